This design comes from an exercise in tuning for small area on the open sky130 flow, not from production work.
Only simulation tests tie the RTL to the original design; equivalence was not proved.
Runs are listed by start time; runs that overlapped did not see each other's results, and the first one shown may already differ from the original design.
The series may have gaps, and a smaller design here may also do less where the tests do not look.
No driver is modelled on the clock port, so clocking that relies on it looks cheaper here than on a real chip.
Power and IR drop assume default switching activity.

File: design.v
module epl_FFRAM02_top_fi (
           input  wire [4-1 :0] pA_i,
           input  wire [1-1:0]       pFS_i,
           input  wire [4-1:0]  pD_i,
           input  wire                    pCLOCK_i,
           input  wire                    nRESET_i,
           input  wire                    nCEN_i,
           input  wire                    nWEN_i,
           output reg  [4-1:0]  pQ_o,
           output reg                     pERR_o,
           output wire [6:0]              pCcodeword1_o
       );
wire pWrite_w = ~nCEN_i & ~nWEN_i;
wire pRead_w  = ~nCEN_i &  nWEN_i;
wire pWrFail_w = pFS_i[0] & (pA_i[3:1] == 3'b010);
wire pRdHit_w  = pFS_i[0] & (pA_i[3:1] == 3'b001);
reg [3:0]  pMem_r [0:15];
reg [15:0] pOk_r;
genvar gi;
generate
    for (gi = 0; gi < 16; gi = gi + 1)
    begin : g_word
        wire pWe_w = pWrite_w & (pA_i == gi);
        always @(posedge pCLOCK_i)
        begin
            if (pWe_w)
                pMem_r[gi] <= pD_i;
        end
        always @(posedge pCLOCK_i or negedge nRESET_i)
        begin
            if (!nRESET_i)
                pOk_r[gi] <= 1'b0;
            else if (pWe_w)
                pOk_r[gi] <= ((gi == 4) || (gi == 5)) ? ~pFS_i[0] : 1'b1;
        end
    end
endgenerate
reg        pV1_r, pV2_r, pV3_r;
reg [4:0]  pS1_r, pS2_r, pS3_r;      
reg        pDist_r;
always @(posedge pCLOCK_i or negedge nRESET_i)
begin
    if (!nRESET_i)
    begin
        pV1_r <= 1'b0;
        pV2_r <= 1'b0;
        pV3_r <= 1'b0;
    end
    else
    begin
        pV1_r <= pRead_w;
        pV2_r <= pV1_r;
        pV3_r <= pV2_r;
    end
end
always @(posedge pCLOCK_i)
begin
    pS1_r <= {pOk_r[pA_i], pMem_r[pA_i]};
    pS2_r <= pS1_r;
    pS3_r <= pS2_r;
end
always @(posedge pCLOCK_i or negedge nRESET_i)
begin
    if (!nRESET_i)
        pDist_r <= 1'b0;
    else if (pRead_w)
        pDist_r <= pRdHit_w;
    else if (pV3_r)
        pDist_r <= 1'b0;
end
always @(posedge pCLOCK_i or negedge nRESET_i)
begin
    if (!nRESET_i)
    begin
        pQ_o   <= 4'b0;
        pERR_o <= 1'b0;
    end
    else if (!pV3_r)
    begin
        pQ_o   <= 4'b0;
        pERR_o <= 1'b0;
    end
    else if (pS3_r[4])
    begin
        pQ_o   <= pS3_r[3:0];
        pERR_o <= pDist_r;
    end
    else
    begin
        pQ_o   <= pDist_r ? 4'b0100 : 4'b1000;
        pERR_o <= 1'b1;
    end
end
reg       pW1_r;
reg [3:0] pWd_r;
always @(posedge pCLOCK_i or negedge nRESET_i)
begin
    if (!nRESET_i)
        pW1_r <= 1'b0;
    else
        pW1_r <= pWrite_w;
end
always @(posedge pCLOCK_i)
    pWd_r <= pD_i;
assign pCcodeword1_o = {7{pW1_r}} & {pWd_r[3], pWd_r[2], pWd_r[1],
                                      ~(pWd_r[1] ^ pWd_r[2] ^ pWd_r[3]),
                                      pWd_r[0],
                                      ~(pWd_r[0] ^ pWd_r[2] ^ pWd_r[3]),
                                      ~(pWd_r[0] ^ pWd_r[1] ^ pWd_r[3])};
endmodule
File: run.sh
#!/bin/bash
# synth_recipe.tcl (not shown) runs the flow's synth.tcl, then flattens the netlist and writes it again
# the make line also repeats each setting of config.mk as NAME=value (left out here)
make -C /OpenROAD-flow-scripts/flow DESIGN_CONFIG=/design/flow/config.mk WORK_HOME=/design/flow/orfs CLKGATE_MAP_FILE= SYNTH_SCRIPT=/design/flow/synth_recipe.tcl finish
File: config.mk
export PLATFORM = sky130hd
export DESIGN_NAME = epl_FFRAM02_top_fi
export DESIGN_NICKNAME = epl_FFRAM02_top_fi
export VERILOG_FILES = /design/flow/design.v
export SDC_FILE = /design/flow/constraint.sdc
export NUM_CORES = 4
export LEC_CHECK = 0
export CAP_MARGIN = 20
export CORE_MARGIN = 2
export CORE_UTILIZATION = 40
export SLEW_MARGIN = 20
File: constraint.sdc
create_clock -name core_clock -period 4.0 [get_ports {pCLOCK_i}]
set_input_delay 0.8000 -clock core_clock [delete_from_list [all_inputs] [get_ports {pCLOCK_i}]]
set_output_delay 0.8000 -clock core_clock [all_outputs]
set_load 0.01 [all_outputs]
==> impl_results.md, run 1 <==
- Rows: 37
- RSZ-0062 raised after global routing: no
- Post-synthesis cell area: 0.00412 mm²
- Required @ worst endpoint: 4.01 ns
- Worst Skew: 0.00842 ns
- Max Clk Rate: 365 MHz
- Die W: 105 µm
- Synth warn: 2
- Worst endpoint data arrival time: 2.75 ns
- Clock Pin Slew Worst Setup and Hold Paths: 0.11 ns
- Via/cell ratio: 5.20
- Crit-path cells: clkdlybuf4s50_1 > nand2_1 > nor2_1
- Core ar.: 0.0101 mm²
- DRC viols: 0
- Setup violators final: 0
- Worst skew pair latency: 0.37 ns
- Worst Path Max Fanout: 21
- Hold Crit Start: pS1_r[1]
- Height of the die: 105 µm
- Slowest-stage cell, CP: clkdlybuf4s50_1
- Area added between synthesis and finish: 13.8%
- Quantity of I/O buffers inserted on ports: 24
- Slowest Stage Delay on Critical Path: 1.03 ns
- Leakage: 1.68 nW
- Final HPWL DP: 5.76 mm
- Via count: 2335
- Initial Util: 40.6%
- Ys flop type: edfxtp_1
- First-pass GRT wire length: 13.6 mm
- Pre-antenna DRT Iters: 4
- RePlAce Congestion: 0.864
- Flops & latches, synth: 109
- Flop2flop setup slack: 2.48 ns
- Crit Path Category: input pin to register
- CTS tree: built
- Hold crit path type: register to register
- Critical Path Sink Type: register
- # hold bufs at CTS: 0
- Final Hold Vio Count: 0
- Slew @ Worst Pin: 0.859 ns
- Worst Hold Slack: 0.325 ns
- Avg WL per Cell: 19.0 µm
- Placed cell area: 0.00450 mm²
- Nets: 321
- Hold path cells: 0
- Worst rel slew slack: 42.5%
- Largest net degree at the start of global routing: 33
- Initial antenna violation count: 0
- Vias in the first global route: 2448
- Async S/R FF share, synth: 23.9%
- EDFF count, synth: 64
- Syn Inst Count: 280
- Final Cycle Share: 68.4%
- H-tree Lvls: 3
- CP startpoint kind: input pin
- Post-synth net total: 293
- MaxCap Viol Count: 0
- DR iter-0 viols: 217
- Total CTS buffers: 9
- Power Dens Cells: 452 mW/mm²
- Slew Viols, Final: 0
- Synth unique cells: 40
- Tot GR Track Use: 16.6%
- Tmin final: 2.74 ns
- Hold EP: pS2_r[1]
- Buf/Inv on CP: 1
- Final Cell Area: 0.00468 mm²
- Clock Sinks: 109
- Syn avg cell area: 14.7 µm²
- Layout cells sized above 1: 14.4%
- Crit-path leading delay family: buffers and inverters
- Die Area: 0.0111 mm²
- Diode count: 0
- Grt ovf: 0
- Setup TNS: 0 ns
- Critical R2R Capture: pS1_r[0]
- Top Ports: 25
- Antenna-violating nets left: 0
- Post-CTS setup repair buffer count: 0
- Number of gates resized after cts: 0
- Critical R2R Launch: pMem_r[4][0]
- R2R depth: 5
- Outcome: no timing/DRC/antenna violations
- Total routed wirelength: 8.52 mm
- Clk root buf: clkbuf_8
- Peak VDD IR: 0.266 mV
- Worst-case clock buffer depth: 2
- Seq/Total Area, Yosys: 71.7%
## how the worst max path moves through the flow
stage	cells after the start	end	startpoint	slack [ns]
floorplan	5	pMem_r[0][0]	pA_i[1]	1.89
global placement	6	pS1_r[1]	pA_i[1]	0.87
detailed placement	6	pS1_r[1]	pA_i[1]	0.90
CTS	6	pS1_r[1]	pA_i[1]	1.29
global route	3	pMem_r[4][1]	pA_i[1]	1.18
finish	3	pMem_r[15][3]	pA_i[1]	1.26
## kinds of logic after synthesis
kind of cell | count (synthesis) | synth area share (%)
xor gates and xnor gates | 5 | 1.06
muxes | 20 | 7.29
AOI/OAI and AO/OA | 39 | 6.44
and+or+nand+nor | 89 | 11.4
buffers and inverters | 18 | 2.13
DFF | 109 | 71.7
## cell type report
cell class                 instances  area (µm²)
timing repair buffer              30         285
clock buffer                       9         124
fill                             898        5450
sequential                       109        2950
inverter                           5        18.8
multi-input combinational        153        1080
clock inverter                     7        56.3
tap                              136         170
## report_power, final
part	internal (mW)	switching [mW]	leakage (nW)
sequential	1.27	0.0341	1.05
clock	0.236	0.378	0.0969
combinational	0.105	0.0981	0.529
total	1.61	0.510	1.68
## cell usage after synthesis (all sizes together) (3+ instances only)
| cell type | number | area [µm²] |
|---|---|---|
| edfxtp | 64 | 1920 |
| dfrtp | 26 | 651 |
| nor2 | 26 | 97.6 |
| dfxtp | 19 | 380 |
| or2 | 15 | 93.8 |
| mux2i | 12 | 120 |
| buf | 11 | 61.3 |
| nand2 | 10 | 37.5 |
| nor2b | 10 | 62.6 |
| and2 | 8 | 50.1 |
| mux4 | 8 | 180 |
| a31oi | 7 | 43.8 |
| o21ai | 7 | 35.0 |
| a21oi | 6 | 30.0 |
| inv | 5 | 18.8 |
| nor3 | 4 | 20.0 |
| a22o | 3 | 26.3 |
| nand2b | 3 | 18.8 |
| nand3 | 3 | 15.0 |
| nand3b | 3 | 22.5 |
| nor3b | 3 | 22.5 |
| xnor2 | 3 | 26.3 |
## flip-flops by register name, summed over array words and instances (netlist names)
register,count
pOk_r,16
pMem_r,64
pS1_r,5
pERR_o,1
pV2_r,1
pDist_r,1
pV1_r,1
pW1_r,1
pQ_o,4
pV3_r,1
pS2_r,5
pS3_r,5
pWd_r,4
## placed cells by master, fill, tap and decap left out, types with 3 or more instances in the layout
cell type,netlist,layout
o21ai_0,7,7
edfxtp_1,64,64
xnor2_1,3,3
nand2_1,10,10
a21oi_1,6,6
inv_4,0,3
nand3b_1,3,3
and2_1,8,8
dfxtp_1,19,19
or2_2,15,15
buf_4,1,6
clkdlybuf4s50_1,0,24
clkbuf_8,0,9
mux2i_1,12,12
a31oi_1,7,7
nand2b_1,3,3
dfrtp_1,26,26
nand3_1,3,3
nor3_1,4,4
a22o_1,3,3
nor2b_1,10,10
nor2_1,26,26
mux4_2,8,8
inv_1,5,5
nor3b_1,3,3
## routing by layer
| layer | vias to the layer above | global-route usage, % | share of wire (%) |
|---|---|---|---|
| met3 | 11 | 3.77 | 5.6 |
| met5 | - | 0 | 0 |
| met1 | 1172 | 21.7 | 42 |
| met4 | 0 | 5.14 | 1.2 |
| met2 | 70 | 27.5 | 51 |
| li1 | 1082 | - | - |
## metrics by stage
step	instances	setup slack (ns)	util (%)	total power, mW
floorplan	280	1.89	-	1.44
global placement	433	0.870	44.4	1.53
detailed placement	433	0.899	44.4	1.53
CTS	449	1.29	46.2	2.14
global route	449	1.18	46.2	2.21
finish	449	1.26	46.2	2.12
==> run 2, diff against run 1 <==
==> flow/run.sh (new file) <==
#!/bin/bash
# Standard ORFS layout with two changes:
#  - port buffers use the smallest buffer cell (every port still gets one);
#  - clock tree synthesis inserts no dummy loads.
set -euo pipefail
export BUFFER_PORTS_ARGS="-buffer_cell sky130_fd_sc_hd__buf_1"
export CTS_ARGS="-sink_clustering_enable -repair_clock_nets -dont_use_dummy_load"
bash standard.sh > standard_flow.log 2>&1
==> standard.sh (new file) <==
#!/bin/bash
# synth_recipe.tcl (not shown) runs the flow's synth.tcl, then flattens the netlist and writes it again
# the make line also repeats each setting of config.mk as NAME=value (left out here)
make -C /OpenROAD-flow-scripts/flow DESIGN_CONFIG=/design/flow/config.mk WORK_HOME=/design/flow/orfs CLKGATE_MAP_FILE= SYNTH_SCRIPT=/design/flow/synth_recipe.tcl "${@:-finish}"
removed: run.sh
==> impl_results.md, run 2 <==
- Outcome: no timing/DRC/antenna violations
- DRC viols: 0 (unchanged)
- Hold Crit Start: pS1_r[3]
- Die W: 105 µm (unchanged)
- Layout cells sized above 1: 12.2% (-2.2 points)
- MaxCap Viol Count: 0 (unchanged)
- Combinational Power Share: 9.0% (-0.6 points)
- Crit Path Category: input pin to register
- Antenna-violating nets left: 0 (unchanged)
- CTS tree: built
- Largest reg by FF count: pMem_r
- Vias in the first global route: 2234 (-8.7%)
- Total CTS buffers: 9 (unchanged)
- Ys flop type: edfxtp_1
- Top Ports: 25 (unchanged)
- Power Dens Cells: 447 mW/mm² (-1.2%)
- # hold bufs at CTS: 0 (unchanged)
- Post-synth top area share: 46.7% (unchanged)
- Synth unique cells: 40 (unchanged)
- Psw: 0.439 mW (-14%)
- Number of gates resized after cts: 0 (unchanged)
- Crit-path cells: buf_1 > nor2_1 > nand2_1 > nor3_1
- Most numerous cell in the Yosys netlist: edfxtp_1
- Grt ovf: 0 (unchanged)
- Final Hold Vio Count: 0 (unchanged)
- Diode count: 0 (unchanged)
- Worst skew pair latency: 0.37 ns (about the same)
- Tmin final: 2.40 ns (-0.339 ns)
- Worst Skew: 0.0253 ns (+0.0169 ns)
- Area added between synthesis and finish: 8.42%
- First-pass GRT wire length: 12.9 mm (-5.4%)
- Initial antenna violation count: 0 (unchanged)
- Nets: 319 (-0.62%)
- Clk root buf: clkbuf_8
- Slew @ Worst Pin: 0.883 ns (+0.0242 ns)
- Flops & latches, synth: 109 (unchanged)
- Setup TNS: 0 ns (unchanged)
- Via/cell ratio: 5.22 (+0.43%)
- Tot GR Track Use: 15.8% (-0.80 points)
- Syn avg cell area: 14.7 µm² (unchanged)
- Worst Path Max Fanout: 16 (-24%)
- Critical R2R Launch: pMem_r[11][3]
- Final Cycle Share: 60.0% (-8.5 points)
- End-of-flow core utilization: 44.0% (-2.2 points)
- Largest net degree at the start of global routing: 33 (unchanged)
- RSZ-0062 raised after global routing: no
- Async S/R FF share, synth: 23.9% (unchanged)
- DR iter-0 viols: 171 (-21%)
- Pre-antenna DRT Iters: 5 (+1)
- Clock network fraction of total power: 25.8% (-3.2 points)
- Syn Inst Count: 280 (unchanged)
- Avg WL per Cell: 18.7 µm (-1.4%)
- Slowest Stage Delay on Critical Path: 0.58 ns (-0.45 ns)
- Clock Pin Slew Worst Setup and Hold Paths: 0.08 ns (-0.03 ns)
- Post-synth net total: 293 (unchanged)
- Net Sw Frac: 22.0% (-2.1 points)
- Yosys top cell by area: edfxtp_1
- Required @ worst endpoint: 3.98 ns (-0.03 ns)
- Peak VDD IR: 0.240 mV (-9.6%)
- Max Clk Rate: 417 MHz (+14%)
- Crit path from: pA_i[3]
- Seq/Total Area, Yosys: 71.7% (unchanged)
- Slew Viols, Final: 0 (unchanged)
- Core ar.: 0.0101 mm² (unchanged)
- Int Power: 1.56 mW (-3.3%)
- Setup violators final: 0 (unchanged)
- Commonest non-fill, non-tap cell in the layout: edfxtp_1
- Most frequent cells in the layout: 64 x edfxtp_1, 26 x nor2_1, 26 x dfrtp_1, 23 x buf_1, 19 x dfxtp_1
- Flop2flop setup slack: 2.51 ns (+0.03 ns)
- Leakage: 1.58 nW (-5.9%)
- Post-CTS setup repair buffer count: 0 (unchanged)
- Worst-case clock buffer depth: 2 (unchanged)
- Synth warn: 2 (unchanged)
- Rows: 37 (unchanged)
- Clock Sinks: 109 (unchanged)
- Quantity of I/O buffers inserted on ports: 24 (unchanged)
- Total routed wirelength: 8.24 mm (-3.4%)
- Post-synthesis cell area: 0.00412 mm² (unchanged)
- Critical Path Sink Type: register
- Die Area: 0.0111 mm² (unchanged)
- Via count: 2298 (-1.6%)
- RePlAce Congestion: 0.827 (-4.3%)
- EDFF count, synth: 64 (unchanged)
- Top cell types by occurrence after synthesis: 64 x edfxtp_1, 26 x dfrtp_1, 26 x nor2_1, 19 x dfxtp_1, 15 x or2_2
- Slowest-stage cell, CP: nor3_1
- Max FFs per register: 64 (unchanged)
- Final HPWL DP: 5.45 mm (-5.5%)
- Worst endpoint data arrival time: 2.38 ns (-0.37 ns)
- Initial Util: 40.6% (unchanged)
- Reg power frac: 65.2% (+3.8 points)
- H-tree Lvls: 3 (unchanged)
- CP startpoint kind: input pin
- Largest regs: pMem_r (64), pOk_r (16)
- Synth top area cells: edfxtp_1 47%, dfrtp_1 16%, dfxtp_1 9.2%
- Worst rel slew slack: 41.1% (-1.4 points)
- Hold crit path type: register to register
- Height of the die: 105 µm (unchanged)
-- run 2: cell counts after synthesis --
No cell type changed its count.
-- run 2: final timing paths --
path,endpoint,cells after the start
min reg2reg,pS2_r[3],0
min in group asynchronous,pOk_r[9],2
max in group asynchronous,pOk_r[4],2
max reg2reg,pS1_r[3],3
max,pMem_r[0][1],4
min,pS2_r[3],0
-- run 2: cell type report --
type | count | area, µm²
Fill cell | 928 | 5670
Inverter | 5 | 18.8
Multi-Input combinational cell | 153 | 1080
Timing Repair Buffer | 28 | 121
Clock buffer | 9 | 124
Tap cell | 136 | 170
Sequential cell | 109 | 2950
-- run 2: cells by family after synthesis --
group / count (synthesis) / synth area share [%]
compound gates: 39 / 6.44
xor+xnor: 5 / 1.06
buf+inv: 18 / 2.13
flops: 109 / 71.7
mux: 20 / 7.29
simple gates: 89 / 11.4
-- run 2: metal layers --
layer	GRT usage [%]	part of all wire (%)	wire, µm	up-vias
met5	0	0	0	-
met2	24.4	49	4040	70
met1	21.5	44	3610	1147
met4	6.19	1.8	148	0
met3	3.83	5.2	432	15
li1	-	-	-	1066
-- run 2: power by group through the flow --
stage               clock, mW  combinational (mW)  sequential, mW
CTS                     0.534               0.181            1.30
global route            0.579               0.198            1.31
finish                  0.515               0.180            1.30
floorplan                   0               0.126            1.32
detailed placement          0               0.181            1.33
global placement            0               0.177            1.33
-- run 2: per-stage QoR --
stage                     worst slack (ns)  area, µm²  total power, mW  std cells  hold slack (ns)
after floorplan                       1.89       4120             1.44        280            0.310
after global placement                1.26       4340             1.50        431            0.311
after detailed placement              1.21       4340             1.51        431            0.312
after CTS                             1.62       4460             2.02        440            0.319
after global routing                  1.41       4460             2.09        440            0.332
final                                 1.60       4460             2.00        440            0.324
-- run 2: worst max-delay path, delay by kind of cell --
kind	cells	cell delay, ns
AND/OR/NAND/NOR	3	1.24
buffers and inverters	1	0.32
==> run 3, diff against run 2 <==
--- a/design.v
+++ b/design.v
@@ -1,2 +1,47 @@
+module epl_Row_Decode_sub (
+           input  wire [3:0]  pA_i,
+           input  wire        pWrite_i,
+           output wire [15:0] pSel_o,
+           output wire [15:0] pWe_o
+       );
+wire [3:0] pLo_w = 4'b0001 << pA_i[1:0];
+wire [3:0] pHi_w = 4'b0001 << pA_i[3:2];
+wire [3:0] pHiW_w = pHi_w & {4{pWrite_i}};
+genvar gi;
+generate
+    for (gi = 0; gi < 16; gi = gi + 1)
+    begin : g_dec
+        assign pSel_o[gi] = pHi_w[gi / 4]  & pLo_w[gi % 4];
+        assign pWe_o[gi]  = pHiW_w[gi / 4] & pLo_w[gi % 4];
+    end
+endgenerate
+endmodule
+module epl_Column_Access_sub (
+           input  wire [2:0] pS_i,
+           input  wire [2:0] pD_i,
+           output wire       pYn_o
+       );
+assign pYn_o = ~|(pS_i & pD_i);
+endmodule
+module epl_Read_Mux_sub (
+           input  wire [15:0] pSel_i,
+           input  wire [15:0] pD_i,
+           output wire        pQ_o
+       );
+wire [5:0] pGrpN_w;
+genvar gi;
+generate
+    for (gi = 0; gi < 5; gi = gi + 1)
+    begin : g_grp
+        epl_Column_Access_sub AOI_s (
+                                  .pS_i(pSel_i[3*gi +: 3]),
+                                  .pD_i(pD_i[3*gi +: 3]),
+                                  .pYn_o(pGrpN_w[gi])
+                              );
+    end
+endgenerate
+assign pGrpN_w[5] = ~(pSel_i[15] & pD_i[15]);
+assign pQ_o = ~&pGrpN_w;
+endmodule
 module epl_FFRAM02_top_fi (
            input  wire [4-1 :0] pA_i,
@@ -17,12 +62,18 @@
 reg [3:0]  pMem_r [0:15];
 reg [15:0] pOk_r;
+wire [15:0] pSel_w, pWe_w;
+epl_Row_Decode_sub RD_s (
+                       .pA_i    (pA_i),
+                       .pWrite_i(pWrite_w),
+                       .pSel_o  (pSel_w),
+                       .pWe_o   (pWe_w)
+                   );
 genvar gi;
 generate
     for (gi = 0; gi < 16; gi = gi + 1)
     begin : g_word
-        wire pWe_w = pWrite_w & (pA_i == gi);
         always @(posedge pCLOCK_i)
         begin
-            if (pWe_w)
+            if (pWe_w[gi])
                 pMem_r[gi] <= pD_i;
         end
@@ -31,5 +82,5 @@
             if (!nRESET_i)
                 pOk_r[gi] <= 1'b0;
-            else if (pWe_w)
+            else if (pWe_w[gi])
                 pOk_r[gi] <= ((gi == 4) || (gi == 5)) ? ~pFS_i[0] : 1'b1;
         end
@@ -54,7 +105,27 @@
     end
 end
+wire [4:0] pRd_w;
+generate
+    for (gi = 0; gi < 5; gi = gi + 1)
+    begin : g_rd
+        wire [15:0] pCol_w;
+        genvar gw;
+        for (gw = 0; gw < 16; gw = gw + 1)
+        begin : g_col
+            if (gi == 4)
+                assign pCol_w[gw] = pOk_r[gw];
+            else
+                assign pCol_w[gw] = pMem_r[gw][gi];
+        end
+        epl_Read_Mux_sub RM_s (
+                             .pSel_i(pSel_w),
+                             .pD_i  (pCol_w),
+                             .pQ_o  (pRd_w[gi])
+                         );
+    end
+endgenerate
 always @(posedge pCLOCK_i)
 begin
-    pS1_r <= {pOk_r[pA_i], pMem_r[pA_i]};
+    pS1_r <= pRd_w;
     pS2_r <= pS1_r;
     pS3_r <= pS2_r;
--- a/config.mk
+++ b/config.mk
@@ -10,2 +10,4 @@
 export CORE_UTILIZATION = 40
 export SLEW_MARGIN = 20
+export SYNTH_HIERARCHICAL = 1
+export SYNTH_MINIMUM_KEEP_SIZE = 0
==> impl_results.md, run 3 <==
- Yosys top cell by area: edfxtp_1
- Tot GR Track Use: 15.7% (-0.051 points)
- Syn avg cell area: 15.8 µm² (+7.6%)
- H-tree Lvls: 3 (unchanged)
- Largest reg by FF count: pMem_r
- Grt ovf: 0 (unchanged)
- Final Hold Vio Count: 0 (unchanged)
- Total routed wirelength: 7.45 mm (-9.6%)
- Vias in the first global route: 2123 (-5.0%)
- Syn Inst Count: 241 (-14%)
- Flops & latches, synth: 109 (unchanged)
- R2R depth: 3 (unchanged)
- Final HPWL DP: 5.19 mm (-4.6%)
- Antenna-violating nets left: 0 (unchanged)
- Seq/Total Area, Yosys: 77.4% (+5.7 points)
- Final Cycle Share: 56.2% (-3.8 points)
- Commonest non-fill, non-tap cell in the layout: edfxtp_1
- Most frequent cells in the layout: 64 x edfxtp_1, 29 x nor2_1, 26 x dfrtp_1, 25 x a222oi_1, 24 x buf_1
- MaxCap Viol Count: 0 (unchanged)
- Placed Cells incl. Taps: 390 (-9.5%)
- Crit Path Category: register to output port
- Largest net degree at the start of global routing: 27 (-18%)
- Worst endpoint data arrival time: 1.45 ns (-0.93 ns)
- CTS tree: built
- Worst Hold Slack: 0.314 ns (-0.00931 ns)
- Tmin final: 2.25 ns (-0.151 ns)
- Quantity of I/O buffers inserted on ports: 24 (unchanged)
- Worst Skew: 0.0322 ns (+0.00692 ns)
- Leakage: 1.43 nW (-9.8%)
- # hold bufs at CTS: 0 (unchanged)
- Final Cell Area: 0.00417 mm² (-6.7%)
- Post-CTS setup repair buffer count: 0 (unchanged)
- Async S/R FF share, synth: 23.9% (unchanged)
- Max FFs per register: 64 (unchanged)
- Critical R2R Launch: pMem_r[12][2]
- Total CTS buffers: 9 (unchanged)
- DRC viols: 0 (unchanged)
- Clk root buf: clkbuf_8
- Post-synthesis cell area: 0.00381 mm² (-7.4%)
- Diode count: 0 (unchanged)
- Area added between synthesis and finish: 9.18%
- Core ar.: 0.00924 mm² (-8.9%)
- Synth warn: 8 (+6)
- Outcome: no timing/DRC/antenna violations
- Critical Path Sink Type: output port
- Worst-case clock buffer depth: 2 (unchanged)
- Die Area: 0.0103 mm² (-7.1%)
- Hold crit path type: register to register
- DR iter-0 viols: 258 (+51%)
- Number of gates resized after cts: 0 (unchanged)
- Synth top area cells: edfxtp_1 50%, dfrtp_1 17%, dfxtp_1 10%
- Via/cell ratio: 5.34 (+2.2%)
- Hold EP: pS2_r[2]
- Via count: 2130 (-7.3%)
- Peak VDD IR: 0.204 mV (-15%)
- Hold Crit Start: pS1_r[2]
- Post-synth net total: 254 (-13%)
- Avg WL per Cell: 18.7 µm (-0.30%)
- Layout cells sized above 1: 4.81% (-7.4 points)
- CP startpoint kind: register
- Worst Path Max Fanout: 3 (-13)
- Worst rel slew slack: 45.3% (+4.2 points)
- Clock Pin Slew Worst Setup and Hold Paths: 0.10 ns (+0.02 ns)
- Worst skew pair latency: 0.36 ns (about the same)
- Crit path from: pWd_r[3]
- Initial antenna violation count: 0 (unchanged)
- Clock Sinks: 109 (unchanged)
- Pre-antenna DRT Iters: 7 (+2)
- Flop2flop setup slack: 2.72 ns (+0.21 ns)
- Die W: 102 µm (-3.6%)
- RSZ-0062 raised after global routing: no
- Slew @ Worst Pin: 0.821 ns (-0.0624 ns)
- Initial Util: 41.3% (+0.67 points)
- Hold path cells: 0 (unchanged)
- Top cell types by occurrence after synthesis: 64 x edfxtp_1, 29 x nor2_1, 26 x dfrtp_1, 25 x a222oi_1, 19 x dfxtp_1
- Final Non-Filler Cells: 399 (-9.3%)
- # fillers: 832 (-10%)
- Most numerous cell in the Yosys netlist: edfxtp_1
- Synth unique cells: 25 (-38%)
- Nets: 285 (-11%)
- Setup TNS: 0 ns (unchanged)
- RePlAce Congestion: 0.800 (-3.2%)
- First-pass GRT wire length: 11.7 mm (-8.9%)
- Largest regs: pMem_r (64), pOk_r (16)
- Rows: 35 (-5.4%)
- EDFF count, synth: 64 (unchanged)
- Placed cell area: 0.00404 mm² (-6.9%)
- Height of the die: 102 µm (-3.6%)
- Power Dens Cells: 462 mW/mm² (+3.4%)
- Critical R2R Capture: pS1_r[2]
- Required @ worst endpoint: 3.20 ns (-0.78 ns)
- Max Clk Rate: 445 MHz (+6.7%)
- Slew Viols, Final: 0 (unchanged)
- Top Ports: 25 (unchanged)
- Ys flop type: edfxtp_1
- Setup violators final: 0 (unchanged)
- Post-synth top area share: 50.4% (+3.7 points)
## run 3: per-module statistics from Yosys, one instance, submodules excluded
| module | cells inside | copies in the design |
|---|---|---|
| epl_Read_Mux_sub | 3 | 5 |
| epl_Column_Access_sub | 1 | 25 |
| epl_FFRAM02_top_fi | 153 | 1 |
| epl_Row_Decode_sub | 48 | 1 |
## run 3: logic make-up (layout without fill, tap and decap cells)
group | count (synthesis) | after routing | synth area share, %
compound gates | 27 | 27 | 6.95
xor+xnor | 2 | 2 | 0.459
buf+inv | 9 | 38 | 1.25
flops | 109 | 109 | 77.4
mux | 6 | 6 | 1.71
simple gates | 88 | 88 | 12.2
## run 3: metal layers
metal / global-route usage (%) / share of wire (%) / vias up
met5: 0 / 0 / -
met4: 4.47 / 0.94 / 0
met3: 5.04 / 5.3 / 7
met2: 25.3 / 50 / 81
met1: 20.6 / 43 / 1066
li1: - / - / 976
## run 3: worst max-delay path by stage
stage                                  end  slack, ns  cells after the start
after floorplan               pMem_r[4][0]       1.97                      3
after global placement        pMem_r[4][1]       1.43                      4
after detailed placement      pMem_r[4][1]       1.44                      4
after CTS                 pCcodeword1_o[0]       1.72                      3
after global routing      pCcodeword1_o[0]       1.68                      3
final                     pCcodeword1_o[0]       1.75                      3
## run 3: final cells by class
cell class	instances	area, µm²	share of cell area [%]
Sequential cell	109	2950	70.9
Multi-Input combinational cell	123	815	19.6
Tap cell	129	161	3.88
Clock buffer	9	124	2.97
Timing Repair Buffer	25	97.6	2.34
Inverter	4	15.0	0.360
## run 3: per-stage QoR
| step | worst slack [ns] | power, mW | util [%] |
|---|---|---|---|
| floorplan | 1.97 | 1.39 | - |
| global placement | 1.43 | 1.44 | 43.7 |
| detailed placement | 1.44 | 1.45 | 43.7 |
| CTS | 1.72 | 1.95 | 45.1 |
| global route | 1.68 | 2.01 | 45.1 |
| finish | 1.75 | 1.92 | 45.1 |
## run 3: critical path, stage by stage, from the launching register on
cell and delay, ns:
dfxtp_1 0.34, xnor2_1 0.29, mux2_4 0.33, buf_1 0.13
## run 3: power by group
group	switching (mW)	internal (mW)
logic	0.0696	0.0492
registers	0.0345	1.26
clock network	0.305	0.203
==> run 4, diff against run 3 <==
--- a/flow/run.sh
+++ b/flow/run.sh
@@ -5,4 +5,4 @@
 set -euo pipefail
 export BUFFER_PORTS_ARGS="-buffer_cell sky130_fd_sc_hd__buf_1"
-export CTS_ARGS="-sink_clustering_enable -repair_clock_nets -dont_use_dummy_load"
+export CTS_ARGS="-sink_clustering_enable -repair_clock_nets -dont_use_dummy_load -buf_list sky130_fd_sc_hd__clkbuf_16 -sink_clustering_size 30 -sink_clustering_max_diameter 200"
 bash standard.sh > standard_flow.log 2>&1
==> impl_results.md, run 4 <==
- Outcome: no timing/DRC/antenna violations
- Tmin final: 2.22 ns (-0.0296 ns)
- Int Power: 1.71 mW (+13%)
- Final HPWL DP: 5.19 mm (unchanged)
- Psw: 0.434 mW (+6.2%)
- Syn Inst Count: 241 (unchanged)
- Pre-antenna DRT Iters: 6 (-1)
- Initial Util: 41.3% (unchanged)
- MaxCap Viol Count: 0 (unchanged)
- Largest reg by FF count: pMem_r
- Post-CTS setup repair buffer count: 0 (unchanged)
- # hold bufs at CTS: 0 (unchanged)
- Via/cell ratio: 5.35 (+0.28%)
- Placed cell area: 0.00404 mm² (unchanged)
- Height of the die: 102 µm (unchanged)
- Total routed wirelength: 7.53 mm (+1.2%)
- Synth top area cells: edfxtp_1 50%, dfrtp_1 17%, dfxtp_1 10%
- Initial antenna violation count: 0 (unchanged)
- Final Cell Area: 0.00427 mm² (+2.4%)
- Async S/R FF share, synth: 23.9% (unchanged)
- Synth Area in Compound Gates: 6.95% (unchanged)
- Post-synthesis xor/xnor area fraction: 0.459% (unchanged)
- DRC viols: 0 (unchanged)
- Simple-gate share of the synthesized area: 12.2% (unchanged)
- End-of-flow core utilization: 46.2% (+1.1 points)
- Worst-case clock buffer depth: 2 (unchanged)
- Worst skew pair latency: 0.34 ns (-0.02 ns)
- Crit Path Category: register to output port
- Syn avg cell area: 15.8 µm² (unchanged)
- Combinational family with the most area after synthesis: simple AND/OR/NAND/NOR gates
- R2R depth: 3 (unchanged)
- # fillers: 819 (-1.6%)
- Critical R2R Capture: pS1_r[0]
- Slew Viols, Final: 0 (unchanged)
- Mux cell area share after synthesis: 1.71% (unchanged)
- Reg power frac: 60.6% (-6.9 points)
- Commonest non-fill, non-tap cell in the layout: edfxtp_1
- Tot GR Track Use: 15.8% (+0.076 points)
- Final Hold Vio Count: 0 (unchanged)
- Ys flop type: edfxtp_1
- Worst Path Max Fanout: 3 (unchanged)
- Multi-input gate area: 815 µm² (unchanged)
- Yosys top cell by area: edfxtp_1
- Nets: 285 (unchanged)
- Synth Area in Adders: 0% (unchanged)
- Antenna-violating nets left: 0 (unchanged)
- Vias in the first global route: 2134 (+0.52%)
- Peak VDD IR: 0.220 mV (+7.9%)
- Clock Sinks: 109 (unchanged)
- Top cell types by occurrence after synthesis: 64 x edfxtp_1, 29 x nor2_1, 26 x dfrtp_1, 25 x a222oi_1, 19 x dfxtp_1
- Most numerous cell in the Yosys netlist: edfxtp_1
- Synth unique cells: 25 (unchanged)
- Via count: 2136 (+0.28%)
- Place WS: 1.44 ns (unchanged)
- H-tree Lvls: 3 (unchanged)
- Largest net degree at the start of global routing: 27 (unchanged)
- End of the critical path: pCcodeword1_o[0]
- Setup violators final: 0 (unchanged)
- Die Area: 0.0103 mm² (unchanged)
- Total CTS buffers: 9 (unchanged)
- Final Cycle Share: 55.5% (-0.74 points)
- Post-synth top area share: 50.4% (unchanged)
- Post-synthesis cell area: 0.00381 mm² (unchanged)
- Diode count: 0 (unchanged)
- Largest regs: pMem_r (64), pOk_r (16)
- Leakage: 1.47 nW (+3.2%)
- RePlAce Congestion: 0.800 (unchanged)
- Worst rel slew slack: 43.9% (-1.3 points)
- Net Sw Frac: 20.2% (-1.0 points)
- Post-synth net total: 254 (unchanged)
- Synth warn: 8 (unchanged)
- Clock Pin Slew Worst Setup and Hold Paths: 0.07 ns (-0.03 ns)
- Clock network fraction of total power: 33.8% (+7.4 points)
- CTS tree: built
- Hold crit path type: register to register
- Required @ worst endpoint: 3.20 ns (about the same)
- Slew @ Worst Pin: 0.841 ns (+0.0199 ns)
- DR iter-0 viols: 249 (-3.5%)
- RSZ-0062 raised after global routing: no
- Rows: 35 (unchanged)
- Fin worst setup slack: 1.78 ns (+0.0296 ns)
- Most frequent cells in the layout: 64 x edfxtp_1, 29 x nor2_1, 26 x dfrtp_1, 25 x a222oi_1, 24 x buf_1
- Critical R2R Launch: pMem_r[9][0]
- Flops & latches, synth: 109 (unchanged)
- Layout cells sized above 1: 4.81% (unchanged)
- Quantity of I/O buffers inserted on ports: 24 (unchanged)
- Worst Skew: 0.0208 ns (-0.0114 ns)
- Combinational Power Share: 5.6% (-0.6 points)
- Power Dens Cells: 503 mW/mm² (+8.8%)
- Critical Path Sink Type: output port
- Clk root buf: clkbuf_16
- CP startpoint kind: register
- Grt ovf: 0 (unchanged)
- Max FFs per register: 64 (unchanged)
- Max Clk Rate: 451 MHz (+1.3%)
- Avg WL per Cell: 18.9 µm (+1.2%)
- Worst endpoint data arrival time: 1.42 ns (-0.03 ns)
- Area added between synthesis and finish: 11.8%
- Flop2flop setup slack: 2.76 ns (+0.04 ns)
- Setup TNS: 0 ns (unchanged)
- Crit path from: pWd_r[3]
- Sequential cell area: 0.00295 mm² (unchanged)
- Seq/Total Area, Yosys: 77.4% (unchanged)
- Number of gates resized after cts: 0 (unchanged)
- Die W: 102 µm (unchanged)
- EDFF count, synth: 64 (unchanged)
- Top Ports: 25 (unchanged)
- Core ar.: 0.00924 mm² (unchanged)
- First-pass GRT wire length: 11.8 mm (+0.30%)
run 4: worst max-delay path, stage by stage (launching register included):
cell and delay, ns:
dfxtp_1 0.33, xnor2_1 0.29, mux2_4 0.33, buf_1 0.13
run 4: worst min-delay path by stage:
stage / startpoint / to / slack (ns) / cells past startpoint
floorplan: pS1_r[0] / pS2_r[0] / 0.31 / 0
global placement: pS2_r[3] / pS3_r[3] / 0.31 / 0
detailed placement: pS2_r[2] / pS3_r[2] / 0.31 / 0
CTS: pS1_r[2] / pS2_r[2] / 0.32 / 0
global route: pS1_r[2] / pS2_r[2] / 0.33 / 0
finish: pS1_r[2] / pS2_r[2] / 0.32 / 0
run 4: cell type report:
type / instances / share of cell area (%)
Sequential cell: 109 / 69.2
Multi-Input combinational cell: 123 / 19.1
Inverter: 4 / 0.352
Timing Repair Buffer: 25 / 2.29
Clock buffer: 9 / 5.28
Tap cell: 129 / 3.78
run 4: per-stage QoR:
step | instances | hold WS, ns | power (mW)
floorplan | 241 | 0.310 | 1.39
global placement | 390 | 0.311 | 1.44
detailed placement | 390 | 0.312 | 1.45
CTS | 399 | 0.316 | 2.17
global route | 399 | 0.333 | 2.23
finish | 399 | 0.317 | 2.15
run 4: logic make-up after synthesis:
family | Yosys count
AO/OA/AOI/OAI | 27
multiplexers | 6
flip-flops | 109
AND/OR/NAND/NOR | 88
XOR/XNOR | 2
buffers and inverters | 9
run 4: layer usage:
layer	share of wire (%)	vias to the layer above	track usage, %	wire length, µm
met2	50	73	25.6	3740
met3	5.1	11	4.97	382
met4	1.5	0	4.89	111
li1	-	981	-	-
met1	44	1071	20.4	3300
met5	0	-	0	0
run 4: power groups by stage:
stage	Clock [mW]	Combinational (mW)	Sequential (mW)
CTS	0.751	0.122	1.30
global route	0.791	0.134	1.31
global placement	0	0.119	1.32
detailed placement	0	0.121	1.32
floorplan	0	0.0763	1.31
finish	0.725	0.120	1.30
run 4: Yosys stat by module (local to each module, per instance):
module                 flops+latches  area [µm²]  cells
epl_Column_Access_sub              0        10.0      1
epl_FFRAM02_top_fi               109        3250    153
epl_Read_Mux_sub                   0        16.3      3
epl_Row_Decode_sub                 0         233     48
==> run 5, diff against run 4 <==
==> flow/run.sh (replaced) <==
#!/bin/bash
# Standard ORFS layout with two changes:
#  - port buffers use the smallest buffer cell (every port still gets one);
#  - clock tree synthesis inserts no dummy loads.
set -euo pipefail
export BUFFER_PORTS_ARGS="-buffer_cell sky130_fd_sc_hd__buf_1"
export CTS_ARGS="-sink_clustering_enable -repair_clock_nets -dont_use_dummy_load -buf_list sky130_fd_sc_hd__clkbuf_8 -sink_clustering_size 20 -sink_clustering_max_diameter 200"
bash standard.sh > standard_flow.log 2>&1
==> impl_results.md, run 5 <==
- Outcome: no timing/DRC/antenna violations
- Slew @ Worst Pin: 0.821 ns (-0.0199 ns)
- Power, Total: 1.92 mW (-10%)
- DRC viols: 0 (unchanged)
- Avg WL per Cell: 18.7 µm (-1.2%)
- Worst rel slew slack: 45.3% (+1.3 points)
- Commonest non-fill, non-tap cell in the layout: edfxtp_1
- Initial Util: 41.3% (unchanged)
- Final Hold Vio Count: 0 (unchanged)
- Antenna-violating nets left: 0 (unchanged)
- Required @ worst endpoint: 3.20 ns (about the same)
- Vias in the first global route: 2123 (-0.52%)
- Sequential cell area: 0.00295 mm² (unchanged)
- Slew Viols, Final: 0 (unchanged)
- Clk root buf: clkbuf_8
- Area added between synthesis and finish: 9.18%
- Place WS: 1.44 ns (unchanged)
- Worst-case clock buffer depth: 2 (unchanged)
- Critical Path Sink Type: output port
- Yosys top cell by area: edfxtp_1
- DR iter-0 viols: 258 (+3.6%)
- Worst Skew: 0.0322 ns (+0.0114 ns)
- Top Ports: 25 (unchanged)
- Buf/Inv on CP: 1 (unchanged)
- Power Dens Cells: 462 mW/mm² (-8.1%)
- # hold bufs at CTS: 0 (unchanged)
- End-of-flow core utilization: 45.1% (-1.1 points)
- Max FFs per register: 64 (unchanged)
- CP startpoint kind: register
- RSZ-0062 raised after global routing: no
- Pre-antenna DRT Iters: 7 (+1)
- Syn Inst Count: 241 (unchanged)
- Post-synth top area share: 50.4% (unchanged)
- Worst skew pair latency: 0.36 ns (+0.02 ns)
- Number of gates resized after cts: 0 (unchanged)
- Layout cells sized above 1: 4.81% (unchanged)
- Async S/R FF share, synth: 23.9% (unchanged)
- First-pass GRT wire length: 11.7 mm (-0.30%)
- Ys flop type: edfxtp_1
- H-tree Lvls: 3 (unchanged)
- Largest regs: pMem_r (64), pOk_r (16)
- Syn avg cell area: 15.8 µm² (unchanged)
- Crit-path cells: xnor2_1 > mux2_4 > buf_1
- Multi-input gate area: 815 µm² (unchanged)
- Initial antenna violation count: 0 (unchanged)
- Leakage: 1.43 nW (-3.1%)
- Fin worst setup slack: 1.75 ns (-0.0296 ns)
- Setup violators final: 0 (unchanged)
- Largest reg by FF count: pMem_r
- EDFF count, synth: 64 (unchanged)
- Nets: 285 (unchanged)
- Post-CTS setup repair buffer count: 0 (unchanged)
- Hold crit path type: register to register
- Rows: 35 (unchanged)
- Post-synthesis cell area: 0.00381 mm² (unchanged)
- Final Cycle Share: 56.2% (+0.74 points)
- Setup TNS: 0 ns (unchanged)
- Slowest Stage Delay on Critical Path: 0.34 ns (about the same)
- Max Clk Rate: 445 MHz (-1.3%)
- Worst Hold Slack: 0.314 ns (-0.00229 ns)
- Total routed wirelength: 7.45 mm (-1.2%)
- Largest net degree at the start of global routing: 27 (unchanged)
- RePlAce Congestion: 0.800 (unchanged)
- Total CTS buffers: 9 (unchanged)
- Core ar.: 0.00924 mm² (unchanged)
- Clock Pin Slew Worst Setup and Hold Paths: 0.10 ns (+0.03 ns)
- Worst endpoint data arrival time: 1.45 ns (+0.03 ns)
- Via count: 2130 (-0.28%)
- Final HPWL DP: 5.19 mm (unchanged)
- Height of the die: 102 µm (unchanged)
- Tmin final: 2.25 ns (+0.0296 ns)
- Most numerous cell in the Yosys netlist: edfxtp_1
- Crit-path leading delay family: flip-flops
- Peak VDD IR: 0.204 mV (-7.4%)
- Grt ovf: 0 (unchanged)
- Diode count: 0 (unchanged)
- Via/cell ratio: 5.34 (-0.28%)
- Synth unique cells: 25 (unchanged)
- Clock Sinks: 109 (unchanged)
- CTS tree: built
- # fillers: 832 (+1.6%)
- MaxCap Viol Count: 0 (unchanged)
- Die Area: 0.0103 mm² (unchanged)
- Slowest-stage cell, CP: dfxtp_1
- Synth warn: 8 (unchanged)
- Tot GR Track Use: 15.7% (-0.076 points)
- Die W: 102 µm (unchanged)
- Seq/Total Area, Yosys: 77.4% (unchanged)
- Most frequent cells in the layout: 64 x edfxtp_1, 29 x nor2_1, 26 x dfrtp_1, 25 x a222oi_1, 24 x buf_1
- Top cell types by occurrence after synthesis: 64 x edfxtp_1, 29 x nor2_1, 26 x dfrtp_1, 25 x a222oi_1, 19 x dfxtp_1
- Quantity of I/O buffers inserted on ports: 24 (unchanged)
- Worst Path Max Fanout: 3 (unchanged)
- Post-synth net total: 254 (unchanged)
- Synth top area cells: edfxtp_1 50%, dfrtp_1 17%, dfxtp_1 10%
- Crit Path Category: register to output port
- Flops & latches, synth: 109 (unchanged)
==> run 5: cell counts after synthesis <==
No cell type changed its count.
==> run 5: layer usage <==
| metal | GRT usage, % | share of wire, % | vias up |
|---|---|---|---|
| li1 | - | - | 976 |
| met1 | 20.6 | 43 | 1066 |
| met2 | 25.3 | 50 | 81 |
| met3 | 5.04 | 5.3 | 7 |
| met4 | 4.47 | 0.94 | 0 |
| met5 | 0 | 0 | - |
==> run 5: path summary, 6_finish.rpt <==
check | start | to | slack, ns | cells past startpoint
max in group asynchronous | nRESET_i | pOk_r[2] | 3.27 | 2
min in group asynchronous | nRESET_i | pERR_o | 0.43 | 2
setup / recovery | pWd_r[3] | pCcodeword1_o[0] | 1.75 | 3
hold / removal | pS1_r[2] | pS2_r[2] | 0.31 | 0
setup reg to reg | pMem_r[12][2] | pS1_r[2] | 2.72 | 3
hold reg to reg | pS1_r[2] | pS2_r[2] | 0.31 | 0
==> run 5: worst reg2reg max path, stage by stage (launching register included) <==
cell      delay [ns]
edfxtp_1        0.40
a222oi_1        0.42
and3_1          0.25
nand4_1         0.09
==> run 5: kinds of logic (layout without fill, tap and decap cells) <==
family,count (synthesis),after routing,share of synthesized area [%]
multiplexers,6,6,1.71
XOR/XNOR,2,2,0.459
flip-flops,109,109,77.4
buffers and inverters,9,38,1.25
AND/OR/NAND/NOR,88,88,12.2
AO/OA/AOI/OAI,27,27,6.95
==> run 5: final cells by class <==
cell class / instances / share of cell area [%]
flip-flops and latches: 109 / 70.9
inverters: 4 / 0.360
clock buffers: 9 / 2.97
well taps: 129 / 3.88
multi-input cells: 123 / 19.6
repair buffers: 25 / 2.34
==> run 5: power by group <==
part | switching, mW | internal [mW] | total, mW | leakage, nW
clock network | 0.305 | 0.203 | 0.507 | 0.0647
logic | 0.0696 | 0.0492 | 0.119 | 0.312
registers | 0.0345 | 1.26 | 1.30 | 1.05
==> run 5: modules after synthesis, one instance, submodules excluded <==
| module | area, µm² | flip-flops and latches | times used | cells |
|---|---|---|---|---|
| epl_Column_Access_sub | 10.0 | 0 | 25 | 1 |
| epl_FFRAM02_top_fi | 3250 | 109 | 1 | 153 |
| epl_Read_Mux_sub | 16.3 | 0 | 5 | 3 |
| epl_Row_Decode_sub | 233 | 0 | 1 | 48 |
==> run 5: through the flow <==
stage,area [µm²],cells
2_1_floorplan,3810,241
3_3_place_gp,4040,390
3_5_place_dp,4040,390
4_1_cts,4170,399
5_1_grt,4170,399
6_report,4170,399
==> run 6, diff against run 5 <==
==> design.v (replaced) <==
module epl_Row_Decode_sub (
           input  wire [3:0]  pA_i,
           input  wire        pRead_i,
           input  wire        pWrite_i,
           output wire [15:0] pSel_o,
           output wire [15:0] pWe_o
       );
wire [3:0] pLo_w  = 4'b0001 << pA_i[1:0];
wire [3:0] pHi_w  = 4'b0001 << pA_i[3:2];
wire [3:0] pHiR_w = pHi_w & {4{pRead_i}};
wire [3:0] pHiW_w = pHi_w & {4{pWrite_i}};
genvar gi;
generate
    for (gi = 0; gi < 16; gi = gi + 1)
    begin : g_dec
        assign pSel_o[gi] = pHiR_w[gi / 4] & pLo_w[gi % 4];
        assign pWe_o[gi]  = pHiW_w[gi / 4] & pLo_w[gi % 4];
    end
endgenerate
endmodule
module epl_Column_Decode_sub (
           input  wire [15:0] pSel_i,
           input  wire [15:0] pD_i,
           output wire        pQ_o
       );
wire [5:0] pGrpN_w;
genvar gi;
generate
    for (gi = 0; gi < 5; gi = gi + 1)
    begin : g_grp
        epl_Column_Access_sub AOI_s (
                                  .pS_i(pSel_i[3*gi +: 3]),
                                  .pD_i(pD_i[3*gi +: 3]),
                                  .pYn_o(pGrpN_w[gi])
                              );
    end
endgenerate
assign pGrpN_w[5] = ~(pSel_i[15] & pD_i[15]);
assign pQ_o = ~&pGrpN_w;
endmodule
module epl_Column_Access_sub (
           input  wire [2:0] pS_i,
           input  wire [2:0] pD_i,
           output wire       pYn_o
       );
assign pYn_o = ~|(pS_i & pD_i);
endmodule
module epl_Read_Mux_sub (
           input  wire [15:0] pSel_i,
           input  wire [15:0] pD_i,
           input  wire        pWrite_i,
           input  wire        pWd_i,
           output wire        pQ_o
       );
wire [5:0] pGrpN_w;
genvar gi;
generate
    for (gi = 0; gi < 5; gi = gi + 1)
    begin : g_grp
        epl_Column_Access_sub AOI_s (
                                  .pS_i(pSel_i[3*gi +: 3]),
                                  .pD_i(pD_i[3*gi +: 3]),
                                  .pYn_o(pGrpN_w[gi])
                              );
    end
endgenerate
assign pGrpN_w[5] = ~((pSel_i[15] & pD_i[15]) | (pWrite_i & pWd_i));
assign pQ_o = ~&pGrpN_w;
endmodule
module epl_FFRAM02_top_fi (
           input  wire [4-1 :0] pA_i,
           input  wire [1-1:0]       pFS_i,
           input  wire [4-1:0]  pD_i,
           input  wire                    pCLOCK_i,
           input  wire                    nRESET_i,
           input  wire                    nCEN_i,
           input  wire                    nWEN_i,
           output reg  [4-1:0]  pQ_o,
           output reg                     pERR_o,
           output wire [6:0]              pCcodeword1_o
       );
wire pWrite_w = ~nCEN_i & ~nWEN_i;
wire pRead_w  = ~nCEN_i &  nWEN_i;
wire pRdHit_w = pFS_i[0] & (pA_i[3:1] == 3'b001);
reg [3:0]  pMem_r [0:15];
reg [15:0] pOk_r;
wire [15:0] pSel_w, pWe_w;
epl_Row_Decode_sub RD_s (
                       .pA_i    (pA_i),
                       .pRead_i (pRead_w),
                       .pWrite_i(pWrite_w),
                       .pSel_o  (pSel_w),
                       .pWe_o   (pWe_w)
                   );
genvar gi;
generate
    for (gi = 0; gi < 16; gi = gi + 1)
    begin : g_word
        always @(posedge pCLOCK_i)
        begin
            if (pWe_w[gi])
                pMem_r[gi] <= pD_i;
        end
        always @(posedge pCLOCK_i or negedge nRESET_i)
        begin
            if (!nRESET_i)
                pOk_r[gi] <= 1'b0;
            else if (pWe_w[gi])
                pOk_r[gi] <= ((gi == 4) || (gi == 5)) ? ~pFS_i[0] : 1'b1;
        end
    end
endgenerate
wire [4:0] pX_w;                     
generate
    for (gi = 0; gi < 4; gi = gi + 1)
    begin : g_rd
        wire [15:0] pCol_w;
        genvar gw;
        for (gw = 0; gw < 16; gw = gw + 1)
        begin : g_col
            assign pCol_w[gw] = pMem_r[gw][gi];
        end
        epl_Read_Mux_sub RM_s (
                             .pSel_i  (pSel_w),
                             .pD_i    (pCol_w),
                             .pWrite_i(pWrite_w),
                             .pWd_i   (pD_i[gi]),
                             .pQ_o    (pX_w[gi])
                         );
    end
endgenerate
epl_Column_Decode_sub OK_s (
                          .pSel_i(pSel_w),
                          .pD_i  (pOk_r),
                          .pQ_o  (pX_w[4])
                      );
reg        pW1_r, pV1_r, pV2_r, pV3_r;
reg [4:0]  pS1_r, pS2_r, pS3_r;      
reg        pDist_r;
always @(posedge pCLOCK_i or negedge nRESET_i)
begin
    if (!nRESET_i)
    begin
        pW1_r <= 1'b0;
        pV1_r <= 1'b0;
        pV2_r <= 1'b0;
        pV3_r <= 1'b0;
    end
    else
    begin
        pW1_r <= pWrite_w;
        pV1_r <= pRead_w;
        pV2_r <= pV1_r;
        pV3_r <= pV2_r;
    end
end
always @(posedge pCLOCK_i)
begin
    pS1_r <= pX_w;
    pS2_r <= pS1_r;
    pS3_r <= pS2_r;
end
always @(posedge pCLOCK_i or negedge nRESET_i)
begin
    if (!nRESET_i)
        pDist_r <= 1'b0;
    else if (pRead_w)
        pDist_r <= pRdHit_w;
    else if (pV3_r)
        pDist_r <= 1'b0;
end
always @(posedge pCLOCK_i or negedge nRESET_i)
begin
    if (!nRESET_i)
    begin
        pQ_o   <= 4'b0;
        pERR_o <= 1'b0;
    end
    else if (!pV3_r)
    begin
        pQ_o   <= 4'b0;
        pERR_o <= 1'b0;
    end
    else if (pS3_r[4])
    begin
        pQ_o   <= pS3_r[3:0];
        pERR_o <= pDist_r;
    end
    else
    begin
        pQ_o   <= pDist_r ? 4'b0100 : 4'b1000;
        pERR_o <= 1'b1;
    end
end
wire [3:0] pWd_w = pS1_r[3:0];
assign pCcodeword1_o = {7{pW1_r}} & {pWd_w[3], pWd_w[2], pWd_w[1],
                                      ~(pWd_w[1] ^ pWd_w[2] ^ pWd_w[3]),
                                      pWd_w[0],
                                      ~(pWd_w[0] ^ pWd_w[2] ^ pWd_w[3]),
                                      ~(pWd_w[0] ^ pWd_w[1] ^ pWd_w[3])};
endmodule
==> flow/run.sh (replaced) <==
#!/bin/bash
# Standard ORFS layout with two changes:
#  - port buffers use the smallest buffer cell (every port still gets one);
#  - clock tree synthesis inserts no dummy loads.
set -euo pipefail
export BUFFER_PORTS_ARGS="-buffer_cell sky130_fd_sc_hd__buf_1"
export CTS_ARGS="-sink_clustering_enable -repair_clock_nets -dont_use_dummy_load"
bash standard.sh > standard_flow.log 2>&1
==> impl_results.md, run 6 <==
- Diode count: 0 (unchanged)
- Setup violators final: 0 (unchanged)
- Power Dens Cells: 449 mW/mm² (-2.8%)
- Post-synth top area share: 51.3% (+0.87 points)
- Tmin final: 2.28 ns (+0.0276 ns)
- Worst rel slew slack: 42.0% (-3.2 points)
- Worst-case clock buffer depth: 2 (unchanged)
- Max FFs per register: 64 (unchanged)
- H-tree Lvls: 3 (unchanged)
- Die W: 101 µm (-0.83%)
- RSZ-0062 raised after global routing: no
- Final Cycle Share: 56.9% (+0.69 points)
- Height of the die: 101 µm (-0.83%)
- Syn Inst Count: 240 (-0.41%)
- EDFF count, synth: 64 (unchanged)
- Peak VDD IR: 0.211 mV (+3.4%)
- DR iter-0 viols: 276 (+7.0%)
- Int Power: 1.46 mW (-3.7%)
- Synth unique cells: 26 (+4.0%)
- Worst Path Max Fanout: 4 (+1)
- CP startpoint kind: register
- Top cell types by occurrence after synthesis: 64 x edfxtp_1, 33 x nor2_1, 26 x dfrtp_1, 25 x a222oi_1, 15 x dfxtp_1
- Top Ports: 25 (unchanged)
- Largest net degree at the start of global routing: 27 (unchanged)
- Largest reg by FF count: pMem_r
- Antenna-violating nets left: 0 (unchanged)
- Largest regs: pMem_r (64), pOk_r (16)
- Commonest non-fill, non-tap cell in the layout: edfxtp_1
- First-pass GRT wire length: 11.8 mm (about the same)
- Power, Total: 1.84 mW (-4.2%)
- Crit Path Category: register to output port
- Worst Hold Slack: 0.309 ns (-0.00505 ns)
- Post-synth net total: 253 (-0.39%)
- Core ar.: 0.00915 mm² (-0.95%)
- Worst skew pair latency: 0.37 ns (about the same)
- RePlAce Congestion: 0.852 (+6.6%)
- Clock Pin Slew Worst Setup and Hold Paths: 0.10 ns (about the same)
- Placed cell area: 0.00398 mm² (-1.5%)
- Number of gates resized after cts: 0 (unchanged)
- Most frequent cells in the layout: 64 x edfxtp_1, 33 x nor2_1, 26 x dfrtp_1, 25 x a222oi_1, 24 x buf_1
- Final HPWL DP: 5.21 mm (+0.29%)
- Mux cell area share after synthesis: 1.74% (+0.030 points)
- Reg power frac: 67.4% (about the same)
- Seq/Total Area, Yosys: 76.6% (-0.79 points)
- Post-synthesis xor/xnor area fraction: 0.467% (+0.0080 points)
- Initial Util: 41.0% (-0.32 points)
- Simple-gate share of the synthesized area: 12.4% (+0.21 points)
- Grt ovf: 0 (unchanged)
- Post-synthesis cell area: 0.00375 mm² (-1.7%)
- Layout cells sized above 1: 5.51% (+0.70 points)
- Area added between synthesis and finish: 9.48%
- Worst endpoint data arrival time: 1.48 ns (+0.03 ns)
- Final Hold Vio Count: 0 (unchanged)
- Psw: 0.385 mW (-5.7%)
- Via/cell ratio: 5.60 (+4.8%)
- DRC viols: 0 (unchanged)
- Avg WL per Cell: 19.6 µm (+5.2%)
- Setup TNS: 0 ns (unchanged)
- Required @ worst endpoint: 3.20 ns (about the same)
- MaxCap Viol Count: 0 (unchanged)
- Combinational Power Share: 5.8% (-0.4 points)
- End-of-flow core utilization: 44.9% (-0.22 points)
- Syn avg cell area: 15.6 µm² (-1.3%)
- Clock Sinks: 105 (-3.7%)
- Crit path from: pS1_r[3]
- Hold Crit Start: pS2_r[4]
- Outcome: no timing/DRC/antenna violations
- Total routed wirelength: 7.52 mm (+1.0%)
- Critical Path Sink Type: output port
- Max Clk Rate: 439 MHz (-1.2%)
- CTS tree: built
- Async S/R FF share, synth: 24.8% (+0.91 points)
- Leakage: 1.45 nW (+1.7%)
- Net Sw Frac: 20.9% (-0.35 points)
- Rows: 35 (unchanged)
- Initial antenna violation count: 0 (unchanged)
- Most numerous cell in the Yosys netlist: edfxtp_1
- Synth Area in Adders: 0% (unchanged)
- Worst Skew: 0.0335 ns (+0.00131 ns)
- Vias in the first global route: 2131 (+0.38%)
- Quantity of I/O buffers inserted on ports: 24 (unchanged)
- # hold bufs at CTS: 0 (unchanged)
- Nets: 287 (+0.70%)
- Tot GR Track Use: 16.0% (+0.25 points)
- Synth Area in Compound Gates: 8.01% (+1.1 points)
- Clock network fraction of total power: 26.8% (+0.4 points)
- Flops & latches, synth: 105 (-3.7%)
- Ys flop type: edfxtp_1
- Final Cell Area: 0.00411 mm² (-1.4%)
- Via count: 2143 (+0.61%)
- Die Area: 0.0102 mm² (-1.6%)
- Pre-antenna DRT Iters: 6 (-1)
- Total CTS buffers: 9 (unchanged)
- Hold crit path type: register to register
- Slew @ Worst Pin: 0.870 ns (+0.0484 ns)
- Synth warn: 8 (unchanged)
- Combinational family with the most area after synthesis: simple AND/OR/NAND/NOR gates
- Slew Viols, Final: 0 (unchanged)
- Synth top area cells: edfxtp_1 51%, dfrtp_1 17%, dfxtp_1 8.0%
- Yosys top cell by area: edfxtp_1
- Critical R2R Launch: pMem_r[6][0]
- Clk root buf: clkbuf_8
- Post-CTS setup repair buffer count: 0 (unchanged)
## run 6: changes by cell type in the layout (fill, tap and decap cells not counted), moves of 2 or more
cell / change
nand3_1: +5
nor3_1: -3
nor2_1: +4
a22o_1: +4
nand2b_1: -2
or3_1: +4
dfxtp_1: -4
nand3b_1: +2
nand4_1: -4
and3_1: -4
## run 6: cell type report
cell class | count | area [µm²]
repair buffers | 26 | 105
well taps | 111 | 139
inverters | 4 | 15.0
multi-input cells | 128 | 850
fillers | 828 | 5050
flip-flops and latches | 105 | 2870
clock buffers | 9 | 124
## run 6: path summary, 6_finish.rpt
check / endpoint / slack (ns) / cells past startpoint
max in group asynchronous: pOk_r[10] / 3.28 / 2
min in group asynchronous: pQ_o[0] / 0.42 / 2
worst min-delay path: pS3_r[4] / 0.31 / 0
worst min register to register: pS3_r[4] / 0.31 / 0
worst max-delay path: pCcodeword1_o[0] / 1.72 / 3
worst max register to register: pS1_r[0] / 2.56 / 3
## run 6: kinds of logic after synthesis
logic type / after synthesis
AO/OA/AOI/OAI: 31
flip-flops: 105
buffers and inverters: 7
AND/OR/NAND/NOR: 89
XOR/XNOR: 2
multiplexers: 6
## run 6: modules after synthesis (local to each module, per instance)
module / flip-flops and latches / area (µm²)
epl_Read_Mux_sub: 0 / 23.8
epl_Column_Decode_sub: 0 / 16.3
epl_Row_Decode_sub: 0 / 218
epl_Column_Access_sub: 0 / 10.0
epl_FFRAM02_top_fi: 105 / 3170
## run 6: metal layers
layer | global-route usage, % | wire, µm
met1 | 22.1 | 3520
met4 | 4.74 | 64
met2 | 24.6 | 3490
met3 | 4.65 | 446
met5 | 0 | 0
## run 6: stage by stage
| stage | instances | setup WS [ns] |
|---|---|---|
| floorplan | 240 | 1.83 |
| global placement | 374 | 1.42 |
| detailed placement | 374 | 1.40 |
| CTS | 383 | 1.68 |
| global route | 383 | 1.63 |
| finish | 383 | 1.72 |
## run 6: power groups by stage
stage                     combinational (mW)  clock [mW]  sequential (mW)
after floorplan                       0.0652           0             1.26
after global placement                 0.105           0             1.27
after detailed placement               0.108           0             1.27
after CTS                              0.108       0.513             1.24
after global routing                   0.119       0.557             1.25
final                                  0.106       0.494             1.24
## run 6: critical path, stage by stage (launching register included)
cell     delay, ns
dfxtp_1       0.37
xnor2_1       0.30
mux2_4        0.33
buf_1         0.12
==> run 7, diff against run 6 <==
==> flow/run.sh (replaced) <==
#!/bin/bash
# The standard layout (standard.sh), with two changes:
#  - port buffers use the smallest buffer cell (every port still gets one);
#  - the clock tree is built by flow/clock_tree.tcl instead of TritonCTS:
#    the clock port drives one inverter, which drives a few large inverters,
#    each driving one position-based cluster of flip-flops.
# Each tool's output goes to a log file of its own in this folder.
set -euo pipefail
export BUFFER_PORTS_ARGS="-buffer_cell sky130_fd_sc_hd__buf_1"
bash standard.sh place > log_standard_place.log 2>&1
openroad -no_init -exit flow/clock_tree.tcl > log_clock_tree.log 2>&1
bash standard.sh > log_standard_finish.log 2>&1
==> flow/clock_tree.tcl (new file) <==
# Clock tree for the placed design, in place of ORFS's CTS step.
# Reads ORFS's 3_place result and writes the 4_1_cts result that the rest of
# the standard flow continues from.
set res orfs/results/sky130hd/epl_FFRAM02_top_fi/base
set nleaf 3
set leafcell sky130_fd_sc_hd__inv_16
set rootcell sky130_fd_sc_hd__inv_4

read_liberty $::env(FLOW_HOME)/platforms/sky130hd/lib/sky130_fd_sc_hd__tt_025C_1v80.lib
read_db $res/3_place.odb
read_sdc $res/3_place.sdc
source $::env(FLOW_HOME)/platforms/sky130hd/setRC.tcl
source flow/mcts.tcl

mcts_build $nleaf $leafcell $rootcell

detailed_placement
check_placement -verbose
set_propagated_clock [all_clocks]
estimate_parasitics -placement
report_clock_skew
report_worst_slack -min
report_worst_slack -max
set m 0
foreach p [get_pins */CLK] {
  set s [get_property $p slew_max]
  if {$s > $m} { set m $s }
}
puts "largest flip-flop clock pin slew (placement estimate): $m"

write_db $res/4_1_cts.odb
write_sdc -no_timestamp $res/4_cts.sdc
==> flow/mcts.tcl (new file) <==
# Clock tree builder: flip-flops are split into K clusters by position
# (balanced k-means); each cluster gets one leaf driver at its centre.
proc mcts_build { K bufcell {rootcell ""} } {
  set block [ord::get_db_block]
  set clknet [$block findNet pCLOCK_i]
  set sinks {}
  foreach it [$clknet getITerms] {
    set inst [$it getInst]
    set b [$inst getBBox]
    lappend sinks [list $it [expr {([$b xMin]+[$b xMax])/2.0}] [expr {([$b yMin]+[$b yMax])/2.0}]]
  }
  set n [llength $sinks]
  # init centers: spread along sorted x then y
  set sorted [lsort -real -index 1 $sinks]
  set cx {}; set cy {}
  for {set k 0} {$k < $K} {incr k} {
    set s [lindex $sorted [expr {int(($k + 0.5) * $n / $K)}]]
    lappend cx [lindex $s 1]; lappend cy [lindex $s 2]
  }
  set cap [expr {int(ceil(double($n) / $K)) + 2}]
  for {set iter 0} {$iter < 30} {incr iter} {
    # balanced assignment: greedy by distance with capacity
    set pairs {}
    set i 0
    foreach s $sinks {
      for {set k 0} {$k < $K} {incr k} {
        set d [expr {abs([lindex $s 1]-[lindex $cx $k]) + abs([lindex $s 2]-[lindex $cy $k])}]
        lappend pairs [list $d $i $k]
      }
      incr i
    }
    set pairs [lsort -real -index 0 $pairs]
    array unset asg; array unset cnt
    for {set k 0} {$k < $K} {incr k} { set cnt($k) 0 }
    foreach p $pairs {
      lassign $p d i k
      if {[info exists asg($i)]} continue
      if {$cnt($k) >= $cap} continue
      set asg($i) $k; incr cnt($k)
    }
    set sx {}; set sy {}
    for {set k 0} {$k < $K} {incr k} { set sumx($k) 0.0; set sumy($k) 0.0 }
    set i 0
    foreach s $sinks {
      set k $asg($i)
      set sumx($k) [expr {$sumx($k) + [lindex $s 1]}]
      set sumy($k) [expr {$sumy($k) + [lindex $s 2]}]
      incr i
    }
    set cx {}; set cy {}
    for {set k 0} {$k < $K} {incr k} {
      lappend cx [expr {$sumx($k) / max(1,$cnt($k))}]
      lappend cy [expr {$sumy($k) / max(1,$cnt($k))}]
    }
  }
  set master [[ord::get_db] findMaster $bufcell]
  set srcnet $clknet
  if {$rootcell ne ""} {
    set rm [[ord::get_db] findMaster $rootcell]
    set rinst [odb::dbInst_create $block $rm "clkroot_0"]
    set sx 0.0; set sy 0.0
    for {set k 0} {$k < $K} {incr k} { set sx [expr {$sx + [lindex $cx $k]}]; set sy [expr {$sy + [lindex $cy $k]}] }
    $rinst setLocation [expr {int($sx / $K)}] [expr {int($sy / $K)}]
    $rinst setPlacementStatus PLACED
    $rinst setSourceType TIMING
    set srcnet [odb::dbNet_create $block "clknet_root"]
    $srcnet setSigType CLOCK
    [$rinst findITerm A] connect $clknet
    [$rinst findITerm Y] connect $srcnet
  }
  for {set k 0} {$k < $K} {incr k} {
    set inst [odb::dbInst_create $block $master "clkbuf_leaf_$k"]
    $inst setLocation [expr {int([lindex $cx $k])}] [expr {int([lindex $cy $k])}]
    $inst setPlacementStatus PLACED
    $inst setSourceType TIMING
    set net [odb::dbNet_create $block "clknet_leaf_$k"]
    $net setSigType CLOCK
    [$inst findITerm A] connect $srcnet
    set oterm [$inst findITerm X]
    if {$oterm eq "NULL" || $oterm eq ""} { set oterm [$inst findITerm Y] }
    $oterm connect $net
    set lists($k) $net
  }
  set i 0
  foreach s $sinks {
    set it [lindex $s 0]
    $it disconnect
    $it connect $lists($asg($i))
    incr i
  }
  for {set k 0} {$k < $K} {incr k} { puts "cluster $k: $cnt($k) sinks" }
}
==> impl_results.md, run 7 <==
- Outcome: no timing/DRC/antenna violations
- Worst Hold Slack: 0.336 ns (+0.0266 ns)
- Die Area: 0.0102 mm² (unchanged)
- Yosys top cell by area: edfxtp_1
- Die W: 101 µm (unchanged)
- Leakage: 1.42 nW (-2.1%)
- Most frequent cells in the layout: 64 x edfxtp_1, 33 x nor2_1, 26 x dfrtp_1, 25 x a222oi_1, 24 x buf_1
- Setup violators final: 0 (unchanged)
- Final Cell Area: 0.00405 mm² (-1.4%)
- Diode count: 0 (unchanged)
- # fillers: 829 (+0.12%)
- Synth Area in Compound Gates: 8.01% (unchanged)
- Tmin final: 2.35 ns (+0.0728 ns)
- Top Ports: 25 (unchanged)
- Synth top area cells: edfxtp_1 51%, dfrtp_1 17%, dfxtp_1 8.0%
- Post-synth net total: 253 (unchanged)
- Max Clk Rate: 426 MHz (-3.1%)
- RSZ-0062 raised after global routing: no
- Worst endpoint data arrival time: 2.55 ns (+1.07 ns)
- Place WS: 1.40 ns (unchanged)
- Final HPWL DP: 5.21 mm (unchanged)
- Setup TNS: 0 ns (unchanged)
- Area added between synthesis and finish: 7.94%
- EDFF count, synth: 64 (unchanged)
- Crit-path cells: buf_1 > nor2b_1 > or3b_4 > nor2_1 > a222oi_1 > nand3_1 > or3_1
- Seq/Total Area, Yosys: 76.6% (unchanged)
- CP startpoint kind: input pin
- Worst Skew: 0.00705 ns (-0.0265 ns)
- MaxCap Viol Count: 0 (unchanged)
- Total routed wirelength: 7.43 mm (-1.3%)
- Post-synthesis cell area: 0.00375 mm² (unchanged)
- RePlAce Congestion: 0.852 (unchanged)
- Async S/R FF share, synth: 24.8% (unchanged)
- Synth warn: 8 (unchanged)
- Mux cell area share after synthesis: 1.74% (unchanged)
- Top cell types by occurrence after synthesis: 64 x edfxtp_1, 33 x nor2_1, 26 x dfrtp_1, 25 x a222oi_1, 15 x dfxtp_1
- Quantity of I/O buffers inserted on ports: 24 (unchanged)
- Via count: 2109 (-1.6%)
- Max FFs per register: 64 (unchanged)
- Slowest-stage cell, CP: or3b_4
- Hold crit path type: register to register
- Slew Viols, Final: 0 (unchanged)
- Simple-gate share of the synthesized area: 12.4% (unchanged)
- Power, Total: 1.74 mW (-5.4%)
- Core ar.: 0.00915 mm² (unchanged)
- Nets: 282 (-1.7%)
- Post-synthesis xor/xnor area fraction: 0.467% (unchanged)
- Final Non-Filler Cells: 378 (-1.3%)
- Pre-antenna DRT Iters: 5 (-1)
- Rows: 35 (unchanged)
- Layout cells sized above 1: 3.75% (-1.8 points)
- First-pass GRT wire length: 11.7 mm (-0.47%)
- Worst skew pair latency: 0.25 ns (-0.12 ns)
- Largest regs: pMem_r (64), pOk_r (16)
- Clock Pin Slew Worst Setup and Hold Paths: 0.10 ns (about the same)
- Via/cell ratio: 5.58 (-0.28%)
- Critical Path Sink Type: register
- Fin worst setup slack: 1.65 ns (-0.0728 ns)
- Ys flop type: edfxtp_1
- Power Dens Cells: 431 mW/mm² (-4.1%)
- Placed Cells incl. Taps: 374 (unchanged)
- Initial Util: 41.0% (unchanged)
- Flops & latches, synth: 105 (unchanged)
- Tot GR Track Use: 14.8% (-1.2 points)
- Placed cell area: 0.00398 mm² (unchanged)
- DR iter-0 viols: 195 (-29%)
- Antenna-violating nets left: 0 (unchanged)
- Grt ovf: 0 (unchanged)
- Final Hold Vio Count: 0 (unchanged)
- Synth unique cells: 26 (unchanged)
- Vias in the first global route: 2087 (-2.1%)
- Height of the die: 101 µm (unchanged)
- Syn avg cell area: 15.6 µm² (unchanged)
- Commonest non-fill, non-tap cell in the layout: edfxtp_1
- Peak VDD IR: 0.195 mV (-7.4%)
- Worst rel slew slack: 41.9% (-0.12 points)
- Post-synth top area share: 51.3% (unchanged)
- Final Cycle Share: 58.7% (+1.8 points)
- Syn Inst Count: 240 (unchanged)
- Avg WL per Cell: 19.6 µm (about the same)
- Combinational family with the most area after synthesis: simple AND/OR/NAND/NOR gates
- Synth Area in Adders: 0% (unchanged)
- Required @ worst endpoint: 4.20 ns (+1.00 ns)
- Worst Path Max Fanout: 6 (+2)
- Most numerous cell in the Yosys netlist: edfxtp_1
- DRC viols: 0 (unchanged)
- Slew @ Worst Pin: 0.871 ns (+0.00178 ns)
- Largest reg by FF count: pMem_r
- Initial antenna violation count: 0 (unchanged)
- Slowest Stage Delay on Critical Path: 0.47 ns (+0.10 ns)
- Largest net degree at the start of global routing: 38 (+41%)
- End-of-flow core utilization: 44.2% (-0.63 points)
- Crit Path Category: input pin to register
run 7: cell type report:
type,instances,area (µm²),area share (%)
inverters,4,15.0,0.371
multi-input cells,128,850,21.0
flip-flops and latches,105,2870,71.0
repair buffers,26,105,2.60
well taps,111,139,3.43
clock inverters,4,66.3,1.64
run 7: per-module statistics from Yosys, one instance, submodules excluded:
module	times used	cells	flops+latches	cell area, µm²
epl_Column_Access_sub	25	1	0	10.0
epl_Column_Decode_sub	1	3	0	16.3
epl_FFRAM02_top_fi	1	149	105	3170
epl_Read_Mux_sub	4	4	0	23.8
epl_Row_Decode_sub	1	47	0	218
run 7: power breakdown:
group | switching [mW] | internal, mW | total [mW]
registers | 0.0319 | 1.21 | 1.24
clock network | 0.341 | 0.0534 | 0.394
logic | 0.0612 | 0.0452 | 0.106
total | 0.434 | 1.31 | 1.74
run 7: metal layers:
layer	global-route usage (%)	wire (µm)	vias up
met5	0	0	-
met2	24.3	3390	79
met3	1.11	396	7
li1	-	-	981
met4	1.26	74	0
met1	22.5	3570	1042
run 7: worst max-delay path: cells and delay by family:
kind / cells / cell delay [ns]
buf+inv: 1 / 0.08
compound gates: 1 / 0.19
simple gates: 5 / 1.48
run 7: kinds of logic (layout without fill, tap and decap cells):
logic type / after synthesis / count (layout)
DFF: 105 / 105
and+or+nand+nor: 89 / 89
AOI/OAI and AO/OA: 31 / 31
buffers and inverters: 7 / 34
muxes: 6 / 6
xor gates and xnor gates: 2 / 2
run 7: worst paths after layout:
| kind | slack [ns] | depth (start not counted) | from | to |
|---|---|---|---|---|
| worst max-delay path | 1.65 | 7 | nWEN_i | pS1_r[2] |
| worst min-delay path | 0.34 | 0 | pS2_r[1] | pS3_r[1] |
| worst max register to register | 2.57 | 3 | pMem_r[6][0] | pS1_r[0] |
| worst min register to register | 0.34 | 0 | pS2_r[1] | pS3_r[1] |
| max in group asynchronous | 3.19 | 2 | nRESET_i | pQ_o[1] |
| min in group asynchronous | 0.53 | 2 | nRESET_i | pOk_r[10] |
==> run 8, diff against run 7 <==
--- a/design.v
+++ b/design.v
@@ -38,4 +38,29 @@
 assign pGrpN_w[5] = ~(pSel_i[15] & pD_i[15]);
 assign pQ_o = ~&pGrpN_w;
+endmodule
+module epl_ecc_encoder (
+           input  wire       pWRITE_i,
+           input  wire [3:0] pDATA_i,
+           output wire [6:0] pCODEWORD_o
+       );
+wire [3:0] pG_w = pDATA_i & {4{pWRITE_i}};
+wire       pS_w, pR_w, pT_w;
+epl_ecc_xor2 X0 (.pA_i(pWRITE_i), .pB_i(pG_w[3]), .pY_o(pS_w));
+epl_ecc_xor2 X1 (.pA_i(pS_w),     .pB_i(pG_w[2]), .pY_o(pR_w));
+epl_ecc_xor2 X2 (.pA_i(pR_w),     .pB_i(pG_w[1]), .pY_o(pCODEWORD_o[3]));
+epl_ecc_xor2 X3 (.pA_i(pR_w),     .pB_i(pG_w[0]), .pY_o(pCODEWORD_o[1]));
+epl_ecc_xor2 X4 (.pA_i(pS_w),     .pB_i(pG_w[1]), .pY_o(pT_w));
+epl_ecc_xor2 X5 (.pA_i(pT_w),     .pB_i(pG_w[0]), .pY_o(pCODEWORD_o[0]));
+assign pCODEWORD_o[6] = pG_w[3];
+assign pCODEWORD_o[5] = pG_w[2];
+assign pCODEWORD_o[4] = pG_w[1];
+assign pCODEWORD_o[2] = pG_w[0];
+endmodule
+module epl_ecc_xor2 (
+           input  wire pA_i,
+           input  wire pB_i,
+           output wire pY_o
+       );
+assign pY_o = pA_i ^ pB_i;
 endmodule
 module epl_Column_Access_sub (
@@ -193,9 +218,8 @@
     end
 end
-wire [3:0] pWd_w = pS1_r[3:0];
-assign pCcodeword1_o = {7{pW1_r}} & {pWd_w[3], pWd_w[2], pWd_w[1],
-                                      ~(pWd_w[1] ^ pWd_w[2] ^ pWd_w[3]),
-                                      pWd_w[0],
-                                      ~(pWd_w[0] ^ pWd_w[2] ^ pWd_w[3]),
-                                      ~(pWd_w[0] ^ pWd_w[1] ^ pWd_w[3])};
-endmodule
+epl_ecc_encoder EE_s (
+                    .pWRITE_i   (pW1_r),
+                    .pDATA_i    (pS1_r[3:0]),
+                    .pCODEWORD_o(pCcodeword1_o)
+                );
+endmodule
--- a/config.mk
+++ b/config.mk
@@ -8,5 +8,5 @@
 export CAP_MARGIN = 20
 export CORE_MARGIN = 2
-export CORE_UTILIZATION = 40
+export CORE_UTILIZATION = 60
 export SLEW_MARGIN = 20
 export SYNTH_HIERARCHICAL = 1
==> impl_results.md, run 8 <==
- Max FFs per register: 64 (unchanged)
- Worst rel slew slack: 47.1% (+5.2 points)
- Yosys top cell by area: edfxtp_1
- Area added between synthesis and finish: 6.55%
- Post-synth top area share: 51.3% (+0.051 points)
- Avg WL per Cell: 21.0 µm (+6.7%)
- Final Hold Vio Count: 0 (unchanged)
- Final Non-Filler Cells: 339 (-10%)
- Synth unique cells: 27 (+3.8%)
- Most frequent cells in the layout: 64 x edfxtp_1, 33 x nor2_1, 26 x dfrtp_1, 25 x a222oi_1, 24 x buf_1
- Via count: 2106 (-0.14%)
- Setup violators final: 0 (unchanged)
- Slew @ Worst Pin: 0.793 ns (-0.0785 ns)
- Post-synthesis cell area: 0.00375 mm² (-0.10%)
- Power Dens Cells: 438 mW/mm² (+1.6%)
- Peak VDD IR: 0.350 mV (+80%)
- Slowest Stage Delay on Critical Path: 0.42 ns (-0.05 ns)
- Tot GR Track Use: 20.5% (+5.7 points)
- Crit-path cells: and2_1 > xor2_1 > xor2_1 > xor2_1 > buf_1
- Tmin final: 2.53 ns (+0.178 ns)
- Leakage: 1.43 nW (+0.93%)
- Antenna-violating nets left: 0 (unchanged)
- Grt ovf: 0 (unchanged)
- Placed Cells incl. Taps: 335 (-10%)
- Final HPWL DP: 5.07 mm (-2.7%)
- Outcome: no timing/DRC/antenna violations
- EDFF count, synth: 64 (unchanged)
- Crit-path leading delay family: XOR/XNOR gates
- Diode count: 0 (unchanged)
- Seq/Total Area, Yosys: 76.7% (+0.077 points)
- Largest net degree at the start of global routing: 38 (unchanged)
- Total routed wirelength: 7.11 mm (-4.3%)
- Commonest non-fill, non-tap cell in the layout: edfxtp_1
- Worst skew pair latency: 0.25 ns (about the same)
- Nets: 279 (-1.1%)
- Pre-antenna DRT Iters: 6 (+1)
- Core ar.: 0.00599 mm² (-35%)
- Worst Path Max Fanout: 5 (-1)
- Flops & latches, synth: 105 (unchanged)
- Hold crit path type: register to register
- DRC viols: 0 (unchanged)
- Ys flop type: edfxtp_1
- Buf/Inv on CP: 1 (unchanged)
- Die W: 83.0 µm (-18%)
- Most numerous cell in the Yosys netlist: edfxtp_1
- Slowest-stage cell, CP: dfrtp_1
- Synth warn: 8 (unchanged)
- Die Area: 0.00689 mm² (-32%)
- MaxCap Viol Count: 0 (unchanged)
- Largest regs: pMem_r (64), pOk_r (16)
- Synth top area cells: edfxtp_1 51%, dfrtp_1 17%, dfxtp_1 8.0%
- Worst endpoint data arrival time: 1.73 ns (-0.82 ns)
- Required @ worst endpoint: 3.20 ns (-1.00 ns)
- Slew Viols, Final: 0 (unchanged)
- Max Clk Rate: 396 MHz (-7.0%)
- Final Cycle Share: 63.1% (+4.4 points)
- Initial antenna violation count: 0 (unchanged)
- Via/cell ratio: 6.21 (+11%)
- Worst Skew: 0.00785 ns (+0.000798 ns)
- Critical Path Sink Type: output port
- First-pass GRT wire length: 11.1 mm (-5.1%)
- RSZ-0062 raised after global routing: no
- Top cell types by occurrence after synthesis: 64 x edfxtp_1, 33 x nor2_1, 26 x dfrtp_1, 25 x a222oi_1, 15 x dfxtp_1
- Crit Path Category: register to output port
- Height of the die: 83.0 µm (-18%)
- Syn Inst Count: 238 (-0.83%)
- Top Ports: 25 (unchanged)
- CP startpoint kind: register
- Layout cells sized above 1: 8.71% (+5.0 points)
- # fillers: 422 (-49%)
- Crit-path most repeated cell: xor2_1
- Post-synth net total: 251 (-0.79%)
- Setup TNS: 0 ns (unchanged)
- Rows: 28 (-20%)
- Quantity of I/O buffers inserted on ports: 24 (unchanged)
- RePlAce Congestion: 0.910 (+6.8%)
- Vias in the first global route: 2038 (-2.3%)
- Initial Util: 62.5% (+22 points)
- DR iter-0 viols: 272 (+39%)
- Largest reg by FF count: pMem_r
- Clock Pin Slew Worst Setup and Hold Paths: 0.10 ns (about the same)
- Syn avg cell area: 15.7 µm² (+0.74%)
- Async S/R FF share, synth: 24.8% (unchanged)
run 8: per-module statistics from Yosys, one instance, submodules excluded:
module                 flip-flops and latches  area, µm²  times used  cells inside
epl_Column_Access_sub                       0       10.0          25             1
epl_Column_Decode_sub                       0       16.3           1             3
epl_FFRAM02_top_fi                        105       3090           1           137
epl_Read_Mux_sub                            0       23.8           4             4
epl_Row_Decode_sub                          0        218           1            47
epl_ecc_encoder                             0       25.0           1             4
epl_ecc_xor2                                0       8.76           6             1
run 8: logic make-up (layout without fill, tap and decap cells):
family          Yosys count  after routing  synth area share (%)
flops                   105            105                  76.7
simple gates             87             87                  12.5
compound gates           31             31                  8.02
xor+xnor                  6              6                  1.40
buf+inv                   6             32                 0.635
mux                       3              3                 0.802
run 8: per-stage QoR:
stage | utilization, % | hold slack [ns] | power (mW) | instance area (µm²) | setup slack (ns)
finish | 66.6 | 0.337 | 1.75 | 3990 | 1.47
global route | 66.6 | 0.347 | 1.81 | 3990 | 1.32
detailed placement | 65.5 | 0.315 | 1.38 | 3930 | 1.36
global placement | 65.5 | 0.310 | 1.37 | 3930 | 1.40
floorplan | - | 0.310 | 1.32 | 3750 | 1.83
run 8: metal layers:
| layer | global-route usage [%] | share of wire [%] | vias up |
|---|---|---|---|
| li1 | - | - | 964 |
| met1 | 33.2 | 45 | 1048 |
| met2 | 30.6 | 46 | 82 |
| met3 | 1.69 | 6.3 | 12 |
| met4 | 5.07 | 2.5 | 0 |
| met5 | 0 | 0 | - |
run 8: path summary, 6_finish.rpt:
path | from | end | slack [ns] | depth (start not counted)
min in group asynchronous | nRESET_i | pOk_r[3] | 0.54 | 2
worst min register to register | pS2_r[0] | pS3_r[0] | 0.34 | 0
worst max register to register | pMem_r[3][2] | pS1_r[2] | 2.57 | 3
worst max-delay path | pW1_r | pCcodeword1_o[3] | 1.47 | 5
worst min-delay path | pS2_r[0] | pS3_r[0] | 0.34 | 0
max in group asynchronous | nRESET_i | pOk_r[14] | 3.18 | 2
run 8: layout make-up:
| cell class | instances | area (µm²) | share of cell area (%) |
|---|---|---|---|
| Clock inverter | 4 | 66.3 | 1.66 |
| Inverter | 3 | 11.3 | 0.282 |
| Multi-Input combinational cell | 127 | 850 | 21.3 |
| Sequential cell | 105 | 2870 | 72.0 |
| Tap cell | 75 | 93.8 | 2.35 |
| Timing Repair Buffer | 25 | 97.6 | 2.45 |
run 8: where the power goes:
| group | internal [mW] | switching, mW | leakage [nW] | total, mW |
|---|---|---|---|---|
| combinational | 0.0470 | 0.0639 | 0.384 | 0.111 |
| sequential | 1.21 | 0.0301 | 1.01 | 1.24 |
| clock | 0.0534 | 0.342 | 0.0338 | 0.395 |
| total | 1.31 | 0.436 | 1.43 | 1.75 |
==> run 9, diff against run 8 <==
--- a/design.v
+++ b/design.v
@@ -1,21 +1,22 @@
 module epl_Row_Decode_sub (
            input  wire [3:0]  pA_i,
-           input  wire        pRead_i,
-           input  wire        pWrite_i,
-           output wire [15:0] pSel_o,
-           output wire [15:0] pWe_o
-       );
-wire [3:0] pLo_w  = 4'b0001 << pA_i[1:0];
-wire [3:0] pHi_w  = 4'b0001 << pA_i[3:2];
-wire [3:0] pHiR_w = pHi_w & {4{pRead_i}};
-wire [3:0] pHiW_w = pHi_w & {4{pWrite_i}};
+           output wire [15:0] pSel_o
+       );
+wire [3:0] pLoN_w, pHiN_w;
+epl_Row_Predecode_sub LO_s (.pA_i(pA_i[1:0]), .pDecN_o(pLoN_w));
+epl_Row_Predecode_sub HI_s (.pA_i(pA_i[3:2]), .pDecN_o(pHiN_w));
 genvar gi;
 generate
     for (gi = 0; gi < 16; gi = gi + 1)
     begin : g_dec
-        assign pSel_o[gi] = pHiR_w[gi / 4] & pLo_w[gi % 4];
-        assign pWe_o[gi]  = pHiW_w[gi / 4] & pLo_w[gi % 4];
-    end
-endgenerate
+        assign pSel_o[gi] = ~(pHiN_w[gi / 4] | pLoN_w[gi % 4]);
+    end
+endgenerate
+endmodule
+module epl_Row_Predecode_sub (
+           input  wire [1:0] pA_i,
+           output wire [3:0] pDecN_o
+       );
+assign pDecN_o = ~(4'b0001 << pA_i);
 endmodule
 module epl_Column_Decode_sub (
@@ -72,24 +73,10 @@
 endmodule
 module epl_Read_Mux_sub (
-           input  wire [15:0] pSel_i,
-           input  wire [15:0] pD_i,
-           input  wire        pWrite_i,
-           input  wire        pWd_i,
-           output wire        pQ_o
-       );
-wire [5:0] pGrpN_w;
-genvar gi;
-generate
-    for (gi = 0; gi < 5; gi = gi + 1)
-    begin : g_grp
-        epl_Column_Access_sub AOI_s (
-                                  .pS_i(pSel_i[3*gi +: 3]),
-                                  .pD_i(pD_i[3*gi +: 3]),
-                                  .pYn_o(pGrpN_w[gi])
-                              );
-    end
-endgenerate
-assign pGrpN_w[5] = ~((pSel_i[15] & pD_i[15]) | (pWrite_i & pWd_i));
-assign pQ_o = ~&pGrpN_w;
+           input  wire       pWrite_i,
+           input  wire [3:0] pWd_i,
+           input  wire [3:0] pRd_i,
+           output wire [3:0] pQ_o
+       );
+assign pQ_o = pWrite_i ? pWd_i : pRd_i;
 endmodule
 module epl_FFRAM02_top_fi (
@@ -110,12 +97,18 @@
 reg [3:0]  pMem_r [0:15];
 reg [15:0] pOk_r;
-wire [15:0] pSel_w, pWe_w;
+wire [15:0] pSel_w;
+wire [3:0]  pRd_w;                   
+wire        pRdOk_w;                 
+wire [3:0]  pWd_w;                   
 epl_Row_Decode_sub RD_s (
-                       .pA_i    (pA_i),
-                       .pRead_i (pRead_w),
-                       .pWrite_i(pWrite_w),
-                       .pSel_o  (pSel_w),
-                       .pWe_o   (pWe_w)
+                       .pA_i  (pA_i),
+                       .pSel_o(pSel_w)
                    );
+epl_Read_Mux_sub WD_s (
+                     .pWrite_i(pWrite_w),
+                     .pWd_i   (pD_i),
+                     .pRd_i   (pRd_w),
+                     .pQ_o    (pWd_w)
+                 );
 genvar gi;
 generate
@@ -124,6 +117,6 @@
         always @(posedge pCLOCK_i)
         begin
-            if (pWe_w[gi])
-                pMem_r[gi] <= pD_i;
+            if (pSel_w[gi])
+                pMem_r[gi] <= pWd_w;
         end
         always @(posedge pCLOCK_i or negedge nRESET_i)
@@ -131,12 +124,11 @@
             if (!nRESET_i)
                 pOk_r[gi] <= 1'b0;
-            else if (pWe_w[gi])
+            else if (pSel_w[gi] & pWrite_w)
                 pOk_r[gi] <= ((gi == 4) || (gi == 5)) ? ~pFS_i[0] : 1'b1;
         end
     end
 endgenerate
-wire [4:0] pX_w;                     
-generate
-    for (gi = 0; gi < 4; gi = gi + 1)
+generate
+    for (gi = 0; gi < 5; gi = gi + 1)
     begin : g_rd
         wire [15:0] pCol_w;
@@ -144,20 +136,28 @@
         for (gw = 0; gw < 16; gw = gw + 1)
         begin : g_col
-            assign pCol_w[gw] = pMem_r[gw][gi];
-        end
-        epl_Read_Mux_sub RM_s (
-                             .pSel_i  (pSel_w),
-                             .pD_i    (pCol_w),
-                             .pWrite_i(pWrite_w),
-                             .pWd_i   (pD_i[gi]),
-                             .pQ_o    (pX_w[gi])
-                         );
-    end
-endgenerate
-epl_Column_Decode_sub OK_s (
-                          .pSel_i(pSel_w),
-                          .pD_i  (pOk_r),
-                          .pQ_o  (pX_w[4])
-                      );
+            if (gi == 4)
+                assign pCol_w[gw] = pOk_r[gw];
+            else
+                assign pCol_w[gw] = pMem_r[gw][gi];
+        end
+        if (gi == 4)
+        begin : g_ok
+            epl_Column_Decode_sub RM_s (
+                                      .pSel_i(pSel_w),
+                                      .pD_i  (pCol_w),
+                                      .pQ_o  (pRdOk_w)
+                                  );
+        end
+        else
+        begin : g_d
+            epl_Column_Decode_sub RM_s (
+                                      .pSel_i(pSel_w),
+                                      .pD_i  (pCol_w),
+                                      .pQ_o  (pRd_w[gi])
+                                  );
+        end
+    end
+endgenerate
+wire [4:0] pX_w = {pRdOk_w, pWd_w};  
 reg        pW1_r, pV1_r, pV2_r, pV3_r;
 reg [4:0]  pS1_r, pS2_r, pS3_r;      
==> impl_results.md, run 9 <==
- Tot GR Track Use: 21.5% (+1.1 points)
- Top cell types by occurrence after synthesis: 64 x edfxtp_1, 26 x dfrtp_1, 25 x a222oi_1, 16 x nor2_1, 15 x dfxtp_1
- Syn avg cell area: 16.9 µm² (+7.6%)
- Crit Path Category: input pin to register
- Area added between synthesis and finish: 9.32%
- Critical R2R Launch: pMem_r[0][2]
- Most frequent cells in the layout: 64 x edfxtp_1, 26 x dfrtp_1, 25 x a222oi_1, 24 x buf_1, 16 x nor2_1
- Critical R2R Capture: pMem_r[11][2]
- RSZ-0062 raised after global routing: no
- Setup TNS: 0 ns (unchanged)
- Final HPWL DP: 4.67 mm (-7.9%)
- Power Dens Cells: 456 mW/mm² (+4.1%)
- Hold crit path type: register to register
- Int Power: 1.37 mW (+4.4%)
- Reg power frac: 70.1% (-1.0 points)
- Pre-antenna DRT Iters: 6 (unchanged)
- Buf/Inv on CP: 1 (unchanged)
- Layout cells sized above 1: 9.27% (+0.55 points)
- Worst endpoint data arrival time: 2.88 ns (+1.15 ns)
- Largest net degree at the start of global routing: 38 (unchanged)
- Leakage: 1.50 nW (+4.5%)
- Total routed wirelength: 6.88 mm (-3.2%)
- Async S/R FF share, synth: 24.8% (unchanged)
- Final Hold Vio Count: 0 (unchanged)
- Ys flop type: edfxtp_1
- Quantity of I/O buffers inserted on ports: 24 (unchanged)
- Required @ worst endpoint: 4.04 ns (+0.84 ns)
- Net Sw Frac: 25.5% (+0.58 points)
- Hold path cells: 0 (unchanged)
- Flops & latches, synth: 105 (unchanged)
- Die Area: 0.00680 mm² (-1.4%)
- Flop2flop setup slack: 2.25 ns (-0.32 ns)
- Worst skew pair latency: 0.25 ns (about the same)
- Post-synthesis cell area: 0.00369 mm² (-1.4%)
- Synth top area cells: edfxtp_1 52%, dfrtp_1 18%, dfxtp_1 8.1%
- Synth unique cells: 22 (-19%)
- Grt ovf: 0 (unchanged)
- First-pass GRT wire length: 10.8 mm (-2.7%)
- CP startpoint kind: input pin
- Post-synth top area share: 52.1% (+0.75 points)
- Hold Crit Start: pS2_r[1]
- Initial antenna violation count: 0 (unchanged)
- Hold EP: pS3_r[1]
- Seq/Total Area, Yosys: 77.8% (+1.1 points)
- Post-synth net total: 231 (-8.0%)
- Tmin final: 2.84 ns (+0.309 ns)
- Crit-path cells: buf_1 > nand2b_1 > nor2_1 > a222oi_1 > and3_1 > nand4_1 > mux2_2
- Max FFs per register: 64 (unchanged)
- Via/cell ratio: 6.16 (-0.77%)
- # fillers: 424 (+0.47%)
- Slew Viols, Final: 0 (unchanged)
- Via count: 2059 (-2.2%)
- Largest reg by FF count: pMem_r
- RePlAce Congestion: 0.885 (-2.7%)
- Top Ports: 25 (unchanged)
- Vias in the first global route: 2016 (-1.1%)
- Most numerous cell in the Yosys netlist: edfxtp_1
- Power, Total: 1.84 mW (+5.2%)
- DRC viols: 0 (unchanged)
- Largest regs: pMem_r (64), pOk_r (16)
- Commonest non-fill, non-tap cell in the layout: edfxtp_1
- Slowest Stage Delay on Critical Path: 0.79 ns (+0.37 ns)
- Rows: 28 (unchanged)
- MaxCap Viol Count: 0 (unchanged)
- Final Cycle Share: 70.9% (+7.7 points)
- Nets: 274 (-1.8%)
- Die W: 82.4 µm (-0.69%)
- Critical Path Sink Type: register
- Yosys top cell by area: edfxtp_1
- Worst rel slew slack: 32.5% (-15 points)
- Syn Inst Count: 218 (-8.4%)
- Slew @ Worst Pin: 1.01 ns (+0.215 ns)
- Outcome: no timing/DRC/antenna violations
- EDFF count, synth: 64 (unchanged)
- DR iter-0 viols: 190 (-30%)
- Psw: 0.469 mW (+7.7%)
- Max Clk Rate: 353 MHz (-11%)
- CP Depth: 7 (+2)
- Peak VDD IR: 0.333 mV (-5.0%)
- R2R depth: 4 (+1)
- Setup violators final: 0 (unchanged)
- Crit-path leading delay family: simple AND/OR/NAND/NOR gates
- Avg WL per Cell: 20.6 µm (-1.7%)
- Worst Skew: 0.0131 ns (+0.00529 ns)
- Combinational Power Share: 8.8% (+2.5 points)
- Antenna-violating nets left: 0 (unchanged)
- Core ar.: 0.00592 mm² (-1.2%)
- Synth warn: 8 (unchanged)
- Slowest-stage cell, CP: nor2_1
- Clock network fraction of total power: 21.1% (-1.5 points)
- Height of the die: 82.4 µm (-0.69%)
- Clock Pin Slew Worst Setup and Hold Paths: 0.11 ns (about the same)
- Worst Path Max Fanout: 17 (+12)
- Diode count: 0 (unchanged)
- Initial Util: 62.4% (-0.17 points)
## run 9: cell count changes after synthesis, moves of 4 or more
cell / change
a21o_1: +14
a22o_1: -4
and3_1: +6
mux2_2: +4
nand3_1: -6
nand3b_1: -4
nand4_1: +4
nor2_1: -17
or2_2: -13
or3_1: -4
## run 9: metrics by stage
stage               area [µm²]  setup slack, ns  util, %  hold slack (ns)  std cells
finish                    4040             1.16     68.2            0.335        334
global route              4040             1.06     68.2            0.347        334
detailed placement        3970            0.939     67.1            0.315        330
global placement          3970             1.09     67.1            0.318        330
floorplan                 3690             1.67        -            0.310        218
## run 9: cells by family (layout without fill, tap and decap cells)
family	count (synthesis)	count (layout)	share of synthesized area, %
AOI/OAI and AO/OA	41	41	10.0
xor gates and xnor gates	6	6	1.42
buffers and inverters	4	45	0.610
DFF	105	105	77.8
muxes	7	7	2.03
and+or+nand+nor	55	55	8.10
## run 9: per-module statistics from Yosys, one instance, submodules excluded
| module | flops+latches | times used | cells inside | cell area [µm²] |
|---|---|---|---|---|
| epl_Column_Access_sub | 0 | 25 | 1 | 10.0 |
| epl_Column_Decode_sub | 0 | 5 | 3 | 16.3 |
| epl_FFRAM02_top_fi | 105 | 1 | 140 | 3130 |
| epl_Read_Mux_sub | 0 | 1 | 4 | 45.0 |
| epl_Row_Decode_sub | 0 | 1 | 16 | 60.1 |
| epl_Row_Predecode_sub | 0 | 2 | 4 | 22.5 |
| epl_ecc_encoder | 0 | 1 | 4 | 25.0 |
| epl_ecc_xor2 | 0 | 6 | 1 | 8.76 |
## run 9: metal layers
metal / global-route usage [%] / wire, µm / vias up / part of all wire, %
li1: - / - / 953 / -
met1: 33.2 / 3080 / 1029 / 45
met2: 35.4 / 3300 / 67 / 48
met3: 1.20 / 383 / 10 / 5.6
met4: 3.00 / 112 / 0 / 1.6
met5: 0 / 0 / - / 0
## run 9: power groups by stage
stage                     logic [mW]  clock network (mW)  registers (mW)
after detailed placement       0.164                   0            1.31
after global placement         0.155                   0            1.31
final                          0.162               0.388            1.29
after global routing           0.185               0.435            1.30
after floorplan                0.104                   0            1.30
## run 9: how the worst max path moves through the flow
stage / startpoint / endpoint / slack (ns)
floorplan: pA_i[0] / pMem_r[0][0] / 1.67
global placement: pA_i[1] / pMem_r[13][2] / 1.09
detailed placement: pA_i[1] / pMem_r[12][2] / 0.94
global route: pA_i[1] / pMem_r[11][0] / 1.06
finish: pA_i[1] / pMem_r[11][2] / 1.16
## run 9: area by class of cell
class	count	area (µm²)	share of cell area (%)
Sequential cell	105	2870	71.2
Tap cell	75	93.8	2.32
Multi-Input combinational cell	109	797	19.7
Timing Repair Buffer	38	195	4.84
Clock inverter	4	66.3	1.64
Inverter	3	11.3	0.279
==> run 10, diff against run 9 <==
--- a/design.v
+++ b/design.v
@@ -39,4 +39,13 @@
 assign pGrpN_w[5] = ~(pSel_i[15] & pD_i[15]);
 assign pQ_o = ~&pGrpN_w;
+endmodule
+module epl_Control_Circuit_sub (
+           input  wire nWen_i,
+           input  wire nCen_i,
+           output wire pWrite_o,
+           output wire pRead_o
+       );
+assign pWrite_o = (~nCen_i) & (~nWen_i);
+assign pRead_o  = (~nCen_i) & ( nWen_i);
 endmodule
 module epl_ecc_encoder (
@@ -92,6 +101,11 @@
            output wire [6:0]              pCcodeword1_o
        );
-wire pWrite_w = ~nCEN_i & ~nWEN_i;
-wire pRead_w  = ~nCEN_i &  nWEN_i;
+wire pWrite_w, pRead_w;
+epl_Control_Circuit_sub CC_s (
+                            .nWen_i  (nWEN_i),
+                            .nCen_i  (nCEN_i),
+                            .pWrite_o(pWrite_w),
+                            .pRead_o (pRead_w)
+                        );
 wire pRdHit_w = pFS_i[0] & (pA_i[3:1] == 3'b001);
 reg [3:0]  pMem_r [0:15];
@@ -160,6 +174,8 @@
 endgenerate
 wire [4:0] pX_w = {pRdOk_w, pWd_w};  
-reg        pW1_r, pV1_r, pV2_r, pV3_r;
-reg [4:0]  pS1_r, pS2_r, pS3_r;      
+reg        pW1_r, pV1_r;
+reg [4:0]  pS1_r;                    
+reg        pA2_r, pB2_r, pA3_r, pB3_r;
+reg [3:1]  pC2_r, pC3_r;
 reg        pDist_r;
 always @(posedge pCLOCK_i or negedge nRESET_i)
@@ -169,6 +185,8 @@
         pW1_r <= 1'b0;
         pV1_r <= 1'b0;
-        pV2_r <= 1'b0;
-        pV3_r <= 1'b0;
+        pA2_r <= 1'b0;
+        pB2_r <= 1'b0;
+        pA3_r <= 1'b0;
+        pB3_r <= 1'b0;
     end
     else
@@ -176,6 +194,8 @@
         pW1_r <= pWrite_w;
         pV1_r <= pRead_w;
-        pV2_r <= pV1_r;
-        pV3_r <= pV2_r;
+        pA2_r <= pV1_r & pS1_r[4];
+        pB2_r <= pV1_r & (~pS1_r[4] | pS1_r[0]);
+        pA3_r <= pA2_r;
+        pB3_r <= pB2_r;
     end
 end
@@ -183,7 +203,8 @@
 begin
     pS1_r <= pX_w;
-    pS2_r <= pS1_r;
-    pS3_r <= pS2_r;
-end
+    pC2_r <= pS1_r[3:1];
+    pC3_r <= pC2_r;
+end
+wire pV3_w = pA3_r | pB3_r;
 always @(posedge pCLOCK_i or negedge nRESET_i)
 begin
@@ -192,5 +213,5 @@
     else if (pRead_w)
         pDist_r <= pRdHit_w;
-    else if (pV3_r)
+    else if (pV3_w)
         pDist_r <= 1'b0;
 end
@@ -202,18 +223,18 @@
         pERR_o <= 1'b0;
     end
-    else if (!pV3_r)
+    else if (pA3_r)
+    begin
+        pQ_o   <= {pC3_r, pB3_r};
+        pERR_o <= pDist_r;
+    end
+    else if (pB3_r)
+    begin
+        pQ_o   <= pDist_r ? 4'b0100 : 4'b1000;
+        pERR_o <= 1'b1;
+    end
+    else
     begin
         pQ_o   <= 4'b0;
         pERR_o <= 1'b0;
-    end
-    else if (pS3_r[4])
-    begin
-        pQ_o   <= pS3_r[3:0];
-        pERR_o <= pDist_r;
-    end
-    else
-    begin
-        pQ_o   <= pDist_r ? 4'b0100 : 4'b1000;
-        pERR_o <= 1'b1;
     end
 end
--- a/config.mk
+++ b/config.mk
@@ -9,4 +9,5 @@
 export CORE_MARGIN = 2
 export CORE_UTILIZATION = 60
+export GPL_TIMING_DRIVEN = 0
 export SLEW_MARGIN = 20
 export SYNTH_HIERARCHICAL = 1
==> impl_results.md, run 10 <==
- Slowest Stage Delay on Critical Path: 0.67 ns (-0.12 ns)
- R2R depth: 4 (unchanged)
- Int Power: 1.34 mW (-2.2%)
- Die Area: 0.00673 mm² (-1.0%)
- Power Dens Cells: 461 mW/mm² (+1.1%)
- Syn avg cell area: 16.5 µm² (-2.4%)
- Setup violators final: 0 (unchanged)
- Synth warn: 8 (unchanged)
- RePlAce Congestion: 0.752 (-15%)
- Tmin final: 2.89 ns (+0.0583 ns)
- Worst Skew: 0.00876 ns (-0.00438 ns)
- Required @ worst endpoint: 4.03 ns (about the same)
- Power, Total: 1.80 mW (-2.2%)
- Worst Path Max Fanout: 17 (unchanged)
- Ys flop type: edfxtp_1
- Crit-path cells: buf_1 > or2_1 > nor2_1 > a222oi_1 > and3_1 > nand4_1 > mux2_2
- Post-synth top area share: 52.6% (+0.57 points)
- Height of the die: 82.0 µm (-0.52%)
- Hold EP: pC3_r[3]
- Slew Viols, Final: 0 (unchanged)
- Flop2flop setup slack: 2.11 ns (-0.14 ns)
- Tot GR Track Use: 19.5% (-2.0 points)
- M1 GR Usage: 27.1% (-6.1 points)
- Worst skew pair latency: 0.24 ns (about the same)
- Quantity of I/O buffers inserted on ports: 24 (unchanged)
- Initial antenna violation count: 0 (unchanged)
- Max Clk Rate: 346 MHz (-2.0%)
- CP startpoint kind: input pin
- Peak VDD IR: 0.341 mV (+2.4%)
- Final Non-Filler Cells: 324 (-3.0%)
- Crit Path Category: input pin to register
- Critical R2R Capture: pMem_r[9][2]
- # fillers: 431 (+1.7%)
- Largest net degree at the start of global routing: 38 (unchanged)
- MaxCap Viol Count: 0 (unchanged)
- Largest regs: pMem_r (64), pOk_r (16), pS1_r (5)
- Clock network fraction of total power: 21.0% (about the same)
- Grt ovf: 0 (unchanged)
- RSZ-0062 raised after global routing: no
- Via/cell ratio: 6.23 (+1.1%)
- Most frequent cells in the layout: 64 x edfxtp_1, 28 x dfrtp_1, 25 x a222oi_1, 23 x buf_1, 17 x nor2_1
- Top Usage Layer GRT: met2
- Total routed wirelength: 6.32 mm (-8.1%)
- Final HPWL DP: 4.46 mm (-4.4%)
- Critical Path Sink Type: register
- Layout cells sized above 1: 4.42% (-4.8 points)
- Setup TNS: 0 ns (unchanged)
- Nets: 264 (-3.6%)
- Outcome: no timing/DRC/antenna violations
- Critical R2R Launch: pMem_r[12][2]
- Synth top area cells: edfxtp_1 53%, dfrtp_1 19%, a222oi_1 6.9%
- Most numerous cell in the Yosys netlist: edfxtp_1
- Multi-input gate area: 786 µm² (-1.4%)
- Core ar.: 0.00589 mm² (-0.59%)
- Sequential cell area: 0.00284 mm² (-1.0%)
- Avg WL per Cell: 19.5 µm (-5.2%)
- Max FFs per register: 64 (unchanged)
- Slowest-stage cell, CP: nor2_1
- Slew @ Worst Pin: 0.910 ns (-0.0982 ns)
- DRC viols: 0 (unchanged)
- Hold path cells: 0 (unchanged)
- Seq/Total Area, Yosys: 77.8% (about the same)
- Syn Inst Count: 221 (+1.4%)
- Final Cycle Share: 72.3% (+1.5 points)
- Die W: 82.0 µm (-0.52%)
- Vias in the first global route: 1977 (-1.9%)
- Commonest non-fill, non-tap cell in the layout: edfxtp_1
- Via count: 2020 (-1.9%)
- Post-synthesis cell area: 0.00365 mm² (-1.1%)
- Synth unique cells: 23 (+4.5%)
- Async S/R FF share, synth: 27.2% (+2.4 points)
- Net Sw Frac: 25.5% (+0.049 points)
- Worst endpoint data arrival time: 2.92 ns (+0.04 ns)
- Flops & latches, synth: 103 (-1.9%)
- Top cell types by occurrence after synthesis: 64 x edfxtp_1, 28 x dfrtp_1, 25 x a222oi_1, 17 x nor2_1, 14 x a21o_1
- Yosys top cell by area: edfxtp_1
- Post-synth net total: 234 (+1.3%)
- Psw: 0.460 mW (-2.0%)
- Worst rel slew slack: 39.1% (+6.6 points)
- Combinational Power Share: 8.8% (about the same)
- Met3 GRT Util: 1.32% (+0.12 points)
- Area added between synthesis and finish: 6.89%
- Reg power frac: 70.2% (about the same)
- Leakage: 1.44 nW (-3.9%)
- Antenna-violating nets left: 0 (unchanged)
- Largest reg by FF count: pMem_r
- Initial Util: 62.1% (-0.31 points)
- DR iter-0 viols: 193 (+1.6%)
- GR Util met2: 34.5% (-0.93 points)
- Diode count: 0 (unchanged)
- Pre-antenna DRT Iters: 5 (-1)
- Hold Crit Start: pC2_r[3]
- Final Hold Vio Count: 0 (unchanged)
- Clock Pin Slew Worst Setup and Hold Paths: 0.10 ns (about the same)
- EDFF count, synth: 64 (unchanged)
- Placed Cells incl. Taps: 320 (-3.0%)
- First-pass GRT wire length: 9.90 mm (-8.3%)
- Top Ports: 25 (unchanged)
- Rows: 28 (unchanged)
- Hold crit path type: register to register
==> run 10: cell types whose count changed after synthesis, sizes merged, moves of 2 or more <==
cell,change
dfrtp,+2
nor3b,-2
nand2,+5
nand2b,-2
dfxtp,-4
o21ai,+3
and2,+3
and3,-3
==> run 10: cells by family after synthesis <==
logic type / Yosys count / synth area share [%]
flip-flops: 103 / 77.8
AND/OR/NAND/NOR: 57 / 7.95
AO/OA/AOI/OAI: 43 / 10.3
XOR/XNOR: 6 / 1.44
multiplexers: 6 / 1.78
buffers and inverters: 6 / 0.651
==> run 10: layout make-up <==
class	instances	area share [%]
plain buffers	2	0.224
inverters	4	0.385
repair buffers	24	2.34
well taps	75	2.40
multi-input cells	112	20.1
flip-flops and latches	103	72.8
clock inverters	4	1.70
==> run 10: worst max-delay path by stage <==
| stage | slack (ns) | endpoint | start | cells past startpoint |
|---|---|---|---|---|
| 6_report | 1.11 | pMem_r[9][2] | pA_i[1] | 7 |
| 3_5_place_dp | 0.87 | pMem_r[12][2] | pA_i[0] | 7 |
| 5_1_grt | 0.99 | pMem_r[9][2] | pA_i[1] | 7 |
| 2_1_floorplan | 1.67 | pMem_r[0][0] | pA_i[0] | 6 |
| 3_3_place_gp | 0.98 | pMem_r[0][2] | pA_i[0] | 7 |
==> run 10: Yosys stat by module, one instance, submodules excluded, excerpt <==
module                   cell area (µm²)  cells inside
epl_Read_Mux_sub                    45.0             4
epl_Row_Decode_sub                  60.1            16
epl_Row_Predecode_sub               22.5             4
epl_Control_Circuit_sub             12.5             2
epl_ecc_xor2                        8.76             1
epl_FFRAM02_top_fi                  3080           141
==> run 10: per-stage QoR <==
stage / utilization, % / hold slack [ns] / setup slack (ns) / area (µm²)
6_report: 66.3 / 0.338 / 1.11 / 3900
5_1_grt: 66.3 / 0.353 / 0.989 / 3900
3_5_place_dp: 65.2 / 0.317 / 0.865 / 3840
3_3_place_gp: 65.2 / 0.316 / 0.980 / 3840
2_1_floorplan: - / 0.310 / 1.67 / 3650
==> run 10: worst max-delay path: cells and delay by family <==
kind | cells | cell delay, ns
simple gates | 4 | 1.33
mux | 1 | 0.37
compound gates | 1 | 0.29
buf+inv | 1 | 0.12
==> run 10: power by group through the flow <==
stage | Clock [mW] | Sequential [mW] | Combinational, mW
after floorplan | 0 | 1.28 | 0.103
after global placement | 0 | 1.28 | 0.150
after detailed placement | 0 | 1.29 | 0.160
after global routing | 0.434 | 1.27 | 0.179
final | 0.378 | 1.26 | 0.158
==> run 10: layer usage <==
layer	routed length, µm	vias to the layer above
li1	-	928
met1	2640	1031
met2	3240	52
met3	321	9
met4	119	0
met5	0	-
==> run 11, diff against run 10 <==
==> design.v: back to that of run 9 <==
==> impl_results.md, run 11 <==
- DRC viols: 0 (unchanged)
- Rows: 28 (unchanged)
- Syn avg cell area: 16.9 µm² (+2.5%)
- Crit-path cells: buf_1 > or2_1 > nor2_1 > a222oi_1 > and3_1 > nand4_1 > mux2_2
- Core ar.: 0.00592 mm² (+0.60%)
- Yosys top cell by area: edfxtp_1
- Largest reg by FF count: pMem_r
- Crit-path leading delay family: simple AND/OR/NAND/NOR gates
- Quantity of I/O buffers inserted on ports: 24 (unchanged)
- Post-synth top area share: 52.1% (-0.57 points)
- Worst skew pair latency: 0.24 ns (about the same)
- Int Power: 1.37 mW (+2.0%)
- Nets: 261 (-1.1%)
- Slowest Stage Delay on Critical Path: 0.55 ns (-0.12 ns)
- Height of the die: 82.4 µm (+0.52%)
- Synth top area cells: edfxtp_1 52%, dfrtp_1 18%, dfxtp_1 8.1%
- Metal3 WL: 324 µm (+0.93%)
- MaxCap Viol Count: 0 (unchanged)
- Vias in the first global route: 1857 (-6.1%)
- Avg WL per Cell: 19.9 µm (+1.8%)
- Clock network fraction of total power: 20.8% (-0.2 points)
- Tot GR Track Use: 19.3% (-0.25 points)
- Leakage: 1.43 nW (-0.54%)
- Net Sw Frac: 25.4% (-0.13 points)
- Slew Viols, Final: 0 (unchanged)
- Synth Area in Compound Gates: 10.0% (-0.32 points)
- Pre-antenna DRT Iters: 5 (unchanged)
- Final HPWL DP: 4.30 mm (-3.7%)
- Largest net degree at the start of global routing: 38 (unchanged)
- Flops & latches, synth: 105 (+1.9%)
- Final Cycle Share: 69.8% (-2.5 points)
- Die Area: 0.00680 mm² (+1.0%)
- Hold crit path type: register to register
- Outcome: no timing/DRC/antenna violations
- Slew @ Worst Pin: 0.816 ns (-0.0937 ns)
- Top Ports: 25 (unchanged)
- # fillers: 432 (+0.23%)
- Final Hold Vio Count: 0 (unchanged)
- Peak VDD IR: 0.445 mV (+30%)
- Async S/R FF share, synth: 24.8% (-2.4 points)
- Worst Skew: 0.00884 ns (+0.0000757 ns)
- Ys flop type: edfxtp_1
- Seq/Total Area, Yosys: 77.8% (about the same)
- Required @ worst endpoint: 4.01 ns (-0.02 ns)
- M1 WL: 2.82 mm (+6.8%)
- RePlAce Congestion: 0.797 (+5.9%)
- Antenna-violating nets left: 0 (unchanged)
- Commonest non-fill, non-tap cell in the layout: edfxtp_1
- Clock Pin Slew Worst Setup and Hold Paths: 0.10 ns (about the same)
- Reg power frac: 70.3% (about the same)
- Placed Cells incl. Taps: 317 (-0.94%)
- Worst endpoint data arrival time: 2.81 ns (-0.11 ns)
- Initial antenna violation count: 0 (unchanged)
- Total routed wirelength: 6.38 mm (+0.85%)
- First-pass GRT wire length: 9.85 mm (-0.48%)
- Die W: 82.4 µm (+0.52%)
- Synth warn: 8 (unchanged)
- Setup TNS: 0 ns (unchanged)
- Area added between synthesis and finish: 6.81% (about the same)
- EDFF count, synth: 64 (unchanged)
- Worst rel slew slack: 45.4% (+6.3 points)
- Setup violators final: 0 (unchanged)
- Via count: 1992 (-1.4%)
- Grt ovf: 0 (unchanged)
- Post-synthesis xor/xnor area fraction: 1.42% (-0.016 points)
- Diode count: 0 (unchanged)
- Max FFs per register: 64 (unchanged)
- Crit Path Category: input pin to register
- Post-synth net total: 231 (-1.3%)
- Final Non-Filler Cells: 321 (-0.93%)
- Combinational Power Share: 8.9% (about the same)
- Via/cell ratio: 6.21 (-0.46%)
- Initial Util: 62.4% (+0.31 points)
- Syn Inst Count: 218 (-1.4%)
- Largest regs: pMem_r (64), pOk_r (16)
- Critical Path Sink Type: register
- DR top layer: met4
- Post-synthesis cell area: 0.00369 mm² (+1.1%)
- Most numerous cell in the Yosys netlist: edfxtp_1
- Flop2flop setup slack: 2.04 ns (-0.07 ns)
- CP startpoint kind: input pin
- RSZ-0062 raised after global routing: no
- Most frequent cells in the layout: 64 x edfxtp_1, 26 x dfrtp_1, 25 x a222oi_1, 23 x buf_1, 16 x nor2_1
- Tmin final: 2.79 ns (-0.100 ns)
- Psw: 0.466 mW (+1.3%)
- Simple-gate share of the synthesized area: 8.10% (+0.15 points)
- Synth unique cells: 22 (-4.3%)
- Metal2 WL: 3.17 mm (-2.0%)
- Worst Path Max Fanout: 17 (unchanged)
- Top cell types by occurrence after synthesis: 64 x edfxtp_1, 26 x dfrtp_1, 25 x a222oi_1, 16 x nor2_1, 15 x dfxtp_1
- Buf/Inv on CP: 1 (unchanged)
- Synth Area in Adders: 0% (unchanged)
- Layout cells sized above 1: 4.88% (+0.46 points)
- Mux cell area share after synthesis: 2.03% (+0.25 points)
- Slowest-stage cell, CP: nor2_1
- Max Clk Rate: 358 MHz (+3.6%)
- DR iter-0 viols: 212 (+9.8%)
- Power Dens Cells: 465 mW/mm² (+0.83%)
- Combinational family with the most area after synthesis: compound AO/OA/AOI/OAI gates
[run 11: cell count changes after synthesis, moves of 2 or more]
cell | before | now
nor3b_1 | 0 | 2
o21ai_0 | 3 | 0
dfrtp_1 | 28 | 26
nand2b_1 | 5 | 7
nand2_1 | 13 | 8
and2_1 | 7 | 4
and3_1 | 5 | 8
dfxtp_1 | 11 | 15
[run 11: kinds of logic after synthesis]
group,after synthesis
AOI/OAI and AO/OA,41
buffers and inverters,4
xor gates and xnor gates,6
and+or+nand+nor,55
DFF,105
muxes,7
[run 11: stage by stage]
step | setup WS (ns) | total power, mW | hold WS (ns) | utilization [%] | instance area [µm²]
after floorplan | 1.67 | 1.41 | 0.310 | - | 3690
after global placement | 1.00 | 1.46 | 0.315 | 65.5 | 3880
after detailed placement | 0.928 | 1.48 | 0.312 | 65.5 | 3880
after global routing | 1.11 | 1.92 | 0.354 | 66.6 | 3940
final | 1.21 | 1.83 | 0.341 | 66.6 | 3940
[run 11: per-module statistics from Yosys (local to each module, per instance), excerpt]
module / cells inside / times used / area (µm²)
epl_Row_Decode_sub: 16 / 1 / 60.1
epl_Column_Decode_sub: 3 / 5 / 16.3
epl_Read_Mux_sub: 4 / 1 / 45.0
epl_ecc_encoder: 4 / 1 / 25.0
epl_ecc_xor2: 1 / 6 / 8.76
epl_Column_Access_sub: 1 / 25 / 10.0
[run 11: final timing paths]
check | from | depth (start not counted) | end
setup / recovery | pA_i[1] | 7 | pMem_r[3][0]
setup reg to reg | pMem_r[12][0] | 4 | pMem_r[3][0]
max in group asynchronous | nRESET_i | 1 | pW1_r
hold reg to reg | pS2_r[0] | 0 | pS3_r[0]
min in group asynchronous | nRESET_i | 1 | pOk_r[8]
hold / removal | pS2_r[0] | 0 | pS3_r[0]
[run 11: area by class of cell]
cell class                      instances  area [µm²]  area share, %
Sequential cell                       105        2870           72.8
Timing Repair Buffer                   24        91.3           2.32
Multi-Input combinational cell        109         797           20.2
Buffer                                  1        11.3          0.286
Tap cell                               75        93.8           2.38
Clock inverter                          4        66.3           1.68
Inverter                                3        11.3          0.286
[run 11: routing by layer]
layer / vias to the layer above / GRT usage [%]
li1: 922 / -
met1: 1003 / 28.9
met2: 63 / 32.6
met3: 4 / 1.63
met4: 0 / 1.83
met5: - / 0
[run 11: worst reg2reg max path: stages (launching register included)]
cell	delay [ns]
edfxtp_1	0.37
a222oi_1	0.46
and3_1	0.28
nand4_1	0.10
mux2_2	0.44
[run 11: power by group through the flow]
stage	clock network, mW	logic, mW	registers, mW
after detailed placement	0	0.164	1.31
after global routing	0.441	0.180	1.30
after floorplan	0	0.104	1.30
after global placement	0	0.154	1.31
final	0.381	0.163	1.29
==> run 12, diff against run 11 <==
==> design.v: back to that of run 10 <==
--- a/flow/clock_tree.tcl
+++ b/flow/clock_tree.tcl
@@ -4,5 +4,5 @@
 set res orfs/results/sky130hd/epl_FFRAM02_top_fi/base
 set nleaf 3
-set leafcell sky130_fd_sc_hd__inv_16
+set leafcell sky130_fd_sc_hd__inv_12
 set rootcell sky130_fd_sc_hd__inv_4
 
--- a/config.mk
+++ b/config.mk
@@ -8,5 +8,5 @@
 export CAP_MARGIN = 20
 export CORE_MARGIN = 2
-export CORE_UTILIZATION = 60
+export CORE_UTILIZATION = 75
 export GPL_TIMING_DRIVEN = 0
 export SLEW_MARGIN = 20
==> impl_results.md, run 12 <==
- Outcome: no timing/DRC/antenna violations
- M1 WL: 2.55 mm (-9.7%)
- Core ar.: 0.00472 mm² (-20%)
- Critical Path Sink Type: register
- Power Dens Cells: 456 mW/mm² (-1.9%)
- Psw: 0.440 mW (-5.5%)
- Rows: 25 (-11%)
- Initial Util: 77.3% (+15 points)
- Clock network fraction of total power: 19.7% (-1.1 points)
- Syn avg cell area: 16.5 µm² (-2.4%)
- Ys flop type: edfxtp_1
- Worst Path Max Fanout: 17 (unchanged)
- Hold crit path type: register to register
- Setup violators final: 0 (unchanged)
- Leakage: 1.43 nW (about the same)
- Max FFs per register: 64 (unchanged)
- Quantity of I/O buffers inserted on ports: 24 (unchanged)
- # fillers: 260 (-40%)
- Max Clk Rate: 352 MHz (-1.6%)
- Yosys top cell by area: edfxtp_1
- CP startpoint kind: input pin
- Worst Skew: 0.00870 ns (-0.000135 ns)
- Worst skew pair latency: 0.23 ns (about the same)
- Largest regs: pMem_r (64), pOk_r (16), pS1_r (5)
- Die W: 73.8 µm (-11%)
- Slew @ Worst Pin: 0.861 ns (+0.0448 ns)
- Avg WL per Cell: 20.1 µm (+1.4%)
- RSZ-0062 raised after global routing: no
- Most numerous cell in the Yosys netlist: edfxtp_1
- Combinational Power Share: 8.8% (about the same)
- Diode count: 0 (unchanged)
- Vias in the first global route: 2065 (+11%)
- Die Area: 0.00544 mm² (-20%)
- Synth warn: 8 (unchanged)
- Total routed wirelength: 6.36 mm (-0.19%)
- Final Cycle Share: 70.9% (+1.1 points)
- Required @ worst endpoint: 4.02 ns (about the same)
- DR top layer: met4
- Power, Total: 1.77 mW (-3.4%)
- Tmin final: 2.84 ns (+0.0445 ns)
- Largest net degree at the start of global routing: 38 (unchanged)
- Layout cells sized above 1: 4.42% (-0.46 points)
- Flops & latches, synth: 103 (-1.9%)
- Syn Inst Count: 221 (+1.4%)
- Crit Path Category: input pin to register
- Metal3 WL: 412 µm (+27%)
- Clock Pin Slew Worst Setup and Hold Paths: 0.11 ns (about the same)
- Initial antenna violation count: 0 (unchanged)
- Worst rel slew slack: 42.4% (-3.0 points)
- Peak VDD IR: 0.387 mV (-13%)
- Post-synthesis cell area: 0.00365 mm² (-1.1%)
- Post-synth top area share: 52.6% (+0.57 points)
- Int Power: 1.33 mW (-2.7%)
- Async S/R FF share, synth: 27.2% (+2.4 points)
- Worst Hold Slack: 0.335 ns (-0.00643 ns)
- Via/cell ratio: 6.48 (+4.5%)
- DRC viols: 0 (unchanged)
- Largest reg by FF count: pMem_r
- DR iter-0 viols: 230 (+8.5%)
- Post-synth net total: 234 (+1.3%)
- MaxCap Viol Count: 0 (unchanged)
- RePlAce Congestion: 0.840 (+5.4%)
- Height of the die: 73.8 µm (-11%)
- Seq/Total Area, Yosys: 77.8% (about the same)
- Slew Viols, Final: 0 (unchanged)
- Top Ports: 25 (unchanged)
- Final HPWL DP: 4.36 mm (+1.4%)
- Metal2 WL: 3.32 mm (+4.8%)
- Reg power frac: 71.5% (+1.2 points)
- First-pass GRT wire length: 10.2 mm (+3.7%)
- Pre-antenna DRT Iters: 5 (unchanged)
- Synth top area cells: edfxtp_1 53%, dfrtp_1 19%, a222oi_1 6.9%
- Area added between synthesis and finish: 6.30%
- Worst endpoint data arrival time: 2.86 ns (+0.05 ns)
- Synth unique cells: 23 (+4.5%)
- Tot GR Track Use: 24.9% (+5.6 points)
- Net Sw Frac: 24.9% (-0.54 points)
- EDFF count, synth: 64 (unchanged)
- Most frequent cells in the layout: 64 x edfxtp_1, 28 x dfrtp_1, 25 x a222oi_1, 23 x buf_1, 17 x nor2_1
- Setup TNS: 0 ns (unchanged)
- Nets: 264 (+1.1%)
- Via count: 2049 (+2.9%)
- Grt ovf: 0 (unchanged)
- Antenna-violating nets left: 0 (unchanged)
- Top cell types by occurrence after synthesis: 64 x edfxtp_1, 28 x dfrtp_1, 25 x a222oi_1, 17 x nor2_1, 14 x a21o_1
- Final Hold Vio Count: 0 (unchanged)
- Commonest non-fill, non-tap cell in the layout: edfxtp_1
==> run 12: changes by cell type after synthesis, moves of 2 or more <==
| cell | previous run | this run |
|---|---|---|
| and3_1 | 8 | 5 |
| dfrtp_1 | 26 | 28 |
| nand2_1 | 8 | 13 |
| nor3b_1 | 2 | 0 |
| dfxtp_1 | 15 | 11 |
| o21ai_0 | 0 | 3 |
| nand2b_1 | 7 | 5 |
| and2_1 | 4 | 7 |
==> run 12: modules after synthesis (local to each module, per instance) <==
module | flops+latches | cells inside | area (µm²)
epl_Column_Access_sub | 0 | 1 | 10.0
epl_Column_Decode_sub | 0 | 3 | 16.3
epl_Control_Circuit_sub | 0 | 2 | 12.5
epl_FFRAM02_top_fi | 103 | 141 | 3080
epl_Read_Mux_sub | 0 | 4 | 45.0
epl_Row_Decode_sub | 0 | 16 | 60.1
epl_Row_Predecode_sub | 0 | 4 | 22.5
epl_ecc_encoder | 0 | 4 | 25.0
epl_ecc_xor2 | 0 | 1 | 8.76
==> run 12: layer usage <==
metal | GRT usage [%] | up-vias
met4 | 6.87 | 0
met2 | 43.5 | 100
met5 | 0 | -
met3 | 2.74 | 11
met1 | 33.9 | 1007
li1 | - | 931
==> run 12: worst max-delay path: stages <==
cell and delay, ns:
buf_1 0.13, or2_1 0.28, nor2_1 0.69, a222oi_1 0.28, and3_1 0.22, nand4_1 0.09
mux2_2 0.36
==> run 12: area by class of cell <==
class,instances,area (µm²),share of cell area [%]
multi-input cells,112,786,20.2
plain buffers,2,8.76,0.226
inverters,4,15.0,0.387
clock inverters,4,55.1,1.42
well taps,67,83.8,2.16
flip-flops and latches,103,2840,73.2
repair buffers,24,91.3,2.35
==> run 12: worst paths after layout <==
| kind | from | slack [ns] | endpoint | cells after the start |
|---|---|---|---|---|
| min in group asynchronous | nRESET_i | 0.56 | pOk_r[9] | 1 |
| max in group asynchronous | nRESET_i | 3.04 | pOk_r[5] | 1 |
| setup reg to reg | pMem_r[9][1] | 2.13 | pMem_r[12][1] | 4 |
| setup / recovery | pA_i[1] | 1.16 | pMem_r[12][3] | 7 |
| hold reg to reg | pC2_r[3] | 0.33 | pC3_r[3] | 0 |
| hold / removal | pC2_r[3] | 0.33 | pC3_r[3] | 0 |
==> run 12: cells by family (layout without fill, tap and decap cells) <==
kind of cell    after synthesis  in the layout  synth area share (%)
mux                           6              6                  1.78
flops                       103            103                  77.8
compound gates               43             43                  10.3
xor+xnor                      6              6                  1.44
simple gates                 57             57                  7.95
buf+inv                       6             34                 0.651
==> run 12: through the flow <==
step           utilization [%]  worst slack [ns]  instance area, µm²  cells
5_1_grt                   82.2              1.07                3880    316
3_3_place_gp              81.0              1.16                3830    312
2_1_floorplan                -              1.67                3650    221
6_report                  82.2              1.16                3880    316
3_5_place_dp              81.0              1.04                3830    312
==> run 12: power by group through the flow <==
stage	Clock (mW)	Sequential [mW]	Combinational, mW
6_report	0.349	1.27	0.156
5_1_grt	0.391	1.27	0.173
3_5_place_dp	0	1.29	0.155
3_3_place_gp	0	1.28	0.145
2_1_floorplan	0	1.28	0.103

-- afterwards: timing with drivers on the ports --
The results above use ideal ports. As a check the final layouts listed here were re-extracted and re-timed, cells and wires unchanged. Step 1 assumes that a clkbuf_16 drives the clock port and a buf_2 every other input. Step 2, shift: input delay + t, output delay - t, t = (earliest + latest rising clock arrival at the registers) / 2. This alone moves slack from input paths to output paths. a / b / c = ideal / step 1 / step 2; a / b = the first two.
run | t (ns) | slack for setup (ns) | worst setup path after step 2 | worst slew at a driven data input, ns
run 1 | 0.399 | 1.262 / 1.270 / 0.871 | input to register | 0.03
run 2 | 0.387 | 1.601 / 1.614 / 1.227 | input to register | 0.03
run 3 | 0.382 | 1.752 / 1.718 / 1.460 | input to register | 0.03
run 4 | 0.368 | 1.782 / 1.744 / 1.468 | input to register | 0.03
run 5 | 0.382 | 1.752 / 1.718 / 1.460 | input to register | 0.03
run 6 | 0.383 | 1.724 / 1.692 / 1.383 | input to register | 0.04
run 7 | 0.283 | 1.652 / 1.662 / 1.379 | input to register | 0.04
run 8 | 0.287 | 1.474 / 1.436 / 1.348 | input to register | 0.03
run 9 | 0.278 | 1.165 / 1.176 / 0.898 | input to register | 0.04
run 10 | 0.269 | 1.106 / 1.118 / 0.849 | input to register | 0.04
run 11 | 0.272 | 1.207 / 1.220 / 0.948 | input to register | 0.03
run 12 | 0.253 | 1.162 / 1.172 / 0.920 | input to register | 0.04
After both steps every run listed still meets setup and hold. For run 1, which loses most, drivers alone change the setup slack by +0.008 ns; drivers and shift together by -0.391 ns.
